Source: an optimization exercise on an open RTL-to-GDS flow (aim: small area). Production flows keep margins and buffers that such runs may drop. In this exercise RTL edits were held to simulation tests only and were not proved equivalent to the original. Runs are listed by start time; runs that overlapped did not see each other's results, and the first one shown may already differ from the original design. Some runs may be left out. An edit can pass the tests and still lose a function that they never use. No driver is modelled on the clock port, so clocking that relies on it looks cheaper here than on a real chip.

$ cat design/flow/config.mk
export PLATFORM = sky130hd
export DESIGN_NAME = pupil_pipeline
export DESIGN_NICKNAME = pupil_pipeline
export VERILOG_FILES = /design/flow/design.v
export SDC_FILE = /design/flow/constraint.sdc
export NUM_CORES = 4
export LEC_CHECK = 0
export CAP_MARGIN = 20
export CORE_MARGIN = 2
export CORE_UTILIZATION = 45
export PLACE_DENSITY = 0.6
export SLEW_MARGIN = 20
$ cat design/flow/constraint.sdc
create_clock -name core_clock -period 8.0 [get_ports {clk}]
set_input_delay 1.6000 -clock core_clock [delete_from_list [all_inputs] [get_ports {clk}]]
set_output_delay 1.6000 -clock core_clock [all_outputs]
set_load 0.01 [all_outputs]
$ cat design/flow/design.v
module line_buffer #
	(
	parameter clock_cycles = 317,
	parameter data_width = 8
	)
	(
	input [data_width-1:0] 	data_in,
	input 			clock_enable,
	input 			clock,
	output [data_width-1:0] data_out,
	output reg line_valid
	);
   reg [clock_cycles*data_width-1:0] shift_reg;
   always @(posedge clock)
      if (clock_enable)
         shift_reg <= {shift_reg[(clock_cycles-1)*data_width-1:0], data_in};
   assign data_out = shift_reg[clock_cycles*data_width-1 -: data_width];
   always @(posedge clock)
      line_valid <= clock_enable;
endmodule
module sliding_window #(
	parameter data_width= 8,
	parameter clock_cycle = 317
	)
	(
	input 		clk,
	input 		rst_n,
	input		data_in_valid,
	input  [data_width-1:0] data_in,
	output	  reg  data_out_valid,
	output reg [data_width-1:0] P1,
	output reg [data_width-1:0] P2,
	output reg [data_width-1:0] P3,
	output reg [data_width-1:0] P4,
	output reg [data_width-1:0] P5,
	output reg [data_width-1:0] P6,
	output reg [data_width-1:0] P7,
	output reg [data_width-1:0] P8,
	output reg [data_width-1:0] P9
   );
	reg v8, v7, v6, v5, v4, v3, v2;
	wire v9 = data_out_valid;
	wire lv1, lv2;
	wire [data_width-1:0] line1_out, line2_out;
	always @(posedge clk)
		if (!rst_n) begin
			data_out_valid <= 1'b0;
			v8 <= 1'b0; v7 <= 1'b0; v6 <= 1'b0; v5 <= 1'b0;
			v4 <= 1'b0; v3 <= 1'b0; v2 <= 1'b0;
			P9 <= 0; P8 <= 0; P7 <= 0; P6 <= 0; P5 <= 0;
			P4 <= 0; P3 <= 0; P2 <= 0; P1 <= 0;
		end else begin
			data_out_valid <= data_in_valid;
			v8 <= v9;  v7 <= v8;
			v6 <= lv1; v5 <= v6; v4 <= v5;
			v3 <= lv2; v2 <= v3;
			P9 <= data_in_valid ? data_in : {data_width{1'b0}};
			P8 <= v9  ? P9 : {data_width{1'b0}};
			P7 <= v8  ? P8 : {data_width{1'b0}};
			P6 <= lv1 ? line1_out : {data_width{1'b0}};
			P5 <= v6  ? P6 : {data_width{1'b0}};
			P4 <= v5  ? P5 : {data_width{1'b0}};
			P3 <= lv2 ? line2_out : {data_width{1'b0}};
			P2 <= v3  ? P3 : {data_width{1'b0}};
			P1 <= v2  ? P2 : {data_width{1'b0}};
		end
	line_buffer #(.clock_cycles(clock_cycle), .data_width(data_width)) buffer_1 (
		.data_in(P7), .clock_enable(v7), .clock(clk),
		.data_out(line1_out), .line_valid(lv1));
	line_buffer #(.clock_cycles(clock_cycle), .data_width(data_width)) buffer_2 (
		.data_in(P4), .clock_enable(v4), .clock(clk),
		.data_out(line2_out), .line_valid(lv2));
endmodule
module double_threshold#(
	parameter data_width = 8,
	parameter line_width = 637
	)
	(
	input clock,
	input rst_n,
	input data_valid,
	input [data_width-1:0] data_in,
	output reg data_out_valid,
	output reg data_out
	);
	function [4:0] pix_code(input [7:0] p);
		pix_code = (p > 8'd25) ? 5'd26 : p[4:0];
	endfunction
	reg [4:0] dly_data;
	reg dly0, dly1;
	wire ex_valid = data_valid | dly1;
	always @(posedge clock)
		if (!rst_n) begin
			dly0 <= 1'b0;
			dly1 <= 1'b0;
			dly_data <= 5'd0;
		end else begin
			dly0 <= data_valid;
			dly1 <= dly0;
			dly_data <= pix_code(data_in);
		end
	reg [4:0] q9, q8, q7;
	reg v8, v7, v6, v5;
	wire v9 = data_out_valid;
	always @(posedge clock) begin
		q9 <= dly_data;
		q8 <= q9;
		q7 <= q8;
	end
	wire [4:0] line1_out;
	wire lv1;
	line_buffer #(.clock_cycles(line_width), .data_width(5)) buffer_1 (
		.data_in(q7), .clock_enable(v7), .clock(clock),
		.data_out(line1_out), .line_valid(lv1));
	reg [4:0] q6, q5;
	always @(posedge clock) begin
		q6 <= line1_out;
		q5 <= q6;
	end
	always @(posedge clock)
		if (!rst_n) begin
			data_out_valid <= 1'b0;
			v8 <= 1'b0; v7 <= 1'b0; v6 <= 1'b0; v5 <= 1'b0;
		end else begin
			data_out_valid <= ex_valid;
			v8 <= v9; v7 <= v8;
			v6 <= lv1; v5 <= v6;
		end
	reg [7:0] T_in;
	reg [4:0] H_T;
	always @(posedge clock)
		if (!rst_n)
			T_in <= 8'd0;
		else if (data_valid) begin
			T_in <= (data_in > T_in) ? data_in : T_in;
			H_T <= T_in / 8'd10;
		end
	wire hit = q5 > H_T;
	always @(posedge clock)
		if (!rst_n)
			data_out <= 1'b0;
		else if (data_out_valid)
			data_out <= v5 & hit;
endmodule
module logic_OR #(
	                 parameter data_width= 8,
	                 parameter clock_cycle = 317
	              )
	            ( input clock, input rst_n, input data_valid, input data_in,
	              output reg out_hi, output reg out_lo, output data_out_valid );
	reg dly_data;
	reg dly0, dly1;
	wire ex_valid = data_valid | dly1;
	always @(posedge clock)
		if (!rst_n) begin
			dly0 <= 1'b0;
			dly1 <= 1'b0;
			dly_data <= 1'b0;
		end else begin
			dly0 <= data_valid;
			dly1 <= dly0;
			dly_data <= data_in;
		end
	wire P1, P2, P3, P4, P5, P6, P7, P8, P9;
	wire window_valid;
	assign data_out_valid = window_valid;
	sliding_window #(.data_width(1), .clock_cycle(clock_cycle)) image_window_nms (
		.clk(clock), .rst_n(rst_n), .data_in_valid(ex_valid), .data_in(dly_data),
		.data_out_valid(window_valid),
		.P1(P1), .P2(P2), .P3(P3), .P4(P4), .P5(P5), .P6(P6), .P7(P7), .P8(P8), .P9(P9));
	wire any = P1 | P2 | P3 | P4 | P5 | P6 | P7 | P8 | P9;
	always @(posedge clock)
		if (!rst_n) begin
			out_hi <= 1'b0;
			out_lo <= 1'b1;
		end else if (window_valid) begin
			out_hi <= any;
			out_lo <= any;
		end
endmodule
module dilation #(
	                 parameter data_width= 8,
	                 parameter clock_cycle = 317
	              )
	            ( input clock, input rst_n, input data_valid, input [1:0] data_in,
	              output reg [1:0] data_out, output data_out_valid );
	reg [1:0] dly_data;
	reg dly0, dly1;
	wire ex_valid = data_valid | dly1;
	always @(posedge clock)
		if (!rst_n) begin
			dly0 <= 1'b0;
			dly1 <= 1'b0;
			dly_data <= 2'b00;
		end else begin
			dly0 <= data_valid;
			dly1 <= dly0;
			dly_data <= data_in;
		end
	wire [1:0] P1, P2, P3, P4, P5, P6, P7, P8, P9;
	wire window_valid;
	assign data_out_valid = window_valid;
	sliding_window #(.data_width(2), .clock_cycle(clock_cycle)) image_window_nms (
		.clk(clock), .rst_n(rst_n), .data_in_valid(ex_valid), .data_in(dly_data),
		.data_out_valid(window_valid),
		.P1(P1), .P2(P2), .P3(P3), .P4(P4), .P5(P5), .P6(P6), .P7(P7), .P8(P8), .P9(P9));
	always @(posedge clock)
		if (!rst_n)
			data_out <= 2'b01;
		else if (window_valid)
			data_out <= P1 | P2 | P3 | P4 | P5 | P6 | P7 | P8 | P9;
endmodule
module erosion #(
	                 parameter data_width= 8,
	                 parameter clock_cycle = 317
	              )
	            ( input clock, input rst_n, input data_valid, input [1:0] data_in,
	              output reg [1:0] data_out, output data_out_valid );
	reg [1:0] dly_data;
	reg dly0, dly1;
	wire ex_valid = data_valid | dly1;
	always @(posedge clock)
		if (!rst_n) begin
			dly0 <= 1'b0;
			dly1 <= 1'b0;
			dly_data <= 2'b00;
		end else begin
			dly0 <= data_valid;
			dly1 <= dly0;
			dly_data <= data_in;
		end
	wire [1:0] P1, P2, P3, P4, P5, P6, P7, P8, P9;
	wire window_valid;
	assign data_out_valid = window_valid;
	sliding_window #(.data_width(2), .clock_cycle(clock_cycle)) image_window_nms (
		.clk(clock), .rst_n(rst_n), .data_in_valid(ex_valid), .data_in(dly_data),
		.data_out_valid(window_valid),
		.P1(P1), .P2(P2), .P3(P3), .P4(P4), .P5(P5), .P6(P6), .P7(P7), .P8(P8), .P9(P9));
	always @(posedge clock)
		if (!rst_n)
			data_out <= 2'b01;
		else if (window_valid)
			data_out <= P1 & P2 & P3 & P4 & P5 & P6 & P7 & P8 & P9;
endmodule
module morphology_operation #(
                  parameter clock_cycle = 317,
					parameter data_width = 8
             )(
									  input clock,
									  input rst_n, input data_valid,
									  input [1:0] data_in,
									  output [1:0] data_out,
									  output data_out_valid
									);
wire [1:0] closed_dilated_data;
wire closed_dilate_valid;
dilation #(.data_width(8), .clock_cycle(clock_cycle)) closed_dilation_dut (
	.clock(clock), .rst_n(rst_n), .data_valid(data_valid), .data_in(data_in),
	.data_out(closed_dilated_data), .data_out_valid(closed_dilate_valid));
erosion #(.data_width(8), .clock_cycle(clock_cycle)) erode_dut (
	.clock(clock), .rst_n(rst_n), .data_valid(closed_dilate_valid),
	.data_in(closed_dilated_data), .data_out(data_out),
	.data_out_valid(data_out_valid));
endmodule
module pupil_pipeline #(
	parameter IMG_WIDTH = 320
	)
	(
	input        clk,
	input        rst_n,
	input        pix_valid,
	input  [7:0] pix_in,
	output       out_valid,
	output [7:0] out_pixel
	);
wire threshold_bit;
wire th_valid;
double_threshold #(
	.data_width (8),
	.line_width (2*IMG_WIDTH-3)
	)
	double_thresh_dut
	(
	.clock(clk),
	.rst_n(rst_n),
	.data_valid(pix_valid),
	.data_in(pix_in),
	.data_out_valid(th_valid),
	.data_out(threshold_bit)
	);
wire or_hi, or_lo;
wire logical_or_out_valid;
logic_OR #(
	.data_width (8),
	.clock_cycle(IMG_WIDTH-3)
	)
	OR_dut( .clock(clk),
	.rst_n(rst_n),
	.data_valid(th_valid),
	.data_in(threshold_bit),
	.out_hi(or_hi),
	.out_lo(or_lo),
	.data_out_valid(logical_or_out_valid)
	);
wire [1:0] closed;
morphology_operation #(
	.data_width (8),
	.clock_cycle(IMG_WIDTH-3)
	)
	morp_closing( .clock(clk),
	.rst_n(rst_n),
	.data_valid(logical_or_out_valid),
	.data_in({or_hi, or_lo}),
	.data_out(closed),
	.data_out_valid(out_valid)
	);
assign out_pixel = {{7{closed[1]}}, closed[0]};
endmodule
$ cat design/flow/run.sh
#!/bin/bash
# synth_recipe.tcl (not shown) runs the flow's synth.tcl, then flattens the netlist and writes it again
# the make line also repeats each setting of config.mk as NAME=value (left out here)
make -C /OpenROAD-flow-scripts/flow DESIGN_CONFIG=/design/flow/config.mk WORK_HOME=/design/flow/orfs CLKGATE_MAP_FILE= SYNTH_SCRIPT=/design/flow/synth_recipe.tcl finish
==> metrics.md, run 1 <==
| Metric | Value |
|---|---|
| Clk latency of the worst-skew pair | `1010 ps` |
| Seq cells post-synth | `6493` |
| Largest net degree at the start of global routing | `234` |
| Worst-path clk slew | `60 ps` |
| Total CTS buffers | `631` |
| Vias/cell | `4.62` |
| Ys flop type | `edfxtp_1` |
| Ports | `20` |
| Die H | `663 um` |
| Root Driver | `clkbuf_16` |
| Starting Density | `0.452` |
| CTS tree | `yes` |
| Post-synthesis async set-or-reset flop share | `0` |
| Crit end category | `primary output` |
| Area leader, netlist | `edfxtp_1` |
| Layout cells sized above 1 | `0.117` |
| Routed wire length | `223000 um` |
| Post-CTS Setup Repair Bufs | `0` |
| CP arrival | `2110 ps` |
| Post-synthesis net count | `6758` |
| Max incr delay on CP | `610 ps` |
| Worst-path cell chain | `clkdlybuf4s50_1` |
| Multi-input gate area | `1410 um^2` |
| Max Buffers Root-to-Sink | `4` |
| Max Slew Vio Count | `0` |
| Skew final | `37.4 ps` |
| Status | `finished clean` |
| PnR worst setup slack | `4290 ps` |
| Chip width | `663 um` |
| Min-Delay Path Class | `reg2reg` |
| Critical path buffers and inverters | `1` |
| Row count | `241` |
| Setup-failing EPs final | `0` |
| NumNets Final | `7448` |
| Commonest cells after routing, fill and taps aside | `6360 x edfxtp_1, 640 x clkbuf_16, 153 x clkbuf_1` |
| Die Area | `439000 um^2` |
| Crit path kind | `reg2out` |
| Storage cell area | `194000 um^2` |
| Vias in the first global route | `62280` |
| PortBufs | `19` |
| Startpoint Class | `register` |
| Hold buffer count at cts | `0` |
| Slew HR | `0.209` |
| Share of the synthesized area in the top cell type | `0.978` |
| F_max | `270 MHz` |
| First-pass detailed-route iteration total | `7` |
| DRC | `0` |
| Hold Vio Cnt, Final | `0` |
| First-pass GRT wire length | `355000 um` |
| Sequential-to-total area share from yosys stat | `0.992` |
| Fin crit period | `3710 ps` |
| DR WL/cell | `16.4 um` |
| GPL Wtd Cong | `0.728` |
| Final TNS setup | `0 ps` |
| Max_cap viols | `0` |
| TritonCTS Sinks | `6493` |
| Worst Path Required | `6400 ps` |
| Most common cell after layout, fill and taps aside | `edfxtp_1` |
| Layout fillers | `32386` |
| Post-CTS sizing | `0` |
| Grt total ovfl | `0` |
| Via count | `62961` |
| Post-place setup slack | `4080 ps` |
| Crit-path max FO | `8` |
| Fin cells | `13637` |
| Initial antenna violation count | `3` |
| Mapped Cells | `6734` |
| Post-DRT Antenna Nets | `0` |
| Unique cell type count in the Yosys netlist | `42` |
| Post-route clock period utilization | `0.464` |
| Post-Syn Area per Cell | `29.0 um^2` |
| YS warnings | `9` |
| RSZ-0062 raised after global routing | `false` |
| Area contributors post-synth | `edfxtp_1 98%, dfxtp_1 1.4%, and3_1 0.13%` |
| Total GRT Usage | `0.0975` |
| Mapped cell area | `195000 um^2` |
| Critical-path top delay cell | `clkdlybuf4s50_1` |
| Dpl hpwl | `84100 um` |
| Maximum level of the CTS H-tree | `6` |
| Cell family with most CP delay | `buffers and inverters` |
| Core box area | `432000 um^2` |
| Layout area overhead | `14.3%` |
| EDFF count, synth | `6360` |
| Dpl cells | `12499` |
| Worst slew pin tran | `1190 ps` |
| Initial drt markers | `6673` |
-- synthesized netlist by cell type (8+ instances only) --
| library cell | instances |
|---|---|
| and2_1 | 37 |
| nor2_1 | 12 |
| ha_1 | 13 |
| o21ai_0 | 9 |
| nand2_1 | 10 |
| o21a_1 | 9 |
| edfxtp_1 | 6360 |
| a21oi_1 | 9 |
| and3_1 | 40 |
| clkbuf_1 | 11 |
| dfxtp_1 | 133 |
| inv_1 | 16 |
| nor2b_1 | 11 |
| mux2i_1 | 8 |
-- final timing paths --
path | startpoint | end | slack, ps | cells past startpoint
worst max-delay path | register | out_valid | 4290 | 1
worst min-delay path | double_thresh_dut.q9[1]$_DFF_P_ | double_thresh_dut.q8[1]$_DFF_P_ | 330 | 0
worst max register to register | OR_dut.dly1$_SDFF_PN0_ | double_thresh_dut.buffer_1.shift_reg[3087]$_DFFE_PP_ | 4910 | 2
worst min register to register | double_thresh_dut.q9[1]$_DFF_P_ | double_thresh_dut.q8[1]$_DFF_P_ | 330 | 0
-- metal layers --
metal | routed length, um | vias up | global-route usage | share of wire
met5 | 0 | - | 0 | 0
met3 | 9450 | 543 | 0.0215 | 0.042
met4 | 6760 | 0 | 0.0385 | 0.030
li1 | - | 28825 | - | -
met1 | 120000 | 32643 | 0.166 | 0.54
met2 | 86900 | 950 | 0.119 | 0.39
-- cell type report --
cell class | instances | share of cell area
clock inverter | 330 | 0.0139
multi-input combinational | 207 | 0.00630
clock buffer | 803 | 0.0749
antenna | 3 | 0.0000337
inverter | 16 | 0.000269
sequential | 6493 | 0.868
tap | 5710 | 0.0320
timing repair buffer | 75 | 0.00426
-- logic make-up after synthesis --
logic type               Yosys count  share of synthesized area
flip-flops                      6493                      0.992
AND/OR/NAND/NOR                  141                    0.00429
AO/OA/AOI/OAI                     44                    0.00161
buffers and inverters             34                   0.000776
adder cells (fa/ha/maj)           14                   0.000885
multiplexers                       8                   0.000410
-- through the flow --
step                hold slack [ps]  utilization  area, um^2
detailed placement              313        0.471      203000
CTS                             326        0.517      223000
global placement                323        0.471      203000
floorplan                       310            -      195000
global route                    330        0.517      223000
finish                          326        0.517      223000
Power of run 1 is not shown: the default activity estimate is doubtful for this run.
==> run 2, diff against run 1 <==
--- a/design/flow/design.v
+++ b/design/flow/design.v
@@ -6,15 +6,17 @@
 	(
 	input [data_width-1:0] 	data_in,
 	input 			clock_enable,
+	input 			clock_enable_n,
 	input 			clock,
 	output [data_width-1:0] data_out,
 	output reg line_valid
 	);
-   reg [clock_cycles*data_width-1:0] shift_reg;
+   localparam W = clock_cycles*data_width;
+   reg  [W-1:0] shift_reg;
+   wire [W-1:0] shift_in = {shift_reg[W-data_width-1:0], data_in};
    always @(posedge clock)
-      if (clock_enable)
-         shift_reg <= {shift_reg[(clock_cycles-1)*data_width-1:0], data_in};
-   assign data_out = shift_reg[clock_cycles*data_width-1 -: data_width];
+      shift_reg <= ({W{clock_enable}} & shift_in) | ({W{clock_enable_n}} & shift_reg);
+   assign data_out = shift_reg[W-1 -: data_width];
    always @(posedge clock)
       line_valid <= clock_enable;
 endmodule
@@ -39,6 +41,7 @@
 	output reg [data_width-1:0] P9
    );
 	reg v8, v7, v6, v5, v4, v3, v2;
+	reg n7, n4;    
 	wire v9 = data_out_valid;
 	wire lv1, lv2;
 	wire [data_width-1:0] line1_out, line2_out;
@@ -47,6 +50,7 @@
 			data_out_valid <= 1'b0;
 			v8 <= 1'b0; v7 <= 1'b0; v6 <= 1'b0; v5 <= 1'b0;
 			v4 <= 1'b0; v3 <= 1'b0; v2 <= 1'b0;
+			n7 <= 1'b1; n4 <= 1'b1;
 			P9 <= 0; P8 <= 0; P7 <= 0; P6 <= 0; P5 <= 0;
 			P4 <= 0; P3 <= 0; P2 <= 0; P1 <= 0;
 		end else begin
@@ -54,6 +58,7 @@
 			v8 <= v9;  v7 <= v8;
 			v6 <= lv1; v5 <= v6; v4 <= v5;
 			v3 <= lv2; v2 <= v3;
+			n7 <= ~v8; n4 <= ~v5;
 			P9 <= data_in_valid ? data_in : {data_width{1'b0}};
 			P8 <= v9  ? P9 : {data_width{1'b0}};
 			P7 <= v8  ? P8 : {data_width{1'b0}};
@@ -65,10 +70,10 @@
 			P1 <= v2  ? P2 : {data_width{1'b0}};
 		end
 	line_buffer #(.clock_cycles(clock_cycle), .data_width(data_width)) buffer_1 (
-		.data_in(P7), .clock_enable(v7), .clock(clk),
+		.data_in(P7), .clock_enable(v7), .clock_enable_n(n7), .clock(clk),
 		.data_out(line1_out), .line_valid(lv1));
 	line_buffer #(.clock_cycles(clock_cycle), .data_width(data_width)) buffer_2 (
-		.data_in(P4), .clock_enable(v4), .clock(clk),
+		.data_in(P4), .clock_enable(v4), .clock_enable_n(n4), .clock(clk),
 		.data_out(line2_out), .line_valid(lv2));
 endmodule
 module double_threshold#(
@@ -101,6 +106,7 @@
 		end
 	reg [4:0] q9, q8, q7;
 	reg v8, v7, v6, v5;
+	reg n7;    
 	wire v9 = data_out_valid;
 	always @(posedge clock) begin
 		q9 <= dly_data;
@@ -110,7 +116,7 @@
 	wire [4:0] line1_out;
 	wire lv1;
 	line_buffer #(.clock_cycles(line_width), .data_width(5)) buffer_1 (
-		.data_in(q7), .clock_enable(v7), .clock(clock),
+		.data_in(q7), .clock_enable(v7), .clock_enable_n(n7), .clock(clock),
 		.data_out(line1_out), .line_valid(lv1));
 	reg [4:0] q6, q5;
 	always @(posedge clock) begin
@@ -121,9 +127,10 @@
 		if (!rst_n) begin
 			data_out_valid <= 1'b0;
 			v8 <= 1'b0; v7 <= 1'b0; v6 <= 1'b0; v5 <= 1'b0;
+			n7 <= 1'b1;
 		end else begin
 			data_out_valid <= ex_valid;
-			v8 <= v9; v7 <= v8;
+			v8 <= v9; v7 <= v8; n7 <= ~v8;
 			v6 <= lv1; v5 <= v6;
 		end
 	reg [7:0] T_in;
--- a/design/flow/config.mk
+++ b/design/flow/config.mk
@@ -8,5 +8,7 @@
 export CAP_MARGIN = 20
 export CORE_MARGIN = 2
 export CORE_UTILIZATION = 45
+export CTS_CLUSTER_DIAMETER = 100
+export CTS_CLUSTER_SIZE = 30
 export PLACE_DENSITY = 0.6
 export SLEW_MARGIN = 20
==> run 2 against run 1 <==
Critical endpoint unchanged. Sequential share of layout area shrank 22 points. Critical path type unchanged. Routed wire length is 23% higher. Cell area shrank 9.3%. Critical path depth did not move. Global-route usage grew 2.3 points. Largest cell class unchanged. Die area shrank 1.1%. Flip-flop and latch count grew 7. Cell count grew 41%. First-iteration DRC count is 15% higher. Worst hold slack improved by 13 ps. Core utilization decreased by 4.3 points. Maximum frequency fell by 0.98%. Highest routed layer unchanged.
==> metrics.md, run 2 <==
| Metric | Value |
|---|---|
| First-pass GRT wire length | `482000 um (+36%)` |
| PortBufs | `19 (unchanged)` |
| Largest net degree at the start of global routing | `261 (+12%)` |
| Met2 Track Usage GR | `0.186 (+0.0666)` |
| Starting Density | `0.452 (-0.000469)` |
| Mapped Cells | `14562 (+120%)` |
| Vias in the first global route | `101449 (+63%)` |
| Critical path buffers and inverters | `1 (unchanged)` |
| Finished Core Util | `0.474 (-0.0432)` |
| Post-Syn Area per Cell | `13.3 um^2 (-54%)` |
| Max Slew Vio Count | `0 (unchanged)` |
| Max Buffers Root-to-Sink | `4 (unchanged)` |
| Met3 Resource Use GR | `0.0161 (-0.00537)` |
| Worst-path clk slew | `110 ps (+50 ps)` |
| Min-Delay Path Class | `reg2reg` |
| Worst-path cell chain | `clkdlybuf4s50_1` |
| Max_cap viols | `0 (unchanged)` |
| RSZ-0062 raised after global routing | `false` |
| Post-synthesis async set-or-reset flop share | `0 (unchanged)` |
| Mapped cell area | `193000 um^2 (-1.1%)` |
| Grt total ovfl | `0 (unchanged)` |
| GR Layer Usage met1 | `0.179 (+0.0133)` |
| Worst hold start | `double_thresh_dut.q9[3]$_DFF_P_` |
| Total CTS buffers | `241 (-62%)` |
| Hold Crit Endpoint | `double_thresh_dut.q8[3]$_DFF_P_` |
| Post-route clock period utilization | `0.468 (+0.00461)` |
| Die Area | `434000 um^2 (-1.1%)` |
| Clk latency of the worst-skew pair | `980 ps (-30 ps)` |
| DRC | `0 (unchanged)` |
| PnR worst setup slack | `4250 ps (-36.9 ps)` |
| Post-synthesis net count | `14586 (+120%)` |
| Setup-failing EPs final | `0 (unchanged)` |
| Layout cells sized above 1 | `0.0281 (-0.0885)` |
| Crit end category | `primary output` |
| Post-place setup slack | `3700 ps (-380 ps)` |
| TritonCTS Sinks | `6500 (+0.11%)` |
| DR WL/cell | `14.3 um (-12%)` |
| Slew HR | `0.244 (+0.0350)` |
| Worst reg-to-reg setup slack | `5150 ps (+240 ps)` |
| Commonest cells after routing, fill and taps aside | `6481 x dfxtp_1, 6355 x a22o_1, 244 x clkbuf_16` |
| Final TNS setup | `0 ps (unchanged)` |
| Fin crit period | `3750 ps (+36.9 ps)` |
| Crit-path max FO | `8 (unchanged)` |
| FF-to-FF path depth | `3 (+1)` |
| Skew final | `35.4 ps (-2.04 ps)` |
| GPL Wtd Cong | `0.669 (-8.2%)` |
| Row count | `240 (-0.41%)` |
| Layout area overhead | `4.83%` |
| Ys flop type | `dfxtp_1` |
| Core box area | `427000 um^2 (-0.97%)` |
| Max incr delay on CP | `610 ps (about the same)` |
| Ports | `20 (unchanged)` |
| F_max | `267 MHz (-0.98%)` |
| Startpoint Class | `register` |
| First-pass detailed-route iteration total | `5 (-2)` |
| Worst Path Required | `6400 ps (about the same)` |
| CTS tree | `yes` |
| Die H | `659 um (-0.53%)` |
| NumNets Final | `13500 (+81%)` |
| Count leader, synth | `dfxtp_1` |
| Initial drt markers | `7641 (+15%)` |
| Worst slew pin tran | `1130 ps (-52.5 ps)` |
| Routed wire length | `275000 um (+23%)` |
| Hold Path Cell Cnt | `0 (unchanged)` |
| Post-CTS sizing | `0 (unchanged)` |
| Dpl hpwl | `129000 um (+54%)` |
| Area leader, netlist | `dfxtp_1` |
| Seq cells post-synth | `6500 (+0.11%)` |
| Cell family with most CP delay | `buffers and inverters` |
| Via count | `106460 (+69%)` |
| Chip width | `659 um (-0.53%)` |
| Hold buffer count at cts | `0 (unchanged)` |
| Area contributors post-synth | `dfxtp_1 67%, a22o_1 29%, clkbuf_1 2.3%` |
| Most common cell after layout, fill and taps aside | `dfxtp_1` |
| Unique cell type count in the Yosys netlist | `49 (+17%)` |
| Total GRT Usage | `0.121 (+0.0231)` |
| Critical R2R Capture | `double_thresh_dut.buffer_1.shift_reg[650]$_DFF_P_` |
| CP arrival | `2150 ps (+40 ps)` |
| Status | `finished clean` |
| Initial antenna violation count | `2 (-1)` |
| Fin Hold WS | `339 ps (+13.1 ps)` |
| Share of the synthesized area in the top cell type | `0.673 (-0.305)` |
| Post-CTS Setup Repair Bufs | `0 (unchanged)` |
| Root Driver | `clkbuf_16` |
| GR peak layer | `met2` |
| Maximum level of the CTS H-tree | `4 (-2)` |
| Hold Vio Cnt, Final | `0 (unchanged)` |
| Critical-path top delay cell | `clkdlybuf4s50_1` |
| EDFF count, synth | `5 (-99.9%)` |
| Sequential-to-total area share from yosys stat | `0.674 (-0.318)` |
| Vias/cell | `5.55 (+20%)` |
| Post-DRT Antenna Nets | `0 (unchanged)` |
| Worst R2R Start | `OR_dut.dly1$_SDFF_PN0_` |
| Synth cell count leaders | `6495 x dfxtp_1, 6355 x a22o_1, 1168 x clkbuf_1` |
| YS warnings | `9 (unchanged)` |
| Crit path kind | `reg2out` |
==> run 2: final cells by class <==
| class | count | area [um^2] |
|---|---|---|
| Clock buffer | 253 | 6160 |
| Antenna cell | 1 | 2.50 |
| Inverter | 26 | 97.6 |
| Clock inverter | 19 | 253 |
| Multi-Input combinational cell | 6595 | 57200 |
| Fill cell | 37739 | 225000 |
| Timing Repair Buffer | 112 | 1380 |
| Tap cell | 5687 | 7120 |
| Sequential cell | 6500 | 130000 |
==> run 2: worst max path at each step <==
stage / end / cells past startpoint / startpoint
2_1_floorplan: double_thresh_dut.T_in[5]$_SDFFE_PN0P_ / 7 / pix_in[7]
3_3_place_gp: double_thresh_dut.T_in[4]$_SDFFE_PN0P_ / 8 / pix_in[3]
3_5_place_dp: double_thresh_dut.T_in[4]$_SDFFE_PN0P_ / 8 / pix_in[3]
4_1_cts: out_valid / 1 / register
5_1_grt: out_valid / 1 / register
6_report: out_valid / 1 / register
==> run 2: routing by layer <==
layer / share of wire / vias up
met4: 0.020 / 0
met5: 0 / -
met2: 0.40 / 585
met3: 0.027 / 322
met1: 0.55 / 52005
li1: - / 53548
==> run 2: logic make-up after synthesis <==
group | count (synthesis) | share of synthesized area
fa+ha+maj | 14 | 0.000894
buf+inv | 1467 | 0.0297
compound gates | 6422 | 0.291
xor+xnor | 4 | 0.000181
flops | 6500 | 0.674
simple gates | 155 | 0.00452
==> run 2: stage by stage <==
stage	instance area (um^2)	instances
final	202000	19193
after global routing	202000	19193
after CTS	202000	19191
after detailed placement	196000	18919
after global placement	196000	18919
after floorplan	193000	14562
Power of run 2 is not shown: the default activity estimate is doubtful for this run.
==> run 3, diff against run 2 <==
==> design/flow/config.mk (replaced) <==
export PLATFORM = sky130hd
export DESIGN_NAME = pupil_pipeline
export DESIGN_NICKNAME = pupil_pipeline
export VERILOG_FILES = /design/flow/design.v
export SDC_FILE = /design/flow/constraint.sdc
export NUM_CORES = 4
export LEC_CHECK = 0
export CAP_MARGIN = 5
export CORE_MARGIN = 2
export CORE_UTILIZATION = 70
export CTS_CLUSTER_DIAMETER = 100
export CTS_CLUSTER_SIZE = 33
export PLACE_DENSITY = 0.8
export SLEW_MARGIN = 5
==> run 3 against run 2 <==
Still clean. First-iteration DRC count increased by 1.7%. Maximum frequency grew 4.3%. Global-route usage is 7.3 points higher. Flip-flop and latch count stayed put. Routed wire length grew 3.0%. Worst hold slack worse by 9.3 ps. Clock skew grew 16 ps. Die area is 36% lower. Cell area down 1.6%. Sequential share of layout area grew 1.1 points. Synthesized cell count unchanged. Non-clock buffer count fell by 14. Critical endpoint unchanged. Largest cell class unchanged.
==> metrics.md, run 3 <==
| Metric | Value |
|---|---|
| Status | `finished clean` |
| FF-to-FF path depth | `3 (unchanged)` |
| Area leader, netlist | `dfxtp_1` |
| Crit path kind | `reg2out` |
| Commonest cells after routing, fill and taps aside | `6481 x dfxtp_1, 6355 x a22o_1, 225 x clkbuf_16` |
| Worst reg-to-reg setup slack | `4990 ps (-160 ps)` |
| Maximum level of the CTS H-tree | `4 (unchanged)` |
| Hold Vio Cnt, Final | `0 (unchanged)` |
| Post-synthesis net count | `14586 (unchanged)` |
| Mapped cell area | `193000 um^2 (unchanged)` |
| NumNets Final | `13464 (-0.27%)` |
| Setup-failing EPs final | `0 (unchanged)` |
| Die Area | `280000 um^2 (-36%)` |
| Row count | `192 (-20%)` |
| Worst-path cell chain | `buf_4 > clkdlybuf4s50_1` |
| Unique cell type count in the Yosys netlist | `49 (unchanged)` |
| Worst Path Required | `6400 ps (about the same)` |
| Max_cap viols | `0 (unchanged)` |
| Root Driver | `clkbuf_16` |
| Routed wire length | `283000 um (+3.0%)` |
| Worst hold start | `double_thresh_dut.dly_data[2]$_SDFF_PP0_` |
| Count leader, synth | `dfxtp_1` |
| Total GRT Usage | `0.194 (+0.0734)` |
| Placed cell areas | `193000 um^2 (-1.4%)` |
| Skew final | `50.9 ps (+15.5 ps)` |
| Post-Syn Area per Cell | `13.3 um^2 (unchanged)` |
| TritonCTS Sinks | `6500 (unchanged)` |
| Layout cells sized above 1 | `0.0247 (-0.00340)` |
| Synth cell count leaders | `6495 x dfxtp_1, 6355 x a22o_1, 1168 x clkbuf_1` |
| Worst-path clk slew | `120 ps (about the same)` |
| Slew HR | `0.118 (-0.126)` |
| Ys flop type | `dfxtp_1` |
| Vias in the first global route | `104375 (+2.9%)` |
| Crit-path max FO | `8 (unchanged)` |
| Seq cells post-synth | `6500 (unchanged)` |
| Sequential-to-total area share from yosys stat | `0.674 (unchanged)` |
| Total CTS buffers | `219 (-9.1%)` |
| Area contributors post-synth | `dfxtp_1 67%, a22o_1 29%, clkbuf_1 2.3%` |
| Via count | `107923 (+1.4%)` |
| EDFF count, synth | `5 (unchanged)` |
| Largest net degree at the start of global routing | `288 (+10%)` |
| F_max | `278 MHz (+4.3%)` |
| Startpoint Class | `register` |
| Hold Crit Endpoint | `double_thresh_dut.q9[2]$_DFF_P_` |
| Most common cell after layout, fill and taps aside | `dfxtp_1` |
| Layout area overhead | `3.10%` |
| Post-route clock period utilization | `0.449 (-0.0194)` |
| Final instance area | `199000 um^2 (-1.6%)` |
| Post-synthesis async set-or-reset flop share | `0 (unchanged)` |
| Min-Delay Path Class | `reg2reg` |
| Layout fillers | `17952 (-52%)` |
| Post-CTS sizing | `0 (unchanged)` |
| Core box area | `274000 um^2 (-36%)` |
| Hold buffer count at cts | `0 (unchanged)` |
| Max Buffers Root-to-Sink | `4 (unchanged)` |
| First-pass GRT wire length | `492000 um (+2.1%)` |
| Starting Density | `0.704 (+0.253)` |
| Dpl hpwl | `149000 um (+16%)` |
| PortBufs | `19 (unchanged)` |
| Clk latency of the worst-skew pair | `940 ps (-40 ps)` |
| Post-CTS Setup Repair Bufs | `0 (unchanged)` |
| GPL Wtd Cong | `0.771 (+15%)` |
| RSZ-0062 raised after global routing | `false` |
| Grt total ovfl | `0 (unchanged)` |
| Vias/cell | `6.29 (+13%)` |
| CP arrival | `1990 ps (-160 ps)` |
| YS warnings | `9 (unchanged)` |
| Fin crit period | `3590 ps (-156 ps)` |
| Hold Path Cell Cnt | `0 (unchanged)` |
| Mapped Cells | `14562 (unchanged)` |
| Max Slew Vio Count | `0 (unchanged)` |
| Crit end category | `primary output` |
| Cell family with most CP delay | `buffers and inverters` |
| Critical-path top delay cell | `clkdlybuf4s50_1` |
| Critical path buffers and inverters | `2 (+1)` |
| DRC | `0 (unchanged)` |
| Initial antenna violation count | `2 (unchanged)` |
| First-pass detailed-route iteration total | `5 (unchanged)` |
| Chip width | `529 um (-20%)` |
| Final TNS setup | `0 ps (unchanged)` |
| Max incr delay on CP | `560 ps (-50 ps)` |
| Worst slew pin tran | `1320 ps (+189 ps)` |
| DR WL/cell | `16.5 um (+15%)` |
| Initial drt markers | `7774 (+1.7%)` |
| Die H | `529 um (-20%)` |
| Ports | `20 (unchanged)` |
| Finished Core Util | `0.726 (+0.253)` |
| Share of the synthesized area in the top cell type | `0.673 (unchanged)` |
| CTS tree | `yes` |
| Post-DRT Antenna Nets | `0 (unchanged)` |
run 3: worst max-delay path by stage:
stage / cells after the start / end / from
after floorplan: 7 / double_thresh_dut.T_in[5]$_SDFFE_PN0P_ / pix_in[7]
after global placement: 8 / double_thresh_dut.T_in[0]$_SDFFE_PN0P_ / pix_in[3]
after detailed placement: 7 / double_thresh_dut.T_in[0]$_SDFFE_PN0P_ / pix_in[7]
after CTS: 2 / out_valid / register
after global routing: 1 / out_pixel[5] / morp_closing.erode_dut.data_out[1]$_SDFFE_PN0P_
final: 2 / out_valid / register
run 3: area by class of cell:
| type | instances | area (um^2) | area share |
|---|---|---|---|
| diodes | 2 | 5.00 | 0.0000251 |
| well taps | 3686 | 4610 | 0.0232 |
| clock buffers | 235 | 5670 | 0.0285 |
| repair buffers | 98 | 1190 | 0.00598 |
| clock inverters | 7 | 104 | 0.000522 |
| multi-input cells | 6595 | 57200 | 0.287 |
| flip-flops and latches | 6500 | 130000 | 0.654 |
| inverters | 26 | 97.6 | 0.000490 |
run 3: cell families after synthesis:
logic type	Yosys count	share of synthesized area
compound gates	6422	0.291
simple gates	155	0.00452
xor+xnor	4	0.000181
flops	6500	0.674
buf+inv	1467	0.0297
fa+ha+maj	14	0.000894
run 3: metrics by stage:
stage / setup slack (ps) / hold slack (ps) / instances
after floorplan: 5010 / 310 / 14562
after global placement: 4150 / 314 / 16905
after detailed placement: 4200 / 312 / 16905
after CTS: 4320 / 331 / 17147
after global routing: 4280 / 341 / 17149
final: 4410 / 330 / 17149
run 3: layer usage:
| layer | wire, um | up-vias | GRT usage |
|---|---|---|---|
| met5 | 0 | - | 0 |
| met4 | 4390 | 0 | 0.0354 |
| met3 | 6330 | 313 | 0.0213 |
| met2 | 128000 | 816 | 0.318 |
| met1 | 144000 | 53419 | 0.281 |
| li1 | - | 53375 | - |
Power of run 3 is not shown: the default activity estimate is doubtful for this run.
==> run 4, diff against run 3 <==
--- a/design/flow/config.mk
+++ b/design/flow/config.mk
@@ -7,8 +7,8 @@
 export LEC_CHECK = 0
 export CAP_MARGIN = 5
 export CORE_MARGIN = 2
-export CORE_UTILIZATION = 70
+export CORE_UTILIZATION = 80
 export CTS_CLUSTER_DIAMETER = 100
 export CTS_CLUSTER_SIZE = 33
-export PLACE_DENSITY = 0.8
+export PLACE_DENSITY = 0.9
 export SLEW_MARGIN = 5
==> run 4 against run 3 <==
Still clean on timing, DRC and antenna. Routed wire length is 5.7% higher. Area after synthesis stayed put. Maximum frequency is 4.0% lower. Cell count is 2.9% lower.
==> metrics.md, run 4 <==
| Metric | Value |
|---|---|
| Status | `finished clean` |
| Max Buffers Root-to-Sink | `3 (-1)` |
| Post-CTS sizing | `0 (unchanged)` |
| Critical-path top delay cell | `dfxtp_1` |
| PortBufs | `19 (unchanged)` |
| Startpoint Class | `register` |
| Simple-Gate Fraction of Synth Area | `0.00452 (unchanged)` |
| RSZ-0062 raised after global routing | `false` |
| Layout area overhead | `2.72%` |
| Row count | `180 (-6.3%)` |
| Worst Path Required | `6400 ps (about the same)` |
| DRC | `0 (unchanged)` |
| Starting Density | `0.804 (+0.0991)` |
| Largest net degree at the start of global routing | `311 (+8.0%)` |
| CP arrival | `2140 ps (+150 ps)` |
| Die H | `495 um (-6.4%)` |
| Grt total ovfl | `0 (unchanged)` |
| Sequential-to-total area share from yosys stat | `0.674 (unchanged)` |
| Max_cap viols | `0 (unchanged)` |
| Initial drt markers | `9183 (+18%)` |
| Area contributors post-synth | `dfxtp_1 67%, a22o_1 29%, clkbuf_1 2.3%` |
| Max Slew Vio Count | `0 (unchanged)` |
| Synth Area in Compound Gates | `0.291 (unchanged)` |
| F_max | `267 MHz (-4.0%)` |
| Crit path kind | `reg2out` |
| Total CTS buffers | `214 (-2.3%)` |
| Post-synthesis async set-or-reset flop share | `0 (unchanged)` |
| Initial antenna violation count | `1 (-1)` |
| EDFF count, synth | `5 (unchanged)` |
| Synth cell count leaders | `6495 x dfxtp_1, 6355 x a22o_1, 1168 x clkbuf_1` |
| DR WL/cell | `18.0 um (+8.8%)` |
| Unique cell type count in the Yosys netlist | `49 (unchanged)` |
| Final TNS setup | `0 ps (unchanged)` |
| Clk latency of the worst-skew pair | `890 ps (-50 ps)` |
| CTS tree | `yes` |
| Critical path buffers and inverters | `1 (-1)` |
| Fin crit period | `3740 ps (+152 ps)` |
| Mapped Cells | `14562 (unchanged)` |
| Slew HR | `0.144 (+0.0259)` |
| Crit-path max FO | `8 (unchanged)` |
| Ports | `20 (unchanged)` |
| Ys flop type | `dfxtp_1` |
| Total GRT Usage | `0.233 (+0.0391)` |
| Worst slew pin tran | `1280 ps (-38.8 ps)` |
| Largest family of logic cells by synthesized area | `compound AO/OA/AOI/OAI gates` |
| Chip width | `495 um (-6.4%)` |
| Skew final | `27.1 ps (-23.8 ps)` |
| Die Area | `245000 um^2 (-12%)` |
| Post-synthesis net count | `14586 (unchanged)` |
| Core box area | `240000 um^2 (-12%)` |
| Post-route clock period utilization | `0.468 (+0.0189)` |
| Area leader, netlist | `dfxtp_1` |
| Vias/cell | `6.53 (+3.8%)` |
| Worst-path clk slew | `120 ps (about the same)` |
| Crit end category | `primary output` |
| Dpl hpwl | `160000 um (+7.3%)` |
| First-pass detailed-route iteration total | `6 (+1)` |
| Seq cells post-synth | `6500 (unchanged)` |
| Xor/xnor share of the synthesized area | `0.000181 (unchanged)` |
| First-pass GRT wire length | `508000 um (+3.3%)` |
| TritonCTS Sinks | `6500 (unchanged)` |
| Hold buffer count at cts | `0 (unchanged)` |
| Most common cell after layout, fill and taps aside | `dfxtp_1` |
| Min-Delay Path Class | `reg2reg` |
| Layout cells sized above 1 | `0.0246 (-0.000149)` |
| Setup-failing EPs final | `0 (unchanged)` |
| Post-Syn Area per Cell | `13.3 um^2 (unchanged)` |
| Vias in the first global route | `104245 (-0.12%)` |
| Via count | `108700 (+0.72%)` |
| Root Driver | `clkbuf_16` |
| GPL Wtd Cong | `0.800 (+3.7%)` |
| Mux cell area share after synthesis | `0 (unchanged)` |
| Hold Vio Cnt, Final | `0 (unchanged)` |
| NumNets Final | `13466 (+0.015%)` |
| YS warnings | `9 (unchanged)` |
| Adder-cell share of the synthesized area | `0.000894 (unchanged)` |
| Commonest cells after routing, fill and taps aside | `6481 x dfxtp_1, 6355 x a22o_1, 222 x clkbuf_16` |
| Max incr delay on CP | `630 ps (+70 ps)` |
| Routed wire length | `299000 um (+5.7%)` |
| Post-DRT Antenna Nets | `0 (unchanged)` |
| Mapped cell area | `193000 um^2 (unchanged)` |
| Count leader, synth | `dfxtp_1` |
| Maximum level of the CTS H-tree | `4 (unchanged)` |
| Share of the synthesized area in the top cell type | `0.673 (unchanged)` |
| Cell family with most CP delay | `flip-flops` |
| Post-CTS Setup Repair Bufs | `0 (unchanged)` |
| Worst-path cell chain | `clkdlybuf4s50_1` |
run 4: worst register-to-register path, stage by stage, from the launching register on:
cell     delay [ps]
dfxtp_4         890
buf_12          640
buf_12          630
buf_16          640
a22o_1          480
run 4: path summary, 6_finish.rpt:
kind | start | end | slack (ps) | cells after the start
worst min-delay path | double_thresh_dut.dly_data[4]$_SDFF_PN0_ | double_thresh_dut.q9[4]$_DFF_P_ | 330 | 0
worst max register to register | double_thresh_dut.n7$_SDFF_PN1_ | double_thresh_dut.buffer_1.shift_reg[14]$_DFF_P_ | 4670 | 4
worst max-delay path | register | out_valid | 4260 | 1
worst min register to register | double_thresh_dut.dly_data[4]$_SDFF_PN0_ | double_thresh_dut.q9[4]$_DFF_P_ | 330 | 0
run 4: routing by layer:
layer  routed length, um  GRT usage  share of wire
met5                   0          0              0
met2              142000      0.380           0.48
met1              146000      0.341           0.49
met4                4590     0.0449          0.015
met3                6740     0.0242          0.023
run 4: final cells by class:
type | instances | area, um^2
fill | 12634 | 42000
timing repair buffer | 105 | 1230
clock inverter | 1 | 16.3
antenna | 2 | 5.00
tap | 3185 | 3990
inverter | 26 | 97.6
sequential | 6500 | 130000
clock buffer | 234 | 5600
multi-input combinational | 6595 | 57200
run 4: through the flow:
step | utilization | area, um^2 | setup WS [ps] | hold slack (ps) | std cells
finish | 0.825 | 198000 | 4260 | 328 | 16648
global route | 0.825 | 198000 | 4180 | 345 | 16647
CTS | 0.825 | 198000 | 4220 | 331 | 16645
detailed placement | 0.802 | 193000 | 4160 | 312 | 16410
global placement | 0.802 | 193000 | 4130 | 316 | 16410
floorplan | - | 193000 | 5010 | 310 | 14562
run 4: logic make-up after synthesis:
| group | Yosys count |
|---|---|
| AND/OR/NAND/NOR | 155 |
| flip-flops | 6500 |
| buffers and inverters | 1467 |
| AO/OA/AOI/OAI | 6422 |
| adder cells (fa/ha/maj) | 14 |
| XOR/XNOR | 4 |
Power of run 4 is not shown: the default activity estimate is doubtful for this run.
==> run 5, diff against run 4 <==
==> design/flow/config.mk (replaced) <==
export PLATFORM = sky130hd
export DESIGN_NAME = pupil_pipeline
export DESIGN_NICKNAME = pupil_pipeline
export VERILOG_FILES = /design/flow/design.v
export SDC_FILE = /design/flow/constraint.sdc
export NUM_CORES = 4
export LEC_CHECK = 0
export CAP_MARGIN = 0
export CORE_MARGIN = 2
export CORE_UTILIZATION = 80
export CTS_CLUSTER_DIAMETER = 100
export CTS_CLUSTER_SIZE = 34
export PLACE_DENSITY = 0.9
export SLEW_MARGIN = 0
==> run 5 against run 4 <==
Critical endpoint unchanged. Flip-flop and latch count did not move. Global-route usage is 0.13 points lower. Register-to-register slack better by 20 ps. Clock skew grew 4.2 ps. Sequential share of layout area barely moved. Still clean on timing, DRC and antenna. Cell area is essentially flat.
==> metrics.md, run 5 <==
| Metric | Value |
|---|---|
| Max Slew Vio Count | `0 (unchanged)` |
| Row count | `180 (unchanged)` |
| Post-synthesis net count | `14586 (unchanged)` |
| Die Area | `245000 um^2 (unchanged)` |
| Critical-path top delay cell | `clkdlybuf4s50_1` |
| Ports | `20 (unchanged)` |
| Worst slew pin tran | `1430 ps (+150 ps)` |
| Seq cells post-synth | `6500 (unchanged)` |
| Dpl hpwl | `160000 um (unchanged)` |
| RSZ-0062 raised after global routing | `false` |
| Routed wire length | `297000 um (-0.69%)` |
| Ys flop type | `dfxtp_1` |
| Initial antenna violation count | `1 (unchanged)` |
| Post-synthesis async set-or-reset flop share | `0 (unchanged)` |
| Commonest cells after routing, fill and taps aside | `6481 x dfxtp_1, 6355 x a22o_1, 217 x clkbuf_16` |
| Starting Density | `0.804 (unchanged)` |
| Maximum level of the CTS H-tree | `4 (unchanged)` |
| Finished Core Util | `0.825 (about the same)` |
| Total CTS buffers | `209 (-2.3%)` |
| Sequential-to-total area share from yosys stat | `0.674 (unchanged)` |
| Multi-input gate area | `57200 um^2 (unchanged)` |
| Status | `finished clean` |
| Worst-path clk slew | `120 ps (about the same)` |
| PortBufs | `19 (unchanged)` |
| Core box area | `240000 um^2 (unchanged)` |
| DRC | `0 (unchanged)` |
| Count leader, synth | `dfxtp_1` |
| Worst Path Required | `6400 ps (about the same)` |
| Worst-path cell chain | `clkdlybuf4s50_1` |
| Post-Syn Area per Cell | `13.3 um^2 (unchanged)` |
| Synth cell count leaders | `6495 x dfxtp_1, 6355 x a22o_1, 1168 x clkbuf_1` |
| Crit path kind | `reg2out` |
| First-pass detailed-route iteration total | `7 (+1)` |
| Slew HR | `0.0439 (-0.100)` |
| Post-CTS Setup Repair Bufs | `0 (unchanged)` |
| Area contributors post-synth | `dfxtp_1 67%, a22o_1 29%, clkbuf_1 2.3%` |
| Fin crit period | `3700 ps (-44.6 ps)` |
| Largest net degree at the start of global routing | `311 (unchanged)` |
| Max_cap viols | `0 (unchanged)` |
| Post-DRT Antenna Nets | `0 (unchanged)` |
| Critical path buffers and inverters | `1 (unchanged)` |
| Post-CTS sizing | `0 (unchanged)` |
| Total GRT Usage | `0.232 (-0.00129)` |
| Via count | `108685 (-0.014%)` |
| Layout fillers | `12542 (-0.73%)` |
| Dpl cells | `16410 (unchanged)` |
| First-pass GRT wire length | `506000 um (-0.36%)` |
| Setup-failing EPs final | `0 (unchanged)` |
| Skew final | `31.3 ps (+4.19 ps)` |
| Root Driver | `clkbuf_16` |
| Final instance area | `198000 um^2 (about the same)` |
| Mapped Cells | `14562 (unchanged)` |
| GPL Wtd Cong | `0.800 (unchanged)` |
| Vias in the first global route | `103958 (-0.28%)` |
| Max incr delay on CP | `620 ps (about the same)` |
| YS warnings | `9 (unchanged)` |
| Clk latency of the worst-skew pair | `870 ps (-20 ps)` |
| Max Buffers Root-to-Sink | `3 (unchanged)` |
| Crit-path max FO | `8 (unchanged)` |
| Share of the synthesized area in the top cell type | `0.673 (unchanged)` |
| Hold buffer count at cts | `0 (unchanged)` |
| Vias/cell | `6.53 (about the same)` |
| Final TNS setup | `0 ps (unchanged)` |
| DR WL/cell | `17.9 um (-0.68%)` |
| Grt total ovfl | `0 (unchanged)` |
| TritonCTS Sinks | `6500 (unchanged)` |
| NumNets Final | `13460 (-0.045%)` |
| Worst R2R Start | `double_thresh_dut.n7$_SDFF_PN1_` |
| Most common cell after layout, fill and taps aside | `dfxtp_1` |
| Mapped cell area | `193000 um^2 (unchanged)` |
| Post-route clock period utilization | `0.462 (-0.00557)` |
| Storage cell area | `130000 um^2 (unchanged)` |
| Die H | `495 um (unchanged)` |
| F_max | `270 MHz (+1.2%)` |
| Min-Delay Path Class | `reg2reg` |
| Chip width | `495 um (unchanged)` |
| Area leader, netlist | `dfxtp_1` |
| EDFF count, synth | `5 (unchanged)` |
| Worst hold start | `double_thresh_dut.dly_data[4]$_SDFF_PN0_` |
| Layout area overhead | `2.66% (about the same)` |
| Crit end category | `primary output` |
| Fin cells | `16646 (-0.012%)` |
| Layout cells sized above 1 | `0.0244 (-0.000143)` |
| Cell family with most CP delay | `buffers and inverters` |
| Unique cell type count in the Yosys netlist | `49 (unchanged)` |
| Hold Vio Cnt, Final | `0 (unchanged)` |
| Placed cell areas | `193000 um^2 (unchanged)` |
| CP arrival | `2100 ps (-40 ps)` |
| Initial drt markers | `8949 (-2.5%)` |
| CTS tree | `yes` |
| Startpoint Class | `register` |
==> run 5: cell counts after synthesis <==
Identical to the previous run, type by type.
==> run 5: stage by stage <==
step / worst slack [ps] / hold slack [ps]
3_3_place_gp: 4130 / 316
6_report: 4300 / 343
4_1_cts: 4240 / 343
5_1_grt: 4200 / 346
2_1_floorplan: 5010 / 310
3_5_place_dp: 4160 / 312
==> run 5: final cells by class <==
class	count	area share
Sequential cell	6500	0.657
Multi-Input combinational cell	6595	0.289
Clock buffer	228	0.0276
Tap cell	3185	0.0201
Timing Repair Buffer	104	0.00605
Inverter	26	0.000492
Clock inverter	5	0.000328
Antenna cell	3	0.0000379
==> run 5: final timing paths <==
kind | end | slack, ps | depth (start not counted)
setup / recovery | out_valid | 4300 | 1
hold / removal | double_thresh_dut.q9[4]$_DFF_P_ | 340 | 0
setup reg to reg | double_thresh_dut.buffer_1.shift_reg[147]$_DFF_P_ | 4690 | 3
hold reg to reg | double_thresh_dut.q9[4]$_DFF_P_ | 340 | 0
==> run 5: cells by family after synthesis <==
family                     after synthesis  share of synthesized area
buffers and inverters                 1467                     0.0297
xor gates and xnor gates                 4                   0.000181
adders and majority gates               14                   0.000894
AOI/OAI and AO/OA                     6422                      0.291
and+or+nand+nor                        155                    0.00452
DFF                                   6500                      0.674
==> run 5: per-layer routing <==
layer,up-vias,global-route usage,part of all wire
met5,-,0,0
met4,0,0.0433,0.014
met3,345,0.0239,0.023
met2,1096,0.377,0.48
met1,53837,0.341,0.49
li1,53407,-,-
Power of run 5 is not shown: the default activity estimate is doubtful for this run.
==> run 6, diff against run 5 <==
--- a/design/flow/design.v
+++ b/design/flow/design.v
@@ -30,6 +30,7 @@
 	input		data_in_valid,
 	input  [data_width-1:0] data_in,
 	output	  reg  data_out_valid,
+	output [9:1] V,
 	output reg [data_width-1:0] P1,
 	output reg [data_width-1:0] P2,
 	output reg [data_width-1:0] P3,
@@ -40,35 +41,36 @@
 	output reg [data_width-1:0] P8,
 	output reg [data_width-1:0] P9
    );
-	reg v8, v7, v6, v5, v4, v3, v2;
+	reg v8, v7, v6, v5, v4, v3, v2, v1;
 	reg n7, n4;    
 	wire v9 = data_out_valid;
 	wire lv1, lv2;
+	assign V = {v9, v8, v7, v6, v5, v4, v3, v2, v1};
 	wire [data_width-1:0] line1_out, line2_out;
 	always @(posedge clk)
 		if (!rst_n) begin
 			data_out_valid <= 1'b0;
 			v8 <= 1'b0; v7 <= 1'b0; v6 <= 1'b0; v5 <= 1'b0;
-			v4 <= 1'b0; v3 <= 1'b0; v2 <= 1'b0;
+			v4 <= 1'b0; v3 <= 1'b0; v2 <= 1'b0; v1 <= 1'b0;
 			n7 <= 1'b1; n4 <= 1'b1;
-			P9 <= 0; P8 <= 0; P7 <= 0; P6 <= 0; P5 <= 0;
-			P4 <= 0; P3 <= 0; P2 <= 0; P1 <= 0;
 		end else begin
 			data_out_valid <= data_in_valid;
 			v8 <= v9;  v7 <= v8;
 			v6 <= lv1; v5 <= v6; v4 <= v5;
-			v3 <= lv2; v2 <= v3;
+			v3 <= lv2; v2 <= v3; v1 <= v2;
 			n7 <= ~v8; n4 <= ~v5;
-			P9 <= data_in_valid ? data_in : {data_width{1'b0}};
-			P8 <= v9  ? P9 : {data_width{1'b0}};
-			P7 <= v8  ? P8 : {data_width{1'b0}};
-			P6 <= lv1 ? line1_out : {data_width{1'b0}};
-			P5 <= v6  ? P6 : {data_width{1'b0}};
-			P4 <= v5  ? P5 : {data_width{1'b0}};
-			P3 <= lv2 ? line2_out : {data_width{1'b0}};
-			P2 <= v3  ? P3 : {data_width{1'b0}};
-			P1 <= v2  ? P2 : {data_width{1'b0}};
 		end
+	always @(posedge clk) begin
+		P9 <= data_in;
+		P8 <= P9;
+		P7 <= P8;
+		P6 <= line1_out;
+		P5 <= P6;
+		P4 <= P5;
+		P3 <= line2_out;
+		P2 <= P3;
+		P1 <= P2;
+	end
 	line_buffer #(.clock_cycles(clock_cycle), .data_width(data_width)) buffer_1 (
 		.data_in(P7), .clock_enable(v7), .clock_enable_n(n7), .clock(clk),
 		.data_out(line1_out), .line_valid(lv1));
@@ -133,14 +135,15 @@
 			v8 <= v9; v7 <= v8; n7 <= ~v8;
 			v6 <= lv1; v5 <= v6;
 		end
-	reg [7:0] T_in;
+	reg [4:0] T_q;    
 	reg [4:0] H_T;
+	wire [4:0] pix_q = data_in / 8'd10;
 	always @(posedge clock)
 		if (!rst_n)
-			T_in <= 8'd0;
+			T_q <= 5'd0;
 		else if (data_valid) begin
-			T_in <= (data_in > T_in) ? data_in : T_in;
-			H_T <= T_in / 8'd10;
+			T_q <= (pix_q > T_q) ? pix_q : T_q;
+			H_T <= T_q;
 		end
 	wire hit = q5 > H_T;
 	always @(posedge clock)
@@ -170,12 +173,14 @@
 		end
 	wire P1, P2, P3, P4, P5, P6, P7, P8, P9;
 	wire window_valid;
+	wire [9:1] V;
 	assign data_out_valid = window_valid;
 	sliding_window #(.data_width(1), .clock_cycle(clock_cycle)) image_window_nms (
 		.clk(clock), .rst_n(rst_n), .data_in_valid(ex_valid), .data_in(dly_data),
-		.data_out_valid(window_valid),
+		.data_out_valid(window_valid), .V(V),
 		.P1(P1), .P2(P2), .P3(P3), .P4(P4), .P5(P5), .P6(P6), .P7(P7), .P8(P8), .P9(P9));
-	wire any = P1 | P2 | P3 | P4 | P5 | P6 | P7 | P8 | P9;
+	wire any = (V[1] & P1) | (V[2] & P2) | (V[3] & P3) | (V[4] & P4) | (V[5] & P5) |
+	           (V[6] & P6) | (V[7] & P7) | (V[8] & P8) | (V[9] & P9);
 	always @(posedge clock)
 		if (!rst_n) begin
 			out_hi <= 1'b0;
@@ -206,16 +211,19 @@
 		end
 	wire [1:0] P1, P2, P3, P4, P5, P6, P7, P8, P9;
 	wire window_valid;
+	wire [9:1] V;
 	assign data_out_valid = window_valid;
 	sliding_window #(.data_width(2), .clock_cycle(clock_cycle)) image_window_nms (
 		.clk(clock), .rst_n(rst_n), .data_in_valid(ex_valid), .data_in(dly_data),
-		.data_out_valid(window_valid),
+		.data_out_valid(window_valid), .V(V),
 		.P1(P1), .P2(P2), .P3(P3), .P4(P4), .P5(P5), .P6(P6), .P7(P7), .P8(P8), .P9(P9));
 	always @(posedge clock)
 		if (!rst_n)
 			data_out <= 2'b01;
 		else if (window_valid)
-			data_out <= P1 | P2 | P3 | P4 | P5 | P6 | P7 | P8 | P9;
+			data_out <= ({2{V[1]}} & P1) | ({2{V[2]}} & P2) | ({2{V[3]}} & P3) |
+			            ({2{V[4]}} & P4) | ({2{V[5]}} & P5) | ({2{V[6]}} & P6) |
+			            ({2{V[7]}} & P7) | ({2{V[8]}} & P8) | ({2{V[9]}} & P9);
 endmodule
 module erosion #(
 	                 parameter data_width= 8,
@@ -238,16 +246,17 @@
 		end
 	wire [1:0] P1, P2, P3, P4, P5, P6, P7, P8, P9;
 	wire window_valid;
+	wire [9:1] V;
 	assign data_out_valid = window_valid;
 	sliding_window #(.data_width(2), .clock_cycle(clock_cycle)) image_window_nms (
 		.clk(clock), .rst_n(rst_n), .data_in_valid(ex_valid), .data_in(dly_data),
-		.data_out_valid(window_valid),
+		.data_out_valid(window_valid), .V(V),
 		.P1(P1), .P2(P2), .P3(P3), .P4(P4), .P5(P5), .P6(P6), .P7(P7), .P8(P8), .P9(P9));
 	always @(posedge clock)
 		if (!rst_n)
 			data_out <= 2'b01;
 		else if (window_valid)
-			data_out <= P1 & P2 & P3 & P4 & P5 & P6 & P7 & P8 & P9;
+			data_out <= {2{&V}} & P1 & P2 & P3 & P4 & P5 & P6 & P7 & P8 & P9;
 endmodule
 module morphology_operation #(
                   parameter clock_cycle = 317,
--- a/design/flow/config.mk
+++ b/design/flow/config.mk
@@ -9,6 +9,6 @@
 export CORE_MARGIN = 2
 export CORE_UTILIZATION = 80
 export CTS_CLUSTER_DIAMETER = 100
-export CTS_CLUSTER_SIZE = 34
+export CTS_CLUSTER_SIZE = 30
 export PLACE_DENSITY = 0.9
 export SLEW_MARGIN = 0
==> run 6 against run 5 <==
Largest cell class unchanged. Sequential share of layout area is 0.055 points lower. Die area fell by 0.31%. Via count fell by 0.38%. Still clean.
==> metrics.md, run 6 <==
| Metric | Value |
|---|---|
| Setup-failing EPs final | `0 (unchanged)` |
| Grt total ovfl | `0 (unchanged)` |
| Seq cells post-synth | `6500 (unchanged)` |
| Hold Crit Endpoint | `double_thresh_dut.q9[1]$_DFF_P_` |
| Ys flop type | `dfxtp_1` |
| Total CTS buffers | `234 (+12%)` |
| GPL Wtd Cong | `0.767 (-4.1%)` |
| Fin crit period | `4460 ps (+758 ps)` |
| Total GRT Usage | `0.235 (+0.00306)` |
| F_max | `224 MHz (-17%)` |
| Via count | `108270 (-0.38%)` |
| Post-Syn Area per Cell | `13.3 um^2 (+0.24%)` |
| Clk latency of the worst-skew pair | `900 ps (+30 ps)` |
| Row count | `180 (unchanged)` |
| Status | `finished clean` |
| Worst Path Required | `8790 ps (+2390 ps)` |
| Die Area | `245000 um^2 (-0.31%)` |
| Hold Path Cell Cnt | `0 (unchanged)` |
| Worst reg-to-reg setup slack | `4850 ps (+160 ps)` |
| Die H | `495 um (-0.15%)` |
| Post-CTS sizing | `0 (unchanged)` |
| TritonCTS Sinks | `6500 (unchanged)` |
| RSZ-0062 raised after global routing | `false` |
| Crit-path max FO | `11 (+3)` |
| Unique cell type count in the Yosys netlist | `51 (+4.1%)` |
| Maximum level of the CTS H-tree | `4 (unchanged)` |
| Min-Delay Path Class | `reg2reg` |
| Fin cells | `16584 (-0.37%)` |
| Vias in the first global route | `104002 (+0.042%)` |
| Core box area | `240000 um^2 (-0.19%)` |
| Layout cells sized above 1 | `0.0255 (+0.00108)` |
| Chip width | `495 um (-0.15%)` |
| FF-to-FF path depth | `3 (unchanged)` |
| Final TNS setup | `0 ps (unchanged)` |
| Initial drt markers | `8821 (-1.4%)` |
| First-pass detailed-route iteration total | `6 (-1)` |
| Post-synthesis async set-or-reset flop share | `0 (unchanged)` |
| Largest net degree at the start of global routing | `321 (+3.2%)` |
| Post-CTS Setup Repair Bufs | `0 (unchanged)` |
| Max_cap viols | `0 (unchanged)` |
| Most common cell after layout, fill and taps aside | `dfxtp_1` |
| Routed wire length | `299000 um (+0.79%)` |
| Dpl cells | `16332 (-0.48%)` |
| Max Slew Vio Count | `0 (unchanged)` |
| Worst slew pin tran | `1280 ps (-158 ps)` |
| Share of the synthesized area in the top cell type | `0.675 (+0.00208)` |
| CTS tree | `yes` |
| Area contributors post-synth | `dfxtp_1 68%, a22o_1 29%, clkbuf_1 2.7%` |
| DRC | `0 (unchanged)` |
| Dpl hpwl | `158000 um (-1.2%)` |
| Worst hold start | `double_thresh_dut.dly_data[1]$_SDFF_PN0_` |
| Worst-path clk slew | `110 ps (about the same)` |
| Starting Density | `0.803 (-0.000974)` |
| Mapped cell area | `193000 um^2 (-0.31%)` |
| Max Buffers Root-to-Sink | `3 (unchanged)` |
| Slew HR | `0.150 (+0.106)` |
| Count leader, synth | `dfxtp_1` |
| Mapped Cells | `14483 (-0.54%)` |
| Skew final | `30.3 ps (-1.05 ps)` |
| Vias/cell | `6.53 (about the same)` |
| Crit end category | `register` |
| Crit path kind | `in2reg` |
| DR WL/cell | `18.1 um (+1.2%)` |
| Hold Vio Cnt, Final | `0 (unchanged)` |
| First-pass GRT wire length | `510000 um (+0.71%)` |
| Finished Core Util | `0.827 (+0.00224)` |
| Hold buffer count at cts | `0 (unchanged)` |
| Post-synthesis net count | `14504 (-0.56%)` |
| Sequential-to-total area share from yosys stat | `0.676 (+0.00209)` |
| PortBufs | `19 (unchanged)` |
| YS warnings | `9 (unchanged)` |
| Area leader, netlist | `dfxtp_1` |
| Post-DRT Antenna Nets | `0 (unchanged)` |
| NumNets Final | `13404 (-0.42%)` |
| Layout area overhead | `3.07%` |
| Layout fillers | `12576 (+0.27%)` |
| CP arrival | `5240 ps (+3140 ps)` |
| Synth cell count leaders | `6495 x dfxtp_1, 6355 x a22o_1, 1369 x clkbuf_1` |
| EDFF count, synth | `5 (unchanged)` |
| Ports | `20 (unchanged)` |
| Root Driver | `clkbuf_16` |
| Initial antenna violation count | `2 (+1)` |
| Post-route clock period utilization | `0.557 (+0.0948)` |
| Startpoint Class | `primary input` |
| Commonest cells after routing, fill and taps aside | `6481 x dfxtp_1, 6355 x a22o_1, 241 x clkbuf_16` |
-- run 6: cell types whose count changed after synthesis, moves of 6 or more --
cell / before / now
buf_2: 148 / 3
buf_1: 115 / 53
clkbuf_1: 1168 / 1369
o21ai_1: 13 / 0
o22ai_1: 6 / 0
and3_1: 40 / 1
-- run 6: final cells by class --
type | count | area [um^2] | area share
antenna | 2 | 5.00 | 0.0000252
tap | 3185 | 3990 | 0.0201
multi-input combinational | 6526 | 56800 | 0.286
sequential | 6500 | 130000 | 0.656
clock inverter | 2 | 13.8 | 0.0000694
timing repair buffer | 97 | 1210 | 0.00609
inverter | 24 | 90.1 | 0.000454
clock buffer | 248 | 6060 | 0.0305
-- run 6: critical path, cell delays in order --
cell,delay (ps)
clkdlybuf4s50_1,600
nor2b_2,280
a221oi_1,350
a21oi_1,180
maj3_1,390
a211oi_1,320
nor3b_1,100
ha_1,300
nand2_1,70
o221ai_1,120
a21oi_1,560
nand2_1,110
o31a_1,250
-- run 6: how the worst max path moves through the flow --
stage / cells past startpoint / start / to
2_1_floorplan: 13 / pix_in[3] / double_thresh_dut.T_q[0]$_SDFFE_PN0P_
3_3_place_gp: 13 / pix_in[5] / double_thresh_dut.T_q[0]$_SDFFE_PN0P_
3_5_place_dp: 13 / pix_in[7] / double_thresh_dut.T_q[0]$_SDFFE_PN0P_
4_1_cts: 13 / pix_in[5] / double_thresh_dut.T_q[0]$_SDFFE_PN0P_
5_1_grt: 13 / pix_in[5] / double_thresh_dut.T_q[0]$_SDFFE_PN0P_
6_report: 13 / pix_in[7] / double_thresh_dut.T_q[0]$_SDFFE_PN0P_
-- run 6: routing by layer --
layer  vias up  part of all wire  track usage
li1      53172                 -            -
met1     53688              0.49        0.345
met2      1057              0.48        0.382
met3       353             0.022       0.0241
met4         0             0.017       0.0469
met5         -                 0            0
-- run 6: per-stage QoR --
| stage | hold WS [ps] | worst slack [ps] | instance area [um^2] |
|---|---|---|---|
| global placement | 314 | 2550 | 192000 |
| floorplan | 310 | 3750 | 193000 |
| global route | 332 | 3300 | 198000 |
| detailed placement | 312 | 2690 | 192000 |
| finish | 333 | 3540 | 198000 |
| CTS | 334 | 3660 | 198000 |
-- run 6: cells by family (layout without fill, tap and decap cells) --
| kind of cell | count (synthesis) | after routing | share of synthesized area |
|---|---|---|---|
| flops | 6500 | 6500 | 0.676 |
| simple gates | 101 | 101 | 0.00293 |
| compound gates | 6409 | 6409 | 0.291 |
| fa+ha+maj | 13 | 13 | 0.000806 |
| buf+inv | 1457 | 371 | 0.0286 |
| xor+xnor | 3 | 3 | 0.000137 |
| other cells | 0 | 2 | 0 |
Power of run 6 is not shown: the default activity estimate is doubtful for this run.
==> run 7, diff against run 6 <==
--- a/design/flow/config.mk
+++ b/design/flow/config.mk
@@ -9,6 +9,6 @@
 export CORE_MARGIN = 2
 export CORE_UTILIZATION = 80
 export CTS_CLUSTER_DIAMETER = 100
-export CTS_CLUSTER_SIZE = 30
+export CTS_CLUSTER_SIZE = 32
 export PLACE_DENSITY = 0.9
 export SLEW_MARGIN = 0
==> run 7 against run 6 <==
Count of clock-buffer cells in the layout fell by 14. Cell count barely moved. First-iteration DRC count rose by 0.99%. Area after synthesis did not move. Synthesized cell count did not move. Die area did not move. Sequential share of layout area rose by 0.089 points. Via count fell by 0.19%. Non-clock buffer count did not move. Maximum frequency barely moved. Register-to-register slack barely moved. Clock skew fell by 9.0 ps. Critical path type unchanged. Largest cell class unchanged.
==> metrics.md, run 7 <==
| Metric | Value |
|---|---|
| Post-synthesis async set-or-reset flop share | `0 (unchanged)` |
| Initial antenna violation count | `1 (-1)` |
| EDFF count, synth | `5 (unchanged)` |
| Post-CTS sizing | `0 (unchanged)` |
| Crit path kind | `in2reg` |
| Post-Syn Area per Cell | `13.3 um^2 (unchanged)` |
| Worst slew pin tran | `1390 ps (+109 ps)` |
| Largest net degree at the start of global routing | `321 (unchanged)` |
| Max Slew Vio Count | `0 (unchanged)` |
| DR WL/cell | `18.0 um (-0.45%)` |
| Hold Path Cell Cnt | `0 (unchanged)` |
| Ports | `20 (unchanged)` |
| Mapped cell area | `193000 um^2 (unchanged)` |
| Post-DRT Antenna Nets | `0 (unchanged)` |
| Die H | `495 um (unchanged)` |
| Final TNS setup | `0 ps (unchanged)` |
| Root Driver | `clkbuf_16` |
| Layout cells sized above 1 | `0.0251 (-0.000437)` |
| GPL Wtd Cong | `0.767 (unchanged)` |
| Row count | `180 (unchanged)` |
| Post-CTS Setup Repair Bufs | `0 (unchanged)` |
| Share of the synthesized area in the top cell type | `0.675 (unchanged)` |
| Worst-path cell chain | `clkdlybuf4s50_1 > nor2b_2 > a221oi_1 > a21oi_1 > maj3_1 > a211oi_1 > nor3b_1 > ha_1 > nand2_1 > o221ai_1 > a21oi_1 > nand2_1 > o31a_1` |
| Most common cell after layout, fill and taps aside | `dfxtp_1` |
| Maximum level of the CTS H-tree | `4 (unchanged)` |
| Worst reg-to-reg setup slack | `4840 ps (about the same)` |
| Critical R2R Capture | `double_thresh_dut.buffer_1.shift_reg[1247]$_DFF_P_` |
| FF-to-FF path depth | `3 (unchanged)` |
| PortBufs | `19 (unchanged)` |
| Dpl hpwl | `158000 um (unchanged)` |
| Die Area | `245000 um^2 (unchanged)` |
| Hold buffer count at cts | `0 (unchanged)` |
| Post-route clock period utilization | `0.557 (about the same)` |
| Status | `finished clean` |
| Commonest cells after routing, fill and taps aside | `6481 x dfxtp_1, 6355 x a22o_1, 227 x clkbuf_16` |
| Sequential-to-total area share from yosys stat | `0.676 (unchanged)` |
| Storage cell area | `130000 um^2 (unchanged)` |
| Area contributors post-synth | `dfxtp_1 68%, a22o_1 29%, clkbuf_1 2.7%` |
| Ys flop type | `dfxtp_1` |
| Routed wire length | `298000 um (-0.48%)` |
| Worst Path Required | `8780 ps (about the same)` |
| Starting Density | `0.803 (unchanged)` |
| Via count | `108064 (-0.19%)` |
| Vias/cell | `6.52 (-0.15%)` |
| Vias in the first global route | `103667 (-0.32%)` |
| Startpoint Class | `primary input` |
| Initial drt markers | `8908 (+0.99%)` |
| Multi-input gate area | `56800 um^2 (unchanged)` |
| Crit-path max FO | `11 (unchanged)` |
| Hold Vio Cnt, Final | `0 (unchanged)` |
| F_max | `224 MHz (about the same)` |
| Fin crit period | `4460 ps (+2.83 ps)` |
| Area leader, netlist | `dfxtp_1` |
| Clk latency of the worst-skew pair | `890 ps (about the same)` |
| RSZ-0062 raised after global routing | `false` |
| Layout area overhead | `2.93%` |
| Grt total ovfl | `0 (unchanged)` |
| CP arrival | `5240 ps (about the same)` |
| Total GRT Usage | `0.234 (-0.00117)` |
| Worst hold start | `double_thresh_dut.dly_data[1]$_SDFF_PN0_` |
| Mapped Cells | `14483 (unchanged)` |
| Layout fillers | `12663 (+0.69%)` |
| TritonCTS Sinks | `6500 (unchanged)` |
| Core box area | `240000 um^2 (unchanged)` |
| Setup-failing EPs final | `0 (unchanged)` |
| Slew HR | `0.0767 (-0.0729)` |
| Post-synthesis net count | `14504 (unchanged)` |
| CTS tree | `yes` |
| Min-Delay Path Class | `reg2reg` |
| Max Buffers Root-to-Sink | `3 (unchanged)` |
| Hold Crit Endpoint | `double_thresh_dut.q9[1]$_DFF_P_` |
| Total CTS buffers | `221 (-5.6%)` |
| DRC | `0 (unchanged)` |
| Critical-path top delay cell | `clkdlybuf4s50_1` |
| Seq cells post-synth | `6500 (unchanged)` |
| YS warnings | `9 (unchanged)` |
| Skew final | `21.3 ps (-8.97 ps)` |
| Max_cap viols | `0 (unchanged)` |
| NumNets Final | `13391 (-0.097%)` |
| Crit end category | `register` |
| Chip width | `495 um (unchanged)` |
| Synth cell count leaders | `6495 x dfxtp_1, 6355 x a22o_1, 1369 x clkbuf_1` |
| Worst R2R Start | `double_thresh_dut.n7$_SDFF_PN1_` |
| First-pass detailed-route iteration total | `5 (-1)` |
| Count leader, synth | `dfxtp_1` |
| Worst-path clk slew | `110 ps (about the same)` |
| Unique cell type count in the Yosys netlist | `51 (unchanged)` |
| First-pass GRT wire length | `508000 um (-0.41%)` |
| Max incr delay on CP | `590 ps (about the same)` |
-- run 7: worst max-delay path by stage --
stage	endpoint	startpoint	cells after the start	slack, ps
final	double_thresh_dut.T_q[0]$_SDFFE_PN0P_	pix_in[7]	13	3540
after global routing	double_thresh_dut.T_q[0]$_SDFFE_PN0P_	pix_in[5]	13	3300
after CTS	double_thresh_dut.T_q[0]$_SDFFE_PN0P_	pix_in[5]	13	3640
after detailed placement	double_thresh_dut.T_q[0]$_SDFFE_PN0P_	pix_in[7]	13	2690
after global placement	double_thresh_dut.T_q[0]$_SDFFE_PN0P_	pix_in[5]	13	2550
after floorplan	double_thresh_dut.T_q[0]$_SDFFE_PN0P_	pix_in[3]	13	3750
-- run 7: cells by family after synthesis --
logic type      share of synthesized area
buf+inv                            0.0286
compound gates                      0.291
flops                               0.676
fa+ha+maj                        0.000806
xor+xnor                         0.000137
simple gates                      0.00293
-- run 7: layout make-up --
class,instances,share of cell area
antenna,2,0.0000253
clock buffer,234,0.0288
clock inverter,10,0.000474
inverter,24,0.000455
multi-input combinational,6526,0.287
sequential,6500,0.657
tap,3185,0.0201
timing repair buffer,97,0.00610
-- run 7: critical path: cells and delay by family --
family	cells	cell delay (ps)
adders and majority gates	2	690
AOI/OAI and AO/OA	6	1780
buffers and inverters	1	590
and+or+nand+nor	4	570
-- run 7: layer usage --
| metal | global-route usage | share of wire | wire (um) |
|---|---|---|---|
| met2 | 0.381 | 0.48 | 142000 |
| met5 | 0 | 0 | 0 |
| met3 | 0.0238 | 0.023 | 6770 |
| met4 | 0.0464 | 0.016 | 4660 |
| met1 | 0.343 | 0.48 | 144000 |
-- run 7: through the flow --
stage                     area [um^2]  setup slack, ps  hold WS (ps)  utilization  instances
after floorplan                193000             3750           310            -      14483
after global placement         192000             2550           314        0.802      16332
after detailed placement       192000             2690           312        0.802      16332
after CTS                      198000             3640           338        0.826      16576
after global routing           198000             3300           342        0.826      16577
final                          198000             3540           331        0.826      16578
Power of run 7 is not shown: the default activity estimate is doubtful for this run.
==> run 8, diff against run 7 <==
--- a/design/flow/config.mk
+++ b/design/flow/config.mk
@@ -9,6 +9,6 @@
 export CORE_MARGIN = 2
 export CORE_UTILIZATION = 80
 export CTS_CLUSTER_DIAMETER = 100
-export CTS_CLUSTER_SIZE = 32
+export CTS_CLUSTER_SIZE = 33
 export PLACE_DENSITY = 0.9
 export SLEW_MARGIN = 0
==> run 8 against run 7 <==
Register-to-register slack hardly changed. Area after synthesis stayed put. Global-route usage is 0.11 points lower. Non-clock buffer count stayed put. Clock skew is 12 ps higher. Critical path type unchanged. Routed wire length is 0.38% lower. First-iteration DRC count is 0.81% lower. Still clean. Highest routed layer unchanged. Cell area hardly changed. Count of clock-buffer cells in the layout is 2 lower. Critical path depth stayed put. Core utilization hardly changed.
==> metrics.md, run 8 <==
| Metric | Value |
|---|---|
| Synth cell count leaders | `6495 x dfxtp_1, 6355 x a22o_1, 1369 x clkbuf_1` |
| Sequential-to-total area share from yosys stat | `0.676 (unchanged)` |
| Most common cell after layout, fill and taps aside | `dfxtp_1` |
| Worst R2R Start | `double_thresh_dut.n7$_SDFF_PN1_` |
| FF-to-FF path depth | `3 (unchanged)` |
| Seq cells post-synth | `6500 (unchanged)` |
| Hold Path Cell Cnt | `0 (unchanged)` |
| Count leader, synth | `dfxtp_1` |
| Crit. path cell count | `13 (unchanged)` |
| First-pass GRT wire length | `506000 um (-0.44%)` |
| Row count | `180 (unchanged)` |
| Post-route clock period utilization | `0.560 (+0.00213)` |
| Area leader, netlist | `dfxtp_1` |
| Vias in the first global route | `103422 (-0.24%)` |
| Unique cell type count in the Yosys netlist | `51 (unchanged)` |
| Final TNS setup | `0 ps (unchanged)` |
| Core box area | `240000 um^2 (unchanged)` |
| Total CTS buffers | `215 (-2.7%)` |
| Slew HR | `0.136 (+0.0598)` |
| Mapped Cells | `14483 (unchanged)` |
| Root Driver | `clkbuf_16` |
| Routed wire length | `297000 um (-0.38%)` |
| Setup-failing EPs final | `0 (unchanged)` |
| Crit path kind | `in2reg` |
| Clk latency of the worst-skew pair | `900 ps (about the same)` |
| Hold Vio Cnt, Final | `0 (unchanged)` |
| GPL Wtd Cong | `0.767 (unchanged)` |
| DR WL/cell | `17.9 um (-0.34%)` |
| CTS tree | `yes` |
| Chip width | `495 um (unchanged)` |
| Met1 WL | `145000 um (+0.25%)` |
| Share of the synthesized area in the top cell type | `0.675 (unchanged)` |
| Post-synthesis net count | `14504 (unchanged)` |
| Mapped cell area | `193000 um^2 (unchanged)` |
| Maximum level of the CTS H-tree | `4 (unchanged)` |
| Starting Density | `0.803 (unchanged)` |
| DRC | `0 (unchanged)` |
| EDFF count, synth | `5 (unchanged)` |
| Worst Path Required | `8780 ps (about the same)` |
| YS warnings | `9 (unchanged)` |
| Uppermost layer routed | `met4` |
| Area contributors post-synth | `dfxtp_1 68%, a22o_1 29%, clkbuf_1 2.7%` |
| Dpl hpwl | `158000 um (unchanged)` |
| Layout area overhead | `2.87% (about the same)` |
| Post-CTS Setup Repair Bufs | `0 (unchanged)` |
| TritonCTS Sinks | `6500 (unchanged)` |
| Met2 wire length | `141000 um (-1.1%)` |
| Vias/cell | `6.52 (about the same)` |
| NumNets Final | `13385 (-0.045%)` |
| Max Slew Vio Count | `0 (unchanged)` |
| Worst-path cell chain | `clkdlybuf4s50_1 > nor2b_2 > a221oi_1 > a21oi_1 > maj3_1 > a211oi_1 > nor3b_1 > ha_1 > nand2_1 > o221ai_1 > a21oi_1 > nand2_1 > o31a_1` |
| Max incr delay on CP | `600 ps (about the same)` |
| PortBufs | `19 (unchanged)` |
| Die Area | `245000 um^2 (unchanged)` |
| Layout cells sized above 1 | `0.0244 (-0.000732)` |
| CP arrival | `5260 ps (+20 ps)` |
| Met3 WL post-DR | `6680 um (-1.4%)` |
| Crit. Startpoint | `pix_in[7]` |
| Cell family with most CP delay | `compound AO/OA/AOI/OAI gates` |
| Crit end category | `register` |
| Fin crit period | `4480 ps (+17.1 ps)` |
| Critical R2R Capture | `double_thresh_dut.buffer_1.shift_reg[1437]$_DFF_P_` |
| Status | `finished clean` |
| Commonest cells after routing, fill and taps aside | `6481 x dfxtp_1, 6355 x a22o_1, 223 x clkbuf_16` |
| Via count | `108018 (-0.043%)` |
| First-pass detailed-route iteration total | `7 (+2)` |
| Total GRT Usage | `0.233 (-0.00105)` |
| Max_cap viols | `0 (unchanged)` |
| Initial antenna violation count | `2 (+1)` |
| Layout fillers | `12674 (+0.087%)` |
| Post-synthesis async set-or-reset flop share | `0 (unchanged)` |
| Critical path buffers and inverters | `1 (unchanged)` |
| Post-place setup slack | `2690 ps (unchanged)` |
| Ports | `20 (unchanged)` |
| Crit-path max FO | `11 (unchanged)` |
| Initial drt markers | `8836 (-0.81%)` |
| Skew final | `33.4 ps (+12.1 ps)` |
| Hold Crit Endpoint | `double_thresh_dut.q9[1]$_DFF_P_` |
| Post-Syn Area per Cell | `13.3 um^2 (unchanged)` |
| Ys flop type | `dfxtp_1` |
| Largest net degree at the start of global routing | `321 (unchanged)` |
| Worst slew pin tran | `1300 ps (-89.7 ps)` |
| Grt total ovfl | `0 (unchanged)` |
| Post-DRT Antenna Nets | `0 (unchanged)` |
| RSZ-0062 raised after global routing | `false` |
| F_max | `223 MHz (-0.38%)` |
| Post-CTS sizing | `0 (unchanged)` |
| Hold buffer count at cts | `0 (unchanged)` |
| PnR worst setup slack | `3520 ps (-17.1 ps)` |
| Max Buffers Root-to-Sink | `3 (unchanged)` |
| Die H | `495 um (unchanged)` |
| Worst reg-to-reg setup slack | `4850 ps (about the same)` |
| Worst hold start | `double_thresh_dut.dly_data[1]$_SDFF_PN0_` |
| Startpoint Class | `primary input` |
| Worst-path clk slew | `110 ps (about the same)` |
| Critical-path top delay cell | `clkdlybuf4s50_1` |
| Min-Delay Path Class | `reg2reg` |
==> run 8: kinds of logic after synthesis <==
kind of cell / count (synthesis) / share of synthesized area
XOR/XNOR: 3 / 0.000137
flip-flops: 6500 / 0.676
AO/OA/AOI/OAI: 6409 / 0.291
adder cells (fa/ha/maj): 13 / 0.000806
buffers and inverters: 1457 / 0.0286
AND/OR/NAND/NOR: 101 / 0.00293
==> run 8: metrics by stage <==
| stage | cells | instance area, um^2 | hold WS, ps | utilization |
|---|---|---|---|---|
| after floorplan | 14483 | 193000 | 310 | - |
| after global placement | 16332 | 192000 | 314 | 0.802 |
| after detailed placement | 16332 | 192000 | 312 | 0.802 |
| after CTS | 16568 | 198000 | 339 | 0.826 |
| after global routing | 16570 | 198000 | 339 | 0.826 |
| final | 16570 | 198000 | 326 | 0.826 |
==> run 8: final cells by class <==
class / count / area (um^2) / share of cell area
clock inverters: 4 / 70.1 / 0.000354
flip-flops and latches: 6500 / 130000 / 0.658
well taps: 3185 / 3990 / 0.0201
inverters: 24 / 90.1 / 0.000455
multi-input cells: 6526 / 56800 / 0.287
diodes: 2 / 5.00 / 0.0000253
clock buffers: 232 / 5610 / 0.0284
repair buffers: 97 / 1210 / 0.00610
==> run 8: how the worst max path moves through the flow <==
stage	endpoint	slack [ps]
floorplan	double_thresh_dut.T_q[0]$_SDFFE_PN0P_	3750
global placement	double_thresh_dut.T_q[0]$_SDFFE_PN0P_	2550
detailed placement	double_thresh_dut.T_q[0]$_SDFFE_PN0P_	2690
CTS	double_thresh_dut.T_q[0]$_SDFFE_PN0P_	3660
global route	double_thresh_dut.T_q[0]$_SDFFE_PN0P_	3300
finish	double_thresh_dut.T_q[0]$_SDFFE_PN0P_	3520
==> run 8: routing by layer <==
layer | track usage | vias up
met2 | 0.377 | 1044
li1 | - | 53106
met4 | 0.0491 | 0
met1 | 0.342 | 53547
met3 | 0.0230 | 321
met5 | 0 | -
Power of run 8 is not shown: the default activity estimate is doubtful for this run.
==> run 9, diff against run 8 <==
--- a/design/flow/config.mk
+++ b/design/flow/config.mk
@@ -7,8 +7,8 @@
 export LEC_CHECK = 0
 export CAP_MARGIN = 0
 export CORE_MARGIN = 2
-export CORE_UTILIZATION = 80
+export CORE_UTILIZATION = 75
 export CTS_CLUSTER_DIAMETER = 100
 export CTS_CLUSTER_SIZE = 33
-export PLACE_DENSITY = 0.9
+export PLACE_DENSITY = 0.85
 export SLEW_MARGIN = 0
==> run 9 against run 8 <==
Critical endpoint is now double_thresh_dut.T_q[1]$_SDFFE_PN0P_. Highest routed layer unchanged. Global-route usage is 2.3 points lower. Critical path type unchanged. Still clean. Worst hold slack better by 6.7 ps. Register-to-register slack worse by 90 ps.
==> metrics.md, run 9 <==
| Metric | Value |
|---|---|
| Status | `finished clean` |
| Vias in the first global route | `102121 (-1.3%)` |
| Worst slew pin tran | `1350 ps (+58.1 ps)` |
| Worst-path clk slew | `120 ps (about the same)` |
| Post-CTS sizing | `0 (unchanged)` |
| Crit-path max FO | `13 (+2)` |
| FF-to-FF path depth | `3 (unchanged)` |
| Unique cell type count in the Yosys netlist | `51 (unchanged)` |
| CTS tree | `yes` |
| Worst reg-to-reg setup slack | `4760 ps (-90 ps)` |
| CP arrival | `5400 ps (+140 ps)` |
| Hold Path Cell Cnt | `0 (unchanged)` |
| Hold Crit Endpoint | `double_thresh_dut.q7[4]$_DFF_P_` |
| Simple-Gate Fraction of Synth Area | `0.00293 (unchanged)` |
| Startpoint Class | `primary input` |
| Adder-cell share of the synthesized area | `0.000806 (unchanged)` |
| Count leader, synth | `dfxtp_1` |
| TritonCTS Sinks | `6500 (unchanged)` |
| Worst Path Required | `8850 ps (+70 ps)` |
| Hold Vio Cnt, Final | `0 (unchanged)` |
| PortBufs | `19 (unchanged)` |
| Synth cell count leaders | `6495 x dfxtp_1, 6355 x a22o_1, 1369 x clkbuf_1` |
| F_max | `220 MHz (-1.6%)` |
| Row count | `185 (+2.8%)` |
| Core box area | `255000 um^2 (+6.2%)` |
| Skew final | `38.4 ps (+4.99 ps)` |
| Final TNS setup | `0 ps (unchanged)` |
| Layout cells sized above 1 | `0.0244 (unchanged)` |
| Post-Syn Area per Cell | `13.3 um^2 (unchanged)` |
| Sequential-to-total area share from yosys stat | `0.676 (unchanged)` |
| First-pass GRT wire length | `495000 um (-2.2%)` |
| Area contributors post-synth | `dfxtp_1 68%, a22o_1 29%, clkbuf_1 2.7%` |
| Vias/cell | `6.41 (-1.6%)` |
| Mapped Cells | `14483 (unchanged)` |
| Final instance area | `198000 um^2 (about the same)` |
| GPL Wtd Cong | `0.787 (+2.6%)` |
| Min-Delay Path Class | `reg2reg` |
| Setup-failing EPs final | `0 (unchanged)` |
| Routed wire length | `286000 um (-3.8%)` |
| Post-CTS Setup Repair Bufs | `0 (unchanged)` |
| Grt total ovfl | `0 (unchanged)` |
| Xor/xnor share of the synthesized area | `0.000136 (unchanged)` |
| Mux cell area share after synthesis | `0 (unchanged)` |
| Ys flop type | `dfxtp_1` |
| DRC | `0 (unchanged)` |
| NumNets Final | `13382 (-0.022%)` |
| Max Slew Vio Count | `0 (unchanged)` |
| Die H | `511 um (+3.3%)` |
| EDFF count, synth | `5 (unchanged)` |
| Largest family of logic cells by synthesized area | `compound AO/OA/AOI/OAI gates` |
| Seq cells post-synth | `6500 (unchanged)` |
| Maximum level of the CTS H-tree | `4 (unchanged)` |
| Crit end category | `register` |
| Multi-input gate area | `56800 um^2 (unchanged)` |
| Slew HR | `0.0977 (-0.0388)` |
| Initial drt markers | `8774 (-0.70%)` |
| Post-synthesis async set-or-reset flop share | `0 (unchanged)` |
| Storage cell area | `130000 um^2 (unchanged)` |
| Total GRT Usage | `0.209 (-0.0234)` |
| Ports | `20 (unchanged)` |
| Initial antenna violation count | `2 (unchanged)` |
| Synth Area in Compound Gates | `0.291 (unchanged)` |
| First-pass detailed-route iteration total | `5 (-2)` |
| Finished Core Util | `0.778 (-0.0474)` |
| Layout area overhead | `2.93% (about the same)` |
| Crit path kind | `in2reg` |
| Post-synthesis net count | `14504 (unchanged)` |
| Area leader, netlist | `dfxtp_1` |
| DR WL/cell | `17.1 um (-4.8%)` |
| Placed cell areas | `193000 um^2 (about the same)` |
| Max Buffers Root-to-Sink | `3 (unchanged)` |
| Share of the synthesized area in the top cell type | `0.675 (unchanged)` |
| RSZ-0062 raised after global routing | `false` |
| Via count | `107412 (-0.56%)` |
| Die Area | `261000 um^2 (+6.6%)` |
| Worst hold start | `double_thresh_dut.q8[4]$_DFF_P_` |
| YS warnings | `9 (unchanged)` |
| Commonest cells after routing, fill and taps aside | `6481 x dfxtp_1, 6355 x a22o_1, 220 x clkbuf_16` |
| Layout fillers | `15141 (+19%)` |
| Root Driver | `clkbuf_16` |
| Max_cap viols | `0 (unchanged)` |
| Mapped cell area | `193000 um^2 (unchanged)` |
| Hold buffer count at cts | `0 (unchanged)` |
| Clk latency of the worst-skew pair | `910 ps (about the same)` |
| Fin crit period | `4550 ps (+74.7 ps)` |
| Dpl hpwl | `152000 um (-4.1%)` |
| Starting Density | `0.756 (-0.0465)` |
| Total CTS buffers | `214 (-0.47%)` |
| Post-route clock period utilization | `0.569 (+0.00933)` |
| Most common cell after layout, fill and taps aside | `dfxtp_1` |
| Post-DRT Antenna Nets | `0 (unchanged)` |
| Largest net degree at the start of global routing | `288 (-10%)` |
| Chip width | `511 um (+3.3%)` |
[run 9: critical path, stage by stage]
cell and delay, ps:
clkdlybuf4s50_1 760, nor2b_2 120, a221oi_1 330, a21oi_1 170, maj3_1 420, a211oi_1 370
nor3b_1 110, ha_1 300, nand2_1 70, o221ai_1 120, a21oi_1 550, o21ai_0 260
a21oi_1 200
[run 9: cell families (layout without fill, tap and decap cells)]
family | after synthesis | after routing
and+or+nand+nor | 101 | 101
DFF | 6500 | 6500
other | 0 | 1
xor gates and xnor gates | 3 | 3
AOI/OAI and AO/OA | 6409 | 6409
buffers and inverters | 1457 | 357
adders and majority gates | 13 | 13
[run 9: worst max-delay path by stage]
| stage | startpoint | end | slack [ps] |
|---|---|---|---|
| 6_report | pix_in[5] | double_thresh_dut.T_q[1]$_SDFFE_PN0P_ | 3450 |
| 5_1_grt | pix_in[7] | double_thresh_dut.T_q[0]$_SDFFE_PN0P_ | 3280 |
| 4_1_cts | pix_in[7] | double_thresh_dut.T_q[1]$_SDFFE_PN0P_ | 3640 |
| 3_5_place_dp | pix_in[7] | double_thresh_dut.T_q[1]$_SDFFE_PN0P_ | 2610 |
| 3_3_place_gp | pix_in[7] | double_thresh_dut.T_q[0]$_SDFFE_PN0P_ | 2740 |
| 2_1_floorplan | pix_in[3] | double_thresh_dut.T_q[0]$_SDFFE_PN0P_ | 3750 |
[run 9: area by class of cell]
cell class,count,share of cell area
multi-input combinational,6526,0.287
antenna,1,0.0000126
clock inverter,9,0.000511
tap,3366,0.0213
clock buffer,229,0.0280
sequential,6500,0.657
inverter,24,0.000455
timing repair buffer,95,0.00577
[run 9: metrics by stage]
step,std cells,hold slack (ps),worst slack [ps]
after global routing,16750,340,3280
final,16750,332,3450
after floorplan,14483,310,3750
after CTS,16749,339,3640
after global placement,16511,311,2740
after detailed placement,16511,312,2610
[run 9: routing by layer]
metal  wire length (um)  global-route usage  vias up
met1             144000               0.315    53113
met4               4370              0.0399        0
li1                   -                   -    53105
met5                  0                   0        -
met2             132000               0.331      862
met3               6120              0.0231      332
Power of run 9 is not shown: the default activity estimate is doubtful for this run.

-- re-timing with driven ports --
The flow's constraints put no driver on any port. The routed layouts listed below were extracted and timed again, unchanged, in two steps. Step 1 assumes that a clkbuf_16 drives the clock port and a buf_2 every other input. Step 2 times the ports against the registers' clock, not the clock port: input delays grow and output delays shrink by t, the midpoint of the rising clock arrivals with the driver on. a / b / c = ideal ports / drivers / drivers and shift; a / b = the first two.
| run | shift t [ns] | slack for setup (ns) | latest minus earliest clock arrival (ns) | slew at the worst register clock pin (ns) |
|---|---|---|---|---|
| run 1 | 1.094 | 4.290 / 4.187 / 3.980 | 0.056 / 0.056 | 0.07 / 0.07 |
| run 2 | 1.064 | 4.253 / 4.151 / 3.794 | 0.044 / 0.044 | 0.11 / 0.11 |
| run 3 | 1.006 | 4.408 / 4.316 / 4.098 | 0.058 / 0.058 | 0.12 / 0.12 |
| run 4 | 0.970 | 4.257 / 4.166 / 4.062 | 0.035 / 0.035 | 0.12 / 0.12 |
| run 5 | 0.958 | 4.301 / 4.210 / 4.049 | 0.046 / 0.045 | 0.12 / 0.12 |
| run 6 | 0.982 | 3.543 / 3.614 / 2.633 | 0.033 / 0.033 | 0.11 / 0.11 |
| run 7 | 0.974 | 3.540 / 3.612 / 2.638 | 0.028 / 0.027 | 0.12 / 0.12 |
| run 8 | 0.978 | 3.523 / 3.590 / 2.612 | 0.036 / 0.037 | 0.12 / 0.12 |
| run 9 | 0.985 | 3.448 / 3.519 / 2.533 | 0.046 / 0.047 | 0.12 / 0.12 |
After both steps setup and hold are still met in every run listed. For run 9, which loses most, drivers alone change the setup slack by +0.071 ns; drivers and shift together by -0.915 ns.
